Context: an optimization exercise on an open-source flow, tuned for small area and a short achievable clock period. The choices shown serve that exercise and are no tape-out recipe. In this exercise RTL edits were held to simulation tests only and were not proved equivalent to the original. Order is by start time. A run may have started before the one above it ended, and the first run may already hold edits. The series may have gaps, and a smaller design here may also do less where the tests do not look. In runs 5 to 7 the design's own scripts or RTL, not TritonCTS, make the clock network. The clock input has no modelled driver; a real chip could not lean on it and would need a root buffer or a full tree. Power figures rest on the tool's default switching activity, not on a simulated workload.

--- design.v ---
module full_adder (A, B, C_in, C_out, S);
input logic A, B, C_in;
output logic S, C_out;
assign S = A ^ B ^ C_in;
assign C_out = (A & B) | (C_in & (A ^ B));
endmodule
module posl_adder_param #(parameter W = 128) (A, B, C_in, C_out, S);
input logic [W-1:0] A, B;
input logic C_in;
output logic [W-1:0] S;
output logic C_out;
logic [W:0] C;
genvar i;
generate
	for (i = 0; i < W; i++) begin :
		add_stage full_adder one_bit_adder(.A(A[i]), .B(B[i]), .C_in(C[i]), .C_out(C[i+1]), .S(S[i]));
	end
endgenerate
assign C[0] = C_in;
assign C_out = C[W];
endmodule
module register #(parameter W = 8)
(input logic clock, reset, enable,
input logic [W-1:0] data_in,
output logic [W-1:0] data_out);
always_ff @(posedge clock or negedge reset)
if(!reset)
data_out <= {W{1'b0}};
else if(enable)
data_out <= data_in;
endmodule
module unit_latch #(parameter W = 1)
(input logic clock,
input logic [W-1:0] data_in,
output logic [W-1:0] data_out);
always_ff @(posedge clock)
data_out <= data_in;
endmodule
module posl_top #(parameter W = 128) (A, B, C_in, C_out, S, CLK_50, reset, enable);
input logic [W-1:0] A, B;
input logic C_in;
output logic [W-1:0] S;
output logic C_out;
logic [W-1:0] Q_A, Q_B, Q_S;
input logic CLK_50, reset, enable;
logic Q_C_in, Q_C_out;
posl_adder_param #(.W(W)) DUT (.A(Q_A), .B(Q_B), .C_in(Q_C_in), .C_out(Q_C_out), .S(Q_S));
register #(.W(W)) A_i (.clock(CLK_50), .reset(reset), .enable(enable), .data_in(A), .data_out(Q_A));
register #(.W(W)) B_i (.clock(CLK_50), .reset(reset), .enable(enable), .data_in(B), .data_out(Q_B));
register #(.W(1)) C_i (.clock(CLK_50), .reset(reset), .enable(enable), .data_in(C_in), .data_out(Q_C_in));
unit_latch #(.W(W)) S_o (.clock(CLK_50), .data_in(Q_S), .data_out(S));
unit_latch #(.W(1)) C_o (.clock(CLK_50), .data_in(Q_C_out), .data_out(C_out));
endmodule
--- run.sh ---
#!/bin/bash
# synth_recipe.tcl (not shown) runs the flow's synth.tcl, then flattens the netlist and writes it again
# the make line also repeats each setting of config.mk as NAME=value (left out here)
make -C /OpenROAD-flow-scripts/flow DESIGN_CONFIG=/design/flow/config.mk WORK_HOME=/design/flow/orfs CLKGATE_MAP_FILE= SYNTH_SCRIPT=/design/flow/synth_recipe.tcl finish
--- config.mk ---
export PLATFORM = sky130hd
export DESIGN_NAME = posl_top
export DESIGN_NICKNAME = posl_top
export VERILOG_FILES = /design/flow/design.v
export SDC_FILE = /design/flow/constraint.sdc
export NUM_CORES = 4
export LEC_CHECK = 0
export CAP_MARGIN = 20
export CORE_MARGIN = 2
export CORE_UTILIZATION = 40
export SLEW_MARGIN = 20
--- constraint.sdc ---
create_clock -name core_clock -period 52.0 [get_ports {CLK_50}]
set_input_delay 10.4000 -clock core_clock [delete_from_list [all_inputs] [get_ports {CLK_50}]]
set_output_delay 10.4000 -clock core_clock [all_outputs]
set_load 0.01 [all_outputs]
==> results of run 1 <==
-- cells in the final DEF, fill, tap and decap left out, drive strengths merged --
| cell type | n |
|---|---|
| buf | 10 |
| bufinv | 5 |
| clkbuf | 62 |
| clkdlybuf4s50 | 386 |
| clkinv | 12 |
| dfrtp | 257 |
| dfxtp | 129 |
| diode | 5 |
| fa | 128 |
| inv | 11 |
| mux2 | 257 |
-- logic make-up after synthesis --
logic type and count (synthesis):
fa+ha+maj 128, buf+inv 39, flops 386, mux 257
-- final cells by class --
cell class | instances | area (sq um)
clock inverter | 18 | 230
tap | 518 | 648
timing repair buffer | 396 | 3970
fill | 3120 | 17000
multi-input combinational | 385 | 6630
sequential | 386 | 9010
antenna | 5 | 12.5
inverter | 10 | 37.5
clock buffer | 62 | 1250
-- critical path, delay by kind of cell (launching register included) --
| kind | cells | cell delay, ps |
|---|---|---|
| buf+inv | 4 | 260 |
| fa+ha+maj | 128 | 49800 |
| flops | 1 | 400 |
-- synthesized netlist by cell type --
| master | n |
|---|---|
| buf_8 | 11 |
| mux2_2 | 27 |
| fa_1 | 128 |
| buf_2 | 2 |
| mux2_4 | 230 |
| inv_1 | 10 |
| buf_6 | 15 |
| buf_12 | 1 |
| dfrtp_1 | 257 |
| dfxtp_1 | 129 |
-- how the worst min path moves through the flow --
stage	start	end	slack [ps]	cells after the start
floorplan	A_i.data_out[99]	A_i.data_out[99]	480	1
global placement	B_i.data_out[99]	B_i.data_out[99]	500	1
detailed placement	B_i.data_out[99]	B_i.data_out[99]	490	1
CTS	A_i.data_out[127]	A_i.data_out[127]	520	1
global route	A_i.data_out[127]	A_i.data_out[127]	530	1
finish	A_i.data_out[127]	A_i.data_out[127]	510	1
-- stage by stage --
step	cells	hold WS, ps	util	setup slack (ps)
CTS	1775	517	0.562	8.76
global placement	1695	503	0.523	-1090
finish	1780	508	0.562	1430
detailed placement	1695	492	0.523	-1350
global route	1779	529	0.562	39.2
floorplan	810	482	-	26.8
-- sequential cells by signal, indices dropped and copies added, names as in the netlist --
| name | flops |
|---|---|
| A_i.data_out | 128 |
| B_i.data_out | 128 |
| S_o.data_out | 128 |
| C_i.data_out | 1 |
| C_o.data_out | 1 |
-- power by group --
part           switching, mW  total (mW)  internal, mW
sequential            0.0306       0.392         0.361
clock                  0.124       0.316         0.192
combinational         0.0853       0.225         0.140
total                  0.240       0.933         0.694
-- repair_timing --
action,4_1_cts,5_1_grt
pin swaps,16,43
resized for setup,10,4
setup endpoints to repair,5,4
hold buffers,0,0
-- metal layers --
layer | part of all wire | wire length, um | up-vias
li1 | - | - | 3548
met2 | 0.48 | 16800 | 226
met1 | 0.42 | 14700 | 4039
met5 | 0.00037 | 13 | -
met3 | 0.070 | 2460 | 69
met4 | 0.033 | 1180 | 2
==> impl_results.rst, run 1 <==
.. list-table::
   :header-rows: 1

   * - Metric
     - Value
   * - Length in cells of the worst reg-to-reg path
     - 132
   * - Die Area
     - 40900 sq um
   * - Port bufs
     - 388
   * - Root cell of the clock tree
     - clkbuf_16
   * - Cell area reported after detailed placement
     - 20300 sq um
   * - Avg WL per Cell
     - 19.7 um
   * - Maximum number of pins on one net before global-route repair
     - 145
   * - Gate count after technology mapping
     - 810
   * - Critical Path Source
     - A_i.data_out[0]
   * - GR Layer Usage met3
     - 0.0555
   * - Share of cell area taken by muxes after synthesis
     - 0.239
   * - Clock latency on the worst-skew pair
     - 560 ps
   * - Category of the critical setup timing path
     - register to register
   * - CTS tree
     - done
   * - Final Net Count
     - 1610
   * - Class of the tightest hold or removal check
     - register to register
   * - Top-area cell type share of the netlist area
     - 0.409
   * - Standard cell core area
     - 38700 sq um
   * - Number of synthesis warnings
     - 4
   * - Leading post-synthesis cells by cell area
     - dfrtp_1 (41%), mux2_4 (22%), dfxtp_1 (16%), fa_1 (16%), mux2_2 (1.9%)
   * - Outcome
     - no timing/DRC/antenna violations
   * - Number of levels in the clock H-tree
     - 2
   * - Final Cycle Share
     - 0.973
   * - Busiest layer in global routing
     - met2
   * - Capturing element of the worst setup path
     - S_o.data_out[127]
   * - Synthesized area per cell
     - 19.4 sq um
   * - Min Clock Period, post-route
     - 50570 ps
   * - Critical path arrival
     - 51070 ps
   * - Num CTS Buffers
     - 43
   * - Delay of the slowest cell on the worst path
     - 430 ps
   * - GRT overflow
     - 0
   * - Overall via count from detail_route
     - 7884
   * - Std cell rows
     - 72
   * - Worst reg2reg endpoint
     - S_o.data_out[127]
   * - Vias in the first global route
     - 9141
   * - Share of final-layout standard cells stronger than drive strength 1
     - 0.366
   * - Chip Height
     - 202 um
   * - Final HPWL from detailed placement
     - 25.4 mm
   * - Worst endpoint required time
     - 52500 ps
   * - Synthesis-stage register bit count
     - 386
   * - Cell area after technology mapping
     - 15700 sq um
   * - # setup viols final
     - 0
   * - Cell type with the largest total area after synthesis
     - dfrtp_1
   * - Register-to-register setup slack
     - 1430 ps
   * - Maximum frequency from static timing analysis
     - 0.0198 GHz
   * - Max-Cap Viols
     - 0
   * - Pin slew with the least headroom to its limit
     - 1120 ps
   * - Starting utilization of the core area
     - 0.406
   * - Clock transition at the registers of the reported paths
     - 60 ps
   * - Setup tns final
     - 0 ps
   * - Met2 GRT Util
     - 0.278
   * - Adder-cell share of the synthesized area
     - 0.163
   * - Area of all placed cells without fillers
     - 21800 sq um
   * - Clock net sink count
     - 386
   * - Compound-Gate Fraction of Synth Area
     - 0
   * - Maximum fanout along the worst path
     - 2
   * - Last weighted congestion value of the routability-driven placer
     - 0.765
   * - Synthesis-to-finish area growth
     - 38.4%
   * - Global-route wire length before repair
     - 55.2 mm
   * - Startpoint of the most critical register-to-register path
     - A_i.data_out[0]
   * - Worst clock skew on the final layout
     - 24.1 ps
   * - DR DRC count
     - 0
   * - Dominant combinational cell family by area after synthesis
     - multiplexers
   * - Post-detailed-route via-to-cell ratio
     - 4.43
   * - Cell type with the highest occurrence count on the critical path
     - fa_2
   * - Overall routing resource usage
     - 0.177
   * - Crit path launch type
     - register
   * - Die X
     - 202 um
   * - Max rail drop VDD
     - 0.0000222 V
   * - Clock Tree Buf Depth
     - 3
   * - Antenna viol nets, final
     - 0
   * - Met1 track demand over resource in global routing
     - 0.228
   * - Number of hold violations in the final report
     - 0
   * - Number of slew-limit violations in the final report
     - 0
   * - Boundary pin count
     - 389
   * - First-iteration detailed-routing DRC count
     - 233
   * - Headroom to the max-slew limit
     - 0.255
   * - Number of buffers added for setup after CTS
     - 0
   * - First-pass DRT Iterations
     - 4
   * - Netlist cell types
     - 10
   * - Tot Pwr
     - 933 uW
   * - Unrepaired setup endpoints after global routing
     - no
   * - Antenna violations before repair
     - 6
   * - Pwr Density
     - 42.8 nW/um^2
   * - Slowest stage cell, crit path
     - fa_2
   * - Area share of xor/xnor cells in the synthesized design
     - 0
   * - Portion of the post-synthesis area used by sequential elements
     - 0.573
   * - Leak
     - 9.29 nW
   * - Post-detailed-routing wire length
     - 35.2 mm
   * - Worst setup EP type
     - register
   * - Share of synthesized cell area in and, or, nand and nor gates
     - 0
==> run 2: changes to the inputs <==
==> design.v (replaced) <==
module full_adder (A, B, C_in, C_out, S);
input logic A, B, C_in;
output logic S, C_out;
assign S = A ^ B ^ C_in;
assign C_out = (A & B) | (C_in & (A ^ B));
endmodule
module posl_adder_param #(parameter W = 128, parameter K = 8) (A, B, C_in, C_out, S);
input logic [W-1:0] A, B;
input logic C_in;
output logic [W-1:0] S;
output logic C_out;
localparam NB = (W + K - 1) / K;
logic [NB:0] BC;           
genvar j, i;
generate
	for (j = 0; j < NB; j++) begin : blk
		localparam LO = j * K;
		localparam N = (W - LO < K) ? (W - LO) : K;
		logic [N:0] c;       
		logic [N-1:0] s;     
		logic [N:0] u;       
		assign c[0] = (j == 0) ? C_in : 1'b0;
		for (i = 0; i < N; i++) begin : bit_stage
			full_adder one_bit_adder(.A(A[LO+i]), .B(B[LO+i]), .C_in(c[i]), .C_out(c[i+1]), .S(s[i]));
		end
		if (j == 0) begin : first
			assign S[LO +: N] = s;
			assign BC[1] = c[N];
		end else begin : rest
			assign BC[j+1] = c[N] | (&s & BC[j]);
			assign u[0] = BC[j];
			for (i = 0; i < N; i++) begin : inc_stage
				assign S[LO+i] = s[i] ^ u[i];
				assign u[i+1] = s[i] & u[i];
			end
		end
	end
endgenerate
assign BC[0] = C_in;
assign C_out = BC[NB];
endmodule
module register #(parameter W = 8)
(input logic clock,
input logic [W-1:0] data_in,
output logic [W-1:0] data_out);
always_ff @(posedge clock)
data_out <= data_in;
endmodule
module register_clr #(parameter W = 1)
(input logic clock, reset,
input logic [W-1:0] data_in,
output logic [W-1:0] data_out);
always_ff @(posedge clock or negedge reset)
if (!reset)
data_out <= {W{1'b0}};
else
data_out <= data_in;
endmodule
module unit_latch #(parameter W = 1)
(input logic clock, reset, enable,
input logic [W-1:0] data_in,
output logic [W-1:0] data_out);
always_ff @(posedge clock or negedge reset)
if (!reset)
data_out <= {W{1'b0}};
else if (enable)
data_out <= data_in;
endmodule
module posl_top #(parameter W = 128) (A, B, C_in, C_out, S, CLK_50, reset, enable);
input logic [W-1:0] A, B;
input logic C_in;
output logic [W-1:0] S;
output logic C_out;
input logic CLK_50, reset, enable;
logic [W-1:0] R_A, R_B, Q_S;
logic R_C, R_EN, Q_C_out;
register #(.W(W)) A_i (.clock(CLK_50), .data_in(A), .data_out(R_A));
register #(.W(W)) B_i (.clock(CLK_50), .data_in(B), .data_out(R_B));
register #(.W(1)) C_i (.clock(CLK_50), .data_in(C_in), .data_out(R_C));
register_clr #(.W(1)) E_i (.clock(CLK_50), .reset(reset), .data_in(enable), .data_out(R_EN));
posl_adder_param #(.W(W)) DUT (.A(R_A), .B(R_B), .C_in(R_C), .C_out(Q_C_out), .S(Q_S));
unit_latch #(.W(W+1)) S_o (.clock(CLK_50), .reset(reset), .enable(R_EN), .data_in({Q_C_out, Q_S}), .data_out({C_out, S}));
endmodule
--- a/config.mk
+++ b/config.mk
@@ -9,3 +9,5 @@
 export CORE_MARGIN = 2
 export CORE_UTILIZATION = 40
 export SLEW_MARGIN = 20
+export SYNTH_HIERARCHICAL = 1
+export SYNTH_MINIMUM_KEEP_SIZE = 0
==> run 2 against run 1 <==
Against the previous run:
- still clean on timing, DRC and antenna
- first-iteration DRC count shrank 29%
- register-to-register slack gained 44000 ps
- routed wire length is 7.1% lower
- critical endpoint is now S[106]
- largest power group unchanged
- highest routed layer unchanged
==> impl_results.rst, run 2 <==
.. list-table::
   :header-rows: 1

   * - Metric
     - Value
   * - First-iteration detailed-routing DRC count
     - 165 (-29%)
   * - Avg WL per Cell
     - 18.2 um (-7.8%)
   * - Class of the tightest hold or removal check
     - register to register
   * - Boundary pin count
     - 389 (unchanged)
   * - Slowest stage cell, crit path
     - clkdlybuf4s50_1
   * - Num CTS Buffers
     - 42 (-2.3%)
   * - Min setup slack post-route
     - 40110 ps (+38680 ps)
   * - Category of the critical setup timing path
     - register to primary output
   * - Headroom to the max-slew limit
     - 0.347 (+0.0921)
   * - Global-route wire length before repair
     - 51.2 mm (-7.1%)
   * - List of cells traversed by the critical path
     - clkdlybuf4s50_1
   * - Max-Cap Viols
     - 0 (unchanged)
   * - Synthesized area per cell
     - 16.9 sq um (-13%)
   * - Overall via count from detail_route
     - 8090 (+2.6%)
   * - CTS tree
     - done
   * - Starting utilization of the core area
     - 0.407 (+0.000894)
   * - Post-detailed-route via-to-cell ratio
     - 4.51 (+1.8%)
   * - Critical path arrival
     - 1490 ps (-49580 ps)
   * - Last weighted congestion value of the routability-driven placer
     - 0.783 (+2.4%)
   * - Kind of cell adding the most delay to the critical path
     - buffers and inverters
   * - Antenna violations before repair
     - 11 (+5)
   * - Delay of the slowest cell on the worst path
     - 600 ps (+170 ps)
   * - Netlist cell types
     - 31 (+21)
   * - Clock Tree Buf Depth
     - 3 (unchanged)
   * - Largest registers
     - S_o.data_out (129), A_i.data_out (128), B_i.data_out (128)
   * - Number of buffers added for setup after CTS
     - 0 (unchanged)
   * - Post-cts repair resize count
     - 0 (-10)
   * - Number of flip-flops under the largest register name
     - 129
   * - Switching power total
     - 213 uW (-11%)
   * - Clock group share of total power
     - 0.339 (about the same)
   * - Root cell of the clock tree
     - clkbuf_16
   * - Share of final-layout standard cells stronger than drive strength 1
     - 0.151 (-0.215)
   * - Final Instance Count excl. Fillers
     - 1794 (+0.79%)
   * - First-pass DRT Iterations
     - 4 (unchanged)
   * - Pin slew with the least headroom to its limit
     - 980 ps (-138 ps)
   * - Clock latency on the worst-skew pair
     - 540 ps (-20 ps)
   * - Register-to-register setup slack
     - 44950 ps (+43520 ps)
   * - Worst setup EP type
     - primary output
   * - Register bank with the most flops
     - S_o.data_out
   * - Most repeated cell in the gate-level netlist after synthesis
     - dfxtp_1
   * - Die Area
     - 37800 sq um (-7.6%)
   * - Highest-count cells in the layout ignoring fill and taps
     - clkdlybuf4s50_1 (387), dfxtp_1 (257), dfrtp_1 (129), mux2_2 (129), fa_1 (128)
   * - Outcome
     - no timing/DRC/antenna violations
   * - Overall routing resource usage
     - 0.179 (+0.00109)
   * - Internal Dissipation
     - 624 uW (-10%)
   * - Fill cell count
     - 2903 (-7.0%)
   * - Std cell rows
     - 69 (-4.2%)
   * - Number of levels in the clock H-tree
     - 2 (unchanged)
   * - Number of placed instances with taps included
     - 1710 (+0.88%)
   * - Ys async rst share
     - 0.336 (-0.330)
   * - # setup viols final
     - 0 (unchanged)
   * - Post-synth EDFFs
     - 0 (unchanged)
   * - Most common cell after layout, fill and taps aside
     - clkdlybuf4s50_1
   * - Switching portion of total power
     - 0.255 (-0.00209)
   * - Worst clock skew on the final layout
     - 10.3 ps (-13.8 ps)
   * - Sequential Power Share
     - 0.432 (+0.012)
   * - Unrepaired setup endpoints after global routing
     - no
   * - Clock net sink count
     - 387 (+0.26%)
   * - GRT overflow
     - 0 (unchanged)
   * - Final HPWL from detailed placement
     - 25.7 mm (+1.1%)
   * - Setup tns final
     - 0 ps (unchanged)
   * - Crit path buf inv count
     - 1 (-3)
   * - Maximum frequency from static timing analysis
     - 0.0841 GHz (+330%)
   * - Utilization after layout
     - 0.568 (+0.00555)
   * - Cell area after technology mapping
     - 14500 sq um (-7.8%)
   * - Top-area cell type share of the netlist area
     - 0.354 (-0.0543)
   * - Met2 GRT Util
     - 0.296 (+0.0181)
   * - Number of slew-limit violations in the final report
     - 0 (unchanged)
   * - Die X
     - 194 um (-3.9%)
   * - Final Net Count
     - 1786 (+11%)
   * - Number of synthesis warnings
     - 10 (+6)
   * - Primary flip-flop cell chosen by synthesis mapping
     - dfxtp_1
   * - Maximum number of pins on one net before global-route repair
     - 72 (-50%)
   * - Synthesis-stage register bit count
     - 387 (+0.26%)
   * - Post-detailed-routing wire length
     - 32.7 mm (-7.1%)
   * - Final Cycle Share
     - 0.229 (-0.744)
   * - Maximum fanout along the worst path
     - 2 (unchanged)
   * - DR DRC count
     - 0 (unchanged)
   * - Synthesis-to-finish area growth
     - 39.5%
   * - Leading post-synthesis cells by cell area
     - dfxtp_1 (35%), dfrtp_1 (22%), fa_1 (18%), mux2_2 (10%), ha_1 (9.1%)
   * - Min Clock Period, post-route
     - 11890 ps (-38680 ps)
   * - Clock transition at the registers of the reported paths
     - 60 ps (about the same)
   * - Busiest layer in global routing
     - met2
   * - Max rail drop VDD
     - 0.0000304 V (+37%)
   * - Met1 track demand over resource in global routing
     - 0.208 (-0.0193)
   * - Logic pwr share
     - 0.229 (-0.013)
   * - GR Layer Usage met3
     - 0.0692 (+0.0138)
   * - Top cells by count, synth
     - dfxtp_1 (257), dfrtp_1 (130), mux2_2 (129)
   * - Crit path launch type
     - register
   * - Number of hold violations in the final report
     - 0 (unchanged)
   * - Leak
     - 8.52 nW (-8.2%)
   * - Antenna viol nets, final
     - 0 (unchanged)
   * - Port bufs
     - 388 (unchanged)
   * - Standard cell core area
     - 35700 sq um (-8.0%)
   * - Worst endpoint required time
     - 41600 ps (-10900 ps)
   * - Count of hold-fix buffers inserted at cts
     - 0 (unchanged)
   * - Cell type with the largest total area after synthesis
     - dfxtp_1
   * - Placement-stage worst setup slack
     - 40090 ps (+41430 ps)
   * - Pwr Density
     - 41.4 nW/um^2 (-3.5%)
   * - Vias in the first global route
     - 9070 (-0.78%)
   * - Gate count after technology mapping
     - 859 (+6.0%)
   * - Portion of the post-synthesis area used by sequential elements
     - 0.579 (+0.00573)
   * - Chip Height
     - 194 um (-3.9%)
run 2: cell count changes after synthesis, sizes merged, moves of 3 or more:
cell / before / now
a21o: 0 / 6
buf: 29 / 14
dfrtp: 257 / 130
dfxtp: 129 / 257
ha: 0 / 105
inv: 10 / 3
mux2: 257 / 129
nand4: 0 / 28
nor2: 0 / 16
o211ai: 0 / 4
o21bai: 0 / 3
xor2: 0 / 15
run 2: power by group through the flow:
| stage | clock [mW] | sequential (mW) | combinational (mW) |
|---|---|---|---|
| final | 0.284 | 0.362 | 0.191 |
| after global routing | 0.306 | 0.368 | 0.209 |
| after CTS | 0.295 | 0.363 | 0.196 |
| after detailed placement | 0 | 0.368 | 0.194 |
| after global placement | 0 | 0.367 | 0.194 |
| after floorplan | 0 | 0.379 | 0.0679 |
run 2: final cells by class:
cell class / count / area [sq um] / area share
sequential: 387 / 8400 / 0.415
timing repair buffer: 390 / 3900 / 0.193
clock inverter: 6 / 33.8 / 0.00167
clock buffer: 71 / 1300 / 0.0643
multi-input combinational: 469 / 6010 / 0.297
inverter: 3 / 11.3 / 0.000556
tap: 461 / 577 / 0.0285
antenna: 7 / 17.5 / 0.000865
run 2: worst paths after layout:
path                                      to         startpoint  depth (start not counted)
setup reg to reg           S_o.data_out[103]    A_i.data_out[8]                         24
hold reg to reg              S_o.data_out[8]    S_o.data_out[8]                          1
hold / removal               S_o.data_out[8]    S_o.data_out[8]                          1
min in group asynchronous   S_o.data_out[79]              reset                          1
max in group asynchronous   S_o.data_out[75]              reset                          2
setup / recovery                      S[106]  S_o.data_out[106]                          1
run 2: routing by layer:
metal / part of all wire / up-vias
met1: 0.40 / 3969
met3: 0.085 / 58
met2: 0.49 / 243
met5: 0.0016 / -
met4: 0.031 / 8
li1: - / 3812
run 2: cell families after synthesis:
logic type | count (synthesis) | synth area share
flip-flops | 387 | 0.579
adder cells (fa/ha/maj) | 233 | 0.267
multiplexers | 129 | 0.100
AND/OR/NAND/NOR | 58 | 0.0217
AO/OA/AOI/OAI | 19 | 0.0121
buffers and inverters | 17 | 0.0112
XOR/XNOR | 15 | 0.00905
other | 1 | 0.000258
run 2: through the flow:
step	area [sq um]	total power, mW	hold WS (ps)
3_3_place_gp	18900	0.561	488
3_5_place_dp	18900	0.562	494
4_1_cts	20200	0.853	507
2_1_floorplan	14600	0.447	551
6_report	20200	0.837	502
5_1_grt	20200	0.884	516
==> run 3: changes to the inputs <==
==> design.v (replaced) <==
module full_adder (A, B, C_in, C_out, S);
input logic A, B, C_in;
output logic S, C_out;
assign S = A ^ B ^ C_in;
assign C_out = (A & B) | (C_in & (A ^ B));
endmodule
module half_adder (A, B, C_out, S);
input logic A, B;
output logic S, C_out;
assign S = A ^ B;
assign C_out = A & B;
endmodule
module posl_adder_param #(parameter W = 128, parameter K0 = 8, parameter K = 8) (A, B, C_in, C_out, S);
input logic [W-1:0] A, B;
input logic C_in;
output logic [W-1:0] S;
output logic C_out;
localparam NB = 1 + (W - K0 + K - 1) / K;
logic [NB:0] BC;           
genvar j, i;
generate
	for (j = 0; j < NB; j++) begin : blk
		localparam LO = (j == 0) ? 0 : K0 + (j - 1) * K;
		localparam KJ = (j == 0) ? K0 : K;
		localparam N = (W - LO < KJ) ? (W - LO) : KJ;
		logic [N:0] c;       
		logic [N-1:0] s;     
		logic [N:0] u;       
		if (j == 0) begin : first
			assign c[0] = C_in;
			full_adder one_bit_adder(.A(A[LO]), .B(B[LO]), .C_in(c[0]), .C_out(c[1]), .S(s[0]));
		end else begin : rest
			half_adder one_bit_adder(.A(A[LO]), .B(B[LO]), .C_out(c[1]), .S(s[0]));
		end
		for (i = 1; i < N; i++) begin : bit_stage
			full_adder one_bit_adder(.A(A[LO+i]), .B(B[LO+i]), .C_in(c[i]), .C_out(c[i+1]), .S(s[i]));
		end
		if (j == 0) begin : sum0
			assign S[LO +: N] = s;
			assign BC[1] = c[N];
		end else begin : sumj
			assign BC[j+1] = c[N] | (&s & BC[j]);
			assign u[0] = BC[j];
			for (i = 0; i < N; i++) begin : inc_stage
				assign S[LO+i] = s[i] ^ u[i];
				assign u[i+1] = s[i] & u[i];
			end
		end
	end
endgenerate
assign BC[0] = C_in;
assign C_out = BC[NB];
endmodule
module register #(parameter W = 8)
(input logic clock,
input logic [W-1:0] data_in,
output logic [W-1:0] data_out);
always_ff @(posedge clock)
data_out <= data_in;
endmodule
module register_clr #(parameter W = 1)
(input logic clock, reset,
input logic [W-1:0] data_in,
output logic [W-1:0] data_out);
always_ff @(posedge clock or negedge reset)
if (!reset)
data_out <= {W{1'b0}};
else
data_out <= data_in;
endmodule
module unit_latch #(parameter W = 1)
(input logic clock, load, hold,
input logic [W-1:0] data_in,
output logic [W-1:0] data_out);
always_ff @(posedge clock)
data_out <= ({W{load}} & data_in) | ({W{hold}} & data_out);
endmodule
module posl_top #(parameter W = 128) (A, B, C_in, C_out, S, CLK_50, reset, enable);
input logic [W-1:0] A, B;
input logic C_in;
output logic [W-1:0] S;
output logic C_out;
input logic CLK_50, reset, enable;
logic [W-1:0] R_A, R_B, Q_S;
logic R_C, L, H, Q_C_out;
register #(.W(W)) A_i (.clock(CLK_50), .data_in(A), .data_out(R_A));
register #(.W(W)) B_i (.clock(CLK_50), .data_in(B), .data_out(R_B));
register #(.W(1)) C_i (.clock(CLK_50), .data_in(C_in), .data_out(R_C));
register_clr #(.W(1)) L_i (.clock(CLK_50), .reset(reset), .data_in(enable), .data_out(L));
register_clr #(.W(1)) H_i (.clock(CLK_50), .reset(reset), .data_in(~enable), .data_out(H));
posl_adder_param #(.W(W)) DUT (.A(R_A), .B(R_B), .C_in(R_C), .C_out(Q_C_out), .S(Q_S));
unit_latch #(.W(W+1)) S_o (.clock(CLK_50), .load(L), .hold(H), .data_in({Q_C_out, Q_S}), .data_out({C_out, S}));
endmodule
==> flow/run.sh (new file) <==
#!/bin/bash
# The standard layout (standard.sh, ORFS from synthesis to finish), with
# the port buffers that ORFS inserts made the smallest buffer cell, buf_1,
# instead of the cell buffer_ports picks by default.  The make output goes to
# standard.log; ORFS keeps each step's log under orfs/logs/.
set -euo pipefail
bash standard.sh "BUFFER_PORTS_ARGS=-buffer_cell sky130_fd_sc_hd__buf_1" finish > standard.log 2>&1
==> standard.sh (new file) <==
#!/bin/bash
# synth_recipe.tcl (not shown) runs the flow's synth.tcl, then flattens the netlist and writes it again
# the make line also repeats each setting of config.mk as NAME=value (left out here)
make -C /OpenROAD-flow-scripts/flow DESIGN_CONFIG=/design/flow/config.mk WORK_HOME=/design/flow/orfs CLKGATE_MAP_FILE= SYNTH_SCRIPT=/design/flow/synth_recipe.tcl "${@:-finish}"
--- a/config.mk
+++ b/config.mk
@@ -8,6 +8,8 @@
 export CAP_MARGIN = 20
 export CORE_MARGIN = 2
 export CORE_UTILIZATION = 40
+export CTS_CLUSTER_DIAMETER = 80
+export CTS_CLUSTER_SIZE = 30
 export SLEW_MARGIN = 20
 export SYNTH_HIERARCHICAL = 1
 export SYNTH_MINIMUM_KEEP_SIZE = 0
removed: run.sh
==> run 3 against run 2 <==
Against the previous run:
- still clean
- sequential share of layout area grew 7.5 points
- register-to-register slack lost 410 ps
- first-iteration DRC count grew 52%
- critical path depth is the same
- routed wire length shrank 4.6%
- clock power shrank about 40%
- cell count shrank 4.6%
- synthesized cell count grew 1.4%
- cell area shrank 21%
- utilization shrank 9.1 points
- hold slack lost 26 ps
- fmax grew 3.2%
- highest routed layer is now met4
==> impl_results.rst, run 3 <==
.. list-table::
   :header-rows: 1

   * - Metric
     - Value
   * - Synthesis-to-finish area growth
     - 17.8%
   * - Startpoint of the most critical register-to-register path
     - A_i.data_out[0]
   * - Kind of cell adding the most delay to the critical path
     - flip-flops
   * - Port bufs
     - 388 (unchanged)
   * - Post-cts repair resize count
     - 0 (unchanged)
   * - Avg WL per Cell
     - 18.2 um (about the same)
   * - Top cells by count, synth
     - dfxtp_1 (386), a22o_1 (129), ha_1 (120)
   * - Post-detailed-route via-to-cell ratio
     - 4.70 (+4.3%)
   * - Top-area cell type share of the netlist area
     - 0.572 (+0.218)
   * - Final HPWL from detailed placement
     - 24.7 mm (-3.5%)
   * - Vias in the first global route
     - 8708 (-4.0%)
   * - Root cell of the clock tree
     - clkbuf_16
   * - Tot Pwr
     - 633 uW (-24%)
   * - First-pass DRT Iterations
     - 4 (unchanged)
   * - Overall routing resource usage
     - 0.176 (-0.00302)
   * - Chip Height
     - 188 um (-3.5%)
   * - Final Cycle Share
     - 0.222 (-0.00713)
   * - Min Clock Period, post-route
     - 11520 ps (-371 ps)
   * - Worst setup EP type
     - primary output
   * - Synthesis-stage register bit count
     - 388 (+0.26%)
   * - Clock Tree Buf Depth
     - 3 (unchanged)
   * - Netlist cell types
     - 28 (-9.7%)
   * - Startpoint of the tightest hold check path
     - S_o.data_out[66]
   * - Global-route wire length before repair
     - 48.3 mm (-5.6%)
   * - Slowest stage cell, crit path
     - dfxtp_1
   * - Std cell rows
     - 67 (-2.9%)
   * - Standard cell core area
     - 33400 sq um (-6.4%)
   * - GRT overflow
     - 0 (unchanged)
   * - Maximum frequency from static timing analysis
     - 0.0868 GHz (+3.2%)
   * - # setup viols final
     - 0 (unchanged)
   * - Cell area reported after detailed placement
     - 15300 sq um (-19%)
   * - Portion of the post-synthesis area used by sequential elements
     - 0.576 (-0.00238)
   * - Utilization after layout
     - 0.477 (-0.0912)
   * - Leak
     - 6.67 nW (-22%)
   * - Class of the tightest hold or removal check
     - register to register
   * - Starting utilization of the core area
     - 0.405 (-0.00254)
   * - Synthesized area per cell
     - 15.5 sq um (-8.3%)
   * - CTS tree
     - done
   * - Largest registers
     - S_o.data_out (129), A_i.data_out (128), B_i.data_out (128)
   * - Number of levels in the clock H-tree
     - 1 (-1)
   * - Delay of the slowest cell on the worst path
     - 410 ps (-190 ps)
   * - Cell type with the largest total area after synthesis
     - dfxtp_1
   * - Number of buffers added for setup after CTS
     - 0 (unchanged)
   * - Unrepaired setup endpoints after global routing
     - no
   * - Overall via count from detail_route
     - 8054 (-0.44%)
   * - Gate count after technology mapping
     - 871 (+1.4%)
   * - Highest-count cells in the layout ignoring fill and taps
     - buf_1 (388), dfxtp_1 (386), a22o_1 (129)
   * - Ys async rst share
     - 0.00515 (-0.331)
   * - Share of final-layout standard cells stronger than drive strength 1
     - 0.0277 (-0.123)
   * - Num CTS Buffers
     - 18 (-57%)
   * - Worst clock skew on the final layout
     - 23.6 ps (+13.3 ps)
   * - Number of slew-limit violations in the final report
     - 0 (unchanged)
   * - Max-Cap Viols
     - 0 (unchanged)
   * - Headroom to the max-slew limit
     - 0.375 (+0.0280)
   * - Outcome
     - no timing/DRC/antenna violations
   * - Setup tns final
     - 0 ps (unchanged)
   * - Number of synthesis warnings
     - 10 (unchanged)
   * - Last weighted congestion value of the routability-driven placer
     - 0.799 (+2.0%)
   * - Die X
     - 188 um (-3.5%)
   * - Critical path arrival
     - 1120 ps (-370 ps)
   * - Clock transition at the registers of the reported paths
     - 100 ps (+40 ps)
   * - Cell area after technology mapping
     - 13500 sq um (-7.0%)
   * - Post-synth EDFFs
     - 0 (unchanged)
   * - First-iteration detailed-routing DRC count
     - 250 (+52%)
   * - Max rail drop VDD
     - 0.0000306 V (+0.74%)
   * - Crit path buf inv count
     - 1 (unchanged)
   * - Crit path launch type
     - register
   * - Area of all placed cells without fillers
     - 15900 sq um (-21%)
   * - Number of flip-flops under the largest register name
     - 129 (unchanged)
   * - Primary flip-flop cell chosen by synthesis mapping
     - dfxtp_1
   * - Boundary pin count
     - 389 (unchanged)
   * - Category of the critical setup timing path
     - register to primary output
   * - Antenna viol nets, final
     - 0 (unchanged)
   * - Pwr Density
     - 39.8 nW/um^2 (-3.8%)
   * - Most repeated cell in the gate-level netlist after synthesis
     - dfxtp_1
   * - Worst endpoint required time
     - 41600 ps (about the same)
   * - Clock net sink count
     - 388 (+0.26%)
   * - Register bank with the most flops
     - S_o.data_out
   * - Number of hold violations in the final report
     - 0 (unchanged)
   * - Pin slew with the least headroom to its limit
     - 938 ps (-42.0 ps)
   * - Critical Path Source
     - S_o.data_out[1]
   * - DR DRC count
     - 0 (unchanged)
   * - Leading post-synthesis cells by cell area
     - dfxtp_1 (57%), fa_1 (17%), ha_1 (11%), a22o_1 (8.4%), nand4_1 (1.3%)
   * - Post-detailed-routing wire length
     - 31.1 mm (-4.6%)
   * - Most common cell after layout, fill and taps aside
     - buf_1
   * - Clock latency on the worst-skew pair
     - 530 ps (about the same)
   * - Maximum fanout along the worst path
     - 2 (unchanged)
   * - Final Net Count
     - 1746 (-2.2%)
   * - Maximum number of pins on one net before global-route repair
     - 78 (+8.3%)
   * - List of cells traversed by the critical path
     - buf_1
   * - Fill cell count
     - 3049 (+5.0%)
   * - Antenna violations before repair
     - 0 (-11)
   * - Count of hold-fix buffers inserted at cts
     - 0 (unchanged)
   * - Die Area
     - 35200 sq um (-6.9%)
-- run 3: power by group --
group          internal [mW]  total [mW]  switching [mW]
registers              0.330       0.351          0.0212
clock network         0.0744       0.170          0.0952
logic                 0.0541       0.112          0.0579
-- run 3: layout make-up --
cell class | instances | area (sq um) | area share
Sequential cell | 388 | 7780 | 0.489
Clock inverter | 9 | 105 | 0.00661
Antenna cell | 2 | 5.00 | 0.000315
Tap cell | 448 | 561 | 0.0352
Timing Repair Buffer | 390 | 1470 | 0.0925
Inverter | 2 | 7.51 | 0.000472
Clock buffer | 20 | 479 | 0.0301
Multi-Input combinational cell | 453 | 5490 | 0.345
-- run 3: final timing paths --
| path | to | slack [ps] | cells after the start |
|---|---|---|---|
| setup / recovery | S[1] | 40480 | 1 |
| hold / removal | S_o.data_out[66] | 480 | 1 |
| setup reg to reg | S_o.data_out[119] | 44540 | 25 |
| hold reg to reg | S_o.data_out[66] | 480 | 1 |
| max in group asynchronous | L_i.data_out | 42210 | 1 |
| min in group asynchronous | H_i.data_out | 9640 | 1 |
-- run 3: layer usage --
metal	GRT usage	wire length, um
met3	0.0481	2280
met5	0	0
met1	0.223	13400
met4	0.0509	856
met2	0.293	14600
-- run 3: per-module statistics from Yosys, one instance, submodules excluded, a selection --
| module | cells | area [sq um] | times used |
|---|---|---|---|
| posl_top | 1 | 3.75 | 1 |
| full_adder | 1 | 20.0 | 113 |
| half_adder | 1 | 12.5 | 15 |
-- run 3: stage by stage --
stage	hold WS [ps]	instances	setup slack, ps
6_report	476	1712	40480
5_1_grt	491	1710	40420
4_1_cts	481	1710	40440
3_5_place_dp	451	1681	41030
3_3_place_gp	450	1681	41030
2_1_floorplan	511	871	41250
-- run 3: kinds of logic after synthesis --
logic type,share of synthesized area
DFF,0.576
buffers and inverters,0.0171
xor gates and xnor gates,0.00973
and+or+nand+nor,0.0229
adders and majority gates,0.279
AOI/OAI and AO/OA,0.0953
==> run 4: changes to the inputs <==
--- a/design.v
+++ b/design.v
@@ -10,46 +10,191 @@
 assign S = A ^ B;
 assign C_out = A & B;
 endmodule
-module posl_adder_param #(parameter W = 128, parameter K0 = 8, parameter K = 8) (A, B, C_in, C_out, S);
+module posl_adder_param #(parameter W = 128) (A, B, C_in, C_out, S);
 input logic [W-1:0] A, B;
 input logic C_in;
 output logic [W-1:0] S;
 output logic C_out;
-localparam NB = 1 + (W - K0 + K - 1) / K;
-logic [NB:0] BC;           
-genvar j, i;
-generate
-	for (j = 0; j < NB; j++) begin : blk
-		localparam LO = (j == 0) ? 0 : K0 + (j - 1) * K;
-		localparam KJ = (j == 0) ? K0 : K;
-		localparam N = (W - LO < KJ) ? (W - LO) : KJ;
-		logic [N:0] c;       
-		logic [N-1:0] s;     
-		logic [N:0] u;       
-		if (j == 0) begin : first
-			assign c[0] = C_in;
-			full_adder one_bit_adder(.A(A[LO]), .B(B[LO]), .C_in(c[0]), .C_out(c[1]), .S(s[0]));
-		end else begin : rest
-			half_adder one_bit_adder(.A(A[LO]), .B(B[LO]), .C_out(c[1]), .S(s[0]));
-		end
-		for (i = 1; i < N; i++) begin : bit_stage
-			full_adder one_bit_adder(.A(A[LO+i]), .B(B[LO+i]), .C_in(c[i]), .C_out(c[i+1]), .S(s[i]));
-		end
-		if (j == 0) begin : sum0
-			assign S[LO +: N] = s;
-			assign BC[1] = c[N];
-		end else begin : sumj
-			assign BC[j+1] = c[N] | (&s & BC[j]);
-			assign u[0] = BC[j];
-			for (i = 0; i < N; i++) begin : inc_stage
-				assign S[LO+i] = s[i] ^ u[i];
-				assign u[i+1] = s[i] & u[i];
-			end
-		end
-	end
-endgenerate
+logic [W:0] c;        
+logic [W-1:0] s;      
+logic [W:0] u;        
+logic [10:0] G, P;     
+logic [10:0] GG, PP;   
+logic [11:0] BC;       
+assign c[0] = C_in;
+genvar i;
+generate
+	for (i = 0; i < 18; i++) begin : b0
+		full_adder fa(.A(A[i]), .B(B[i]), .C_in(c[i]), .C_out(c[i+1]), .S(s[i]));
+		assign S[i] = s[i];
+	end
+endgenerate
+assign BC[1] = c[18];
+half_adder ha18(.A(A[18]), .B(B[18]), .C_out(c[19]), .S(s[18]));
+generate
+	for (i = 19; i < 29; i++) begin : b1
+		full_adder fa(.A(A[i]), .B(B[i]), .C_in(c[i]), .C_out(c[i+1]), .S(s[i]));
+	end
+	for (i = 18; i < 28; i++) begin : i1
+		half_adder inc(.A(s[i]), .B(u[i]), .C_out(u[i+1]), .S(S[i]));
+	end
+endgenerate
+assign S[28] = s[28] ^ u[28];
+assign G[1] = c[29];
+assign P[1] = &s[28:18];
+assign u[18] = BC[1];
+assign GG[1] = G[1];
+assign PP[1] = P[1];
+half_adder ha29(.A(A[29]), .B(B[29]), .C_out(c[30]), .S(s[29]));
+generate
+	for (i = 30; i < 40; i++) begin : b2
+		full_adder fa(.A(A[i]), .B(B[i]), .C_in(c[i]), .C_out(c[i+1]), .S(s[i]));
+	end
+	for (i = 29; i < 39; i++) begin : i2
+		half_adder inc(.A(s[i]), .B(u[i]), .C_out(u[i+1]), .S(S[i]));
+	end
+endgenerate
+assign S[39] = s[39] ^ u[39];
+assign G[2] = c[40];
+assign P[2] = &s[39:29];
+assign u[29] = BC[2];
+assign GG[2] = G[2] | (P[2] & GG[1]);
+assign PP[2] = P[2] & PP[1];
+assign BC[2] = GG[1] | (PP[1] & BC[1]);
+half_adder ha40(.A(A[40]), .B(B[40]), .C_out(c[41]), .S(s[40]));
+generate
+	for (i = 41; i < 51; i++) begin : b3
+		full_adder fa(.A(A[i]), .B(B[i]), .C_in(c[i]), .C_out(c[i+1]), .S(s[i]));
+	end
+	for (i = 40; i < 50; i++) begin : i3
+		half_adder inc(.A(s[i]), .B(u[i]), .C_out(u[i+1]), .S(S[i]));
+	end
+endgenerate
+assign S[50] = s[50] ^ u[50];
+assign G[3] = c[51];
+assign P[3] = &s[50:40];
+assign u[40] = BC[3];
+assign GG[3] = G[3] | (P[3] & GG[2]);
+assign PP[3] = P[3] & PP[2];
+assign BC[3] = GG[2] | (PP[2] & BC[1]);
+half_adder ha51(.A(A[51]), .B(B[51]), .C_out(c[52]), .S(s[51]));
+generate
+	for (i = 52; i < 62; i++) begin : b4
+		full_adder fa(.A(A[i]), .B(B[i]), .C_in(c[i]), .C_out(c[i+1]), .S(s[i]));
+	end
+	for (i = 51; i < 61; i++) begin : i4
+		half_adder inc(.A(s[i]), .B(u[i]), .C_out(u[i+1]), .S(S[i]));
+	end
+endgenerate
+assign S[61] = s[61] ^ u[61];
+assign G[4] = c[62];
+assign P[4] = &s[61:51];
+assign u[51] = BC[4];
+assign GG[4] = G[4] | (P[4] & GG[3]);
+assign PP[4] = P[4] & PP[3];
+assign BC[4] = GG[3] | (PP[3] & BC[1]);
+half_adder ha62(.A(A[62]), .B(B[62]), .C_out(c[63]), .S(s[62]));
+generate
+	for (i = 63; i < 73; i++) begin : b5
+		full_adder fa(.A(A[i]), .B(B[i]), .C_in(c[i]), .C_out(c[i+1]), .S(s[i]));
+	end
+	for (i = 62; i < 72; i++) begin : i5
+		half_adder inc(.A(s[i]), .B(u[i]), .C_out(u[i+1]), .S(S[i]));
+	end
+endgenerate
+assign S[72] = s[72] ^ u[72];
+assign G[5] = c[73];
+assign P[5] = &s[72:62];
+assign u[62] = BC[5];
+assign GG[5] = G[5] | (P[5] & GG[4]);
+assign PP[5] = P[5] & PP[4];
+assign BC[5] = GG[4] | (PP[4] & BC[1]);
+half_adder ha73(.A(A[73]), .B(B[73]), .C_out(c[74]), .S(s[73]));
+generate
+	for (i = 74; i < 84; i++) begin : b6
+		full_adder fa(.A(A[i]), .B(B[i]), .C_in(c[i]), .C_out(c[i+1]), .S(s[i]));
+	end
+	for (i = 73; i < 83; i++) begin : i6
+		half_adder inc(.A(s[i]), .B(u[i]), .C_out(u[i+1]), .S(S[i]));
+	end
+endgenerate
+assign S[83] = s[83] ^ u[83];
+assign G[6] = c[84];
+assign P[6] = &s[83:73];
+assign u[73] = BC[6];
+assign GG[6] = G[6] | (P[6] & GG[5]);
+assign PP[6] = P[6] & PP[5];
+assign BC[6] = GG[5] | (PP[5] & BC[1]);
+half_adder ha84(.A(A[84]), .B(B[84]), .C_out(c[85]), .S(s[84]));
+generate
+	for (i = 85; i < 95; i++) begin : b7
+		full_adder fa(.A(A[i]), .B(B[i]), .C_in(c[i]), .C_out(c[i+1]), .S(s[i]));
+	end
+	for (i = 84; i < 94; i++) begin : i7
+		half_adder inc(.A(s[i]), .B(u[i]), .C_out(u[i+1]), .S(S[i]));
+	end
+endgenerate
+assign S[94] = s[94] ^ u[94];
+assign G[7] = c[95];
+assign P[7] = &s[94:84];
+assign u[84] = BC[7];
+assign GG[7] = G[7] | (P[7] & GG[6]);
+assign PP[7] = P[7] & PP[6];
+assign BC[7] = GG[6] | (PP[6] & BC[1]);
+half_adder ha95(.A(A[95]), .B(B[95]), .C_out(c[96]), .S(s[95]));
+generate
+	for (i = 96; i < 106; i++) begin : b8
+		full_adder fa(.A(A[i]), .B(B[i]), .C_in(c[i]), .C_out(c[i+1]), .S(s[i]));
+	end
+	for (i = 95; i < 105; i++) begin : i8
+		half_adder inc(.A(s[i]), .B(u[i]), .C_out(u[i+1]), .S(S[i]));
+	end
+endgenerate
+assign S[105] = s[105] ^ u[105];
+assign G[8] = c[106];
+assign P[8] = &s[105:95];
+assign u[95] = BC[8];
+assign GG[8] = G[8] | (P[8] & GG[7]);
+assign PP[8] = P[8] & PP[7];
+assign BC[8] = GG[7] | (PP[7] & BC[1]);
+half_adder ha106(.A(A[106]), .B(B[106]), .C_out(c[107]), .S(s[106]));
+generate
+	for (i = 107; i < 117; i++) begin : b9
+		full_adder fa(.A(A[i]), .B(B[i]), .C_in(c[i]), .C_out(c[i+1]), .S(s[i]));
+	end
+	for (i = 106; i < 116; i++) begin : i9
+		half_adder inc(.A(s[i]), .B(u[i]), .C_out(u[i+1]), .S(S[i]));
+	end
+endgenerate
+assign S[116] = s[116] ^ u[116];
+assign G[9] = c[117];
+assign P[9] = &s[116:106];
+assign u[106] = BC[9];
+assign GG[9] = G[9] | (P[9] & GG[8]);
+assign PP[9] = P[9] & PP[8];
+assign BC[9] = GG[8] | (PP[8] & BC[1]);
+half_adder ha117(.A(A[117]), .B(B[117]), .C_out(c[118]), .S(s[117]));
+generate
+	for (i = 118; i < 128; i++) begin : b10
+		full_adder fa(.A(A[i]), .B(B[i]), .C_in(c[i]), .C_out(c[i+1]), .S(s[i]));
+	end
+	for (i = 117; i < 127; i++) begin : i10
+		half_adder inc(.A(s[i]), .B(u[i]), .C_out(u[i+1]), .S(S[i]));
+	end
+endgenerate
+assign S[127] = s[127] ^ u[127];
+assign G[10] = c[128];
+assign P[10] = &s[127:117];
+assign u[117] = BC[10];
+assign GG[10] = G[10] | (P[10] & GG[9]);
+assign PP[10] = P[10] & PP[9];
+assign BC[10] = GG[9] | (PP[9] & BC[1]);
+assign C_out = GG[10] | (PP[10] & BC[1]);
+assign G[0] = 1'b0;
+assign P[0] = 1'b0;
+assign GG[0] = 1'b0;
+assign PP[0] = 1'b0;
 assign BC[0] = C_in;
-assign C_out = BC[NB];
 endmodule
 module register #(parameter W = 8)
 (input logic clock,
==> run 4 against run 3 <==
Against the previous run:
- critical endpoint is now S[24]
- critical path depth stayed put
- highest routed layer unchanged
- utilization is 0.24 points lower
- clock-buffer cell count stayed put
- combinational power hardly changed
- sequential power hardly changed
- sequential share of layout area is 0.12 points higher
- register-to-register slack worse by 3600 ps
- die area is 0.41% higher
- synthesized area is 0.42% higher
==> impl_results.rst, run 4 <==
.. list-table::
   :header-rows: 1

   * - Metric
     - Value
   * - Post-synth EDFFs
     - 0 (unchanged)
   * - Synthesis-stage register bit count
     - 388 (unchanged)
   * - Port bufs
     - 388 (unchanged)
   * - Highest routed layer
     - met4
   * - Register-to-register setup slack
     - 40920 ps (-3620 ps)
   * - DR DRC count
     - 0 (unchanged)
   * - Clock Tree Buf Depth
     - 3 (unchanged)
   * - Portion of the post-synthesis area used by sequential elements
     - 0.574 (-0.00239)
   * - Number of placed instances with taps included
     - 1663 (-1.1%)
   * - Switching portion of total power
     - 0.278 (+0.00245)
   * - Final Net Count
     - 1724 (-1.3%)
   * - Internal Dissipation
     - 458 uW (about the same)
   * - Largest registers
     - S_o.data_out (129), A_i.data_out (128), B_i.data_out (128)
   * - Global-route wire length before repair
     - 47.9 mm (-0.87%)
   * - Max-Cap Viols
     - 0 (unchanged)
   * - Antenna violations before repair
     - 1 (+1)
   * - Die Area
     - 35400 sq um (+0.41%)
   * - Overall via count from detail_route
     - 7847 (-2.6%)
   * - Die X
     - 188 um (+0.21%)
   * - Pin slew with the least headroom to its limit
     - 957 ps (+19.0 ps)
   * - Setup tns final
     - 0 ps (unchanged)
   * - Register bank with the most flops
     - S_o.data_out
   * - Cell area after technology mapping
     - 13600 sq um (+0.42%)
   * - Post-detailed-route via-to-cell ratio
     - 4.64 (-1.4%)
   * - Post-cts repair resize count
     - 0 (unchanged)
   * - Most repeated cell in the gate-level netlist after synthesis
     - dfxtp_1
   * - Highest-count cells in the layout ignoring fill and taps
     - buf_1 (388), dfxtp_1 (386), a22o_1 (129)
   * - Share of final-layout standard cells stronger than drive strength 1
     - 0.0330 (+0.00525)
   * - Clock group share of total power
     - 0.278 (+0.010)
   * - Headroom to the max-slew limit
     - 0.362 (-0.0127)
   * - Antenna viol nets, final
     - 0 (unchanged)
   * - Critical Path Source
     - S_o.data_out[24]
   * - GRT overflow
     - 0 (unchanged)
   * - Outcome
     - no timing/DRC/antenna violations
   * - Count of hold-fix buffers inserted at cts
     - 0 (unchanged)
   * - Critical path arrival
     - 1110 ps (about the same)
   * - # setup viols final
     - 0 (unchanged)
   * - Max rail drop VDD
     - 0.0000267 V (-13%)
   * - Synthesis-to-finish area growth
     - 17.0%
   * - Final HPWL from detailed placement
     - 24.0 mm (-3.0%)
   * - Unrepaired setup endpoints after global routing
     - no
   * - First-iteration detailed-routing DRC count
     - 260 (+4.0%)
   * - Met3 WL
     - 2.28 mm (unchanged)
   * - Overall routing resource usage
     - 0.173 (-0.00293)
   * - Routed wire length on met2
     - 15.0 mm (+3.0%)
   * - Crit path launch type
     - register
   * - Logic pwr share
     - 0.173 (-0.004)
   * - Post-detailed-routing wire length
     - 30.2 mm (-2.9%)
   * - Category of the critical setup timing path
     - register to primary output
   * - Final Instance Count excl. Fillers
     - 1692 (-1.2%)
   * - Number of hold violations in the final report
     - 0 (unchanged)
   * - Startpoint of the most critical register-to-register path
     - A_i.data_out[0]
   * - Number of slew-limit violations in the final report
     - 0 (unchanged)
   * - Class of the tightest hold or removal check
     - register to register
   * - Number of flip-flops under the largest register name
     - 129 (unchanged)
   * - Std cell rows
     - 67 (unchanged)
   * - Boundary pin count
     - 389 (unchanged)
   * - Gate count after technology mapping
     - 871 (unchanged)
   * - Number of synthesis warnings
     - 10 (unchanged)
   * - Synthesized area per cell
     - 15.6 sq um (+0.42%)
   * - Ys async rst share
     - 0.00515 (unchanged)
   * - Startpoint of the tightest hold check path
     - S_o.data_out[55]
   * - Final Cycle Share
     - 0.221 (about the same)
   * - Netlist cell types
     - 31 (+11%)
   * - Clock latency on the worst-skew pair
     - 540 ps (about the same)
   * - Kind of cell adding the most delay to the critical path
     - flip-flops
   * - List of cells traversed by the critical path
     - buf_1
   * - Slowest stage cell, crit path
     - dfxtp_1
   * - Primary flip-flop cell chosen by synthesis mapping
     - dfxtp_1
   * - Worst setup EP type
     - primary output
   * - Top cells by count, synth
     - dfxtp_1 (386), a22o_1 (129), fa_1 (118)
   * - Number of buffers added for setup after CTS
     - 0 (unchanged)
   * - First-pass DRT Iterations
     - 4 (unchanged)
   * - Chip Height
     - 188 um (+0.21%)
   * - Delay of the slowest cell on the worst path
     - 360 ps (-50 ps)
   * - Avg WL per Cell
     - 17.9 um (-1.8%)
   * - Cell type with the largest total area after synthesis
     - dfxtp_1
   * - Maximum number of pins on one net before global-route repair
     - 83 (+6.4%)
   * - Starting utilization of the core area
     - 0.405 (+0.000669)
   * - Maximum frequency from static timing analysis
     - 0.0869 GHz (about the same)
   * - Last weighted congestion value of the routability-driven placer
     - 0.804 (+0.61%)
   * - CTS tree
     - done
   * - Met1 wire length
     - 12.1 mm (-10%)
   * - Root cell of the clock tree
     - clkbuf_16
   * - Worst endpoint required time
     - 41600 ps (about the same)
   * - Leak
     - 6.56 nW (-1.8%)
   * - Vias in the first global route
     - 8692 (-0.18%)
   * - Maximum fanout along the worst path
     - 2 (unchanged)
   * - Pwr Density
     - 40.0 nW/um^2 (+0.54%)
   * - Clock net sink count
     - 388 (unchanged)
   * - Worst clock skew on the final layout
     - 29.3 ps (+5.68 ps)
   * - Crit path buf inv count
     - 1 (unchanged)
   * - Sequential Power Share
     - 0.549 (-0.006)
   * - Leading post-synthesis cells by cell area
     - dfxtp_1 (57%), fa_1 (17%), ha_1 (10%), a22o_1 (8.3%), buf_4 (1.2%)
   * - Most common cell after layout, fill and taps aside
     - buf_1
   * - Num CTS Buffers
     - 19 (+1)
   * - Number of levels in the clock H-tree
     - 1 (unchanged)
   * - Clock transition at the registers of the reported paths
     - 110 ps (about the same)
   * - Switching power total
     - 176 uW (+1.2%)
   * - Min Clock Period, post-route
     - 11510 ps (-6.20 ps)
   * - Top-area cell type share of the netlist area
     - 0.570 (-0.00238)
   * - Standard cell core area
     - 33400 sq um (+0.25%)
==> run 4: cell types whose count changed in the layout (fill, tap and decap cells not counted), moves of 5 or more <==
| cell | previous run | this run |
|---|---|---|
| nor2_1 | 16 | 1 |
| ha_1 | 120 | 110 |
| nand4_1 | 28 | 18 |
| nand3_1 | 0 | 9 |
| nor3_1 | 2 | 9 |
| a21o_1 | 8 | 3 |
| fa_1 | 113 | 118 |
| xor2_1 | 15 | 10 |
==> run 4: kinds of logic after synthesis <==
| kind of cell | after synthesis | synth area share |
|---|---|---|
| XOR/XNOR | 10 | 0.00646 |
| AO/OA/AOI/OAI | 144 | 0.0919 |
| buffers and inverters | 51 | 0.0278 |
| AND/OR/NAND/NOR | 50 | 0.0242 |
| flip-flops | 388 | 0.574 |
| adder cells (fa/ha/maj) | 228 | 0.276 |
==> run 4: final cells by class <==
cell class	count	area, sq um
fill	3062	17600
sequential	388	7780
multi-input combinational	432	5400
timing repair buffer	390	1470
tap	448	561
clock buffer	20	489
clock inverter	8	136
inverter	5	18.8
antenna	1	2.50
==> run 4: per-stage QoR <==
step	setup slack, ps	util	power (mW)	instance area (sq um)	hold slack [ps]
after floorplan	41250	-	0.422	13600	511
after global placement	40940	0.456	0.465	15200	453
after detailed placement	40840	0.456	0.466	15200	451
after CTS	40460	0.474	0.644	15900	479
after global routing	40350	0.474	0.668	15900	489
final	40490	0.474	0.634	15900	477
==> run 4: final timing paths <==
kind                            cells after the start           endpoint
worst max-delay path                                1              S[24]
worst min-delay path                                1   S_o.data_out[55]
worst max register to register                     36  S_o.data_out[127]
worst min register to register                      1   S_o.data_out[55]
max in group asynchronous                           1       L_i.data_out
min in group asynchronous                           1       H_i.data_out
==> run 4: metal layers <==
| metal | track usage | vias up |
|---|---|---|
| met5 | 0 | - |
| met2 | 0.305 | 271 |
| li1 | - | 3774 |
| met1 | 0.207 | 3761 |
| met4 | 0.0472 | 0 |
| met3 | 0.0468 | 41 |
==> run 4: Yosys stat by module, one instance, submodules excluded, excerpt <==
module,times used,cells,flops+latches
posl_top,1,1,0
half_adder,110,1,0
full_adder,118,1,0
==> run 4: power by group through the flow <==
stage	sequential (mW)	combinational (mW)	clock, mW
final	0.348	0.109	0.177
after global routing	0.352	0.123	0.192
after CTS	0.349	0.112	0.183
after detailed placement	0.355	0.111	0
after global placement	0.354	0.111	0
after floorplan	0.361	0.0604	0
==> run 4: worst register-to-register path, delay by kind of cell, from the launching register on <==
kind                     cells  cell delay, ps
AND/OR/NAND/NOR              4             730
adder cells (fa/ha/maj)     28            8920
XOR/XNOR                     1             140
AO/OA/AOI/OAI                3             860
flip-flops                   1             340
==> run 5: changes to the inputs <==
==> flow/run.sh (replaced) <==
#!/bin/bash
# Layout: the standard flow (standard.sh) to placement, with the port
# buffers made buf_1 cells; then the clock tree from flow/cts.tcl in place of
# ORFS's clock tree synthesis; then the standard flow again from global
# routing to the end.  Each tool's output goes to a log file in this folder.
set -euo pipefail
B="BUFFER_PORTS_ARGS=-buffer_cell sky130_fd_sc_hd__buf_1"
bash standard.sh "$B" place > standard_place.log 2>&1
export RD=orfs/results/$FLOW_PLATFORM/posl_top/base
export CTS_MID_DEPTH=2 CTS_LEAF_DEPTH=2
export CTS_MID_CELL=sky130_fd_sc_hd__clkbuf_16 CTS_LEAF_CELL=sky130_fd_sc_hd__clkbuf_16
openroad -no_init -exit flow/cts.tcl > cts.log 2>&1
mkdir -p orfs/logs/$FLOW_PLATFORM/posl_top/base
cp cts.log orfs/logs/$FLOW_PLATFORM/posl_top/base/4_1_cts.log
bash standard.sh "$B" finish > standard_finish.log 2>&1
==> flow/cts.tcl (new file) <==
# Clock tree for this design, built in place of TritonCTS: the clock port
# drives NMID buffers, each of which drives NLEAF leaf buffers, each of which
# drives one cluster of flip-flops.  The clusters come from splitting the
# placed flip-flops in halves at the median, along the wider side, so every
# flip-flop sees the same two buffer stages.
set platform_dir $::env(FLOW_HOME)/platforms/$::env(FLOW_PLATFORM)
set rd $::env(RD)
set nmid_depth $::env(CTS_MID_DEPTH)
set nleaf_depth $::env(CTS_LEAF_DEPTH)
set mid_cell $::env(CTS_MID_CELL)
set leaf_cell $::env(CTS_LEAF_CELL)

read_liberty $platform_dir/lib/sky130_fd_sc_hd__tt_025C_1v80.lib
read_db $rd/3_place.odb
read_sdc $rd/3_place.sdc
source $platform_dir/setRC.tcl

set db [ord::get_db]
set block [ord::get_db_block]
set clk_net [$block findNet CLK_50]

# the clock pins on the clock net, with their locations
set items {}
foreach it [$clk_net getITerms] {
  set inst [$it getInst]
  lassign [$inst getLocation] x y
  set m [$inst getMaster]
  lappend items [list [expr {$x + [$m getWidth] / 2}] [expr {$y + [$m getHeight] / 2}] $it]
}
puts "clock sinks: [llength $items]"

proc bisect {items depth} {
  if {$depth == 0} { return [list $items] }
  set xs {}; set ys {}
  foreach i $items { lappend xs [lindex $i 0]; lappend ys [lindex $i 1] }
  set xs [lsort -integer $xs]; set ys [lsort -integer $ys]
  set ax [expr {[lindex $xs end] - [lindex $xs 0] >= [lindex $ys end] - [lindex $ys 0] ? 0 : 1}]
  set s [lsort -integer -index $ax $items]
  set h [expr {[llength $s] / 2}]
  return [concat [bisect [lrange $s 0 [expr {$h - 1}]] [expr {$depth - 1}]] \
                 [bisect [lrange $s $h end] [expr {$depth - 1}]]]
}

proc centroid {items} {
  set sx 0; set sy 0
  foreach i $items { set sx [expr {$sx + [lindex $i 0]}]; set sy [expr {$sy + [lindex $i 1]}] }
  set n [llength $items]
  return [list [expr {$sx / $n}] [expr {$sy / $n}]]
}

set n 0
proc add_buffer {name master x y in_net} {
  global block
  set inst [odb::dbInst_create $block $master $name]
  set w [$master getWidth]; set h [$master getHeight]
  $inst setLocation [expr {int($x - $w / 2)}] [expr {int($y - $h / 2)}]
  $inst setPlacementStatus PLACED
  set net [odb::dbNet_create $block ${name}_net]
  $net setSigType CLOCK
  [$inst findITerm A] connect $in_net
  [$inst findITerm X] connect $net
  return [list $inst $net]
}

set mid_master [$db findMaster $mid_cell]
set leaf_master [$db findMaster $leaf_cell]
set mi 0
foreach mg [bisect $items $nmid_depth] {
  set leaves [bisect $mg $nleaf_depth]
  set lc {}
  foreach lg $leaves { lappend lc [concat [centroid $lg] x] }
  lassign [centroid $lc] mx my
  lassign [add_buffer clkmid_$mi $mid_master $mx $my $clk_net] minst mnet
  set li 0
  foreach lg $leaves {
    lassign [centroid $lg] lx ly
    lassign [add_buffer clkleaf_${mi}_$li $leaf_master $lx $ly $mnet] linst lnet
    foreach i $lg {
      set it [lindex $i 2]
      $it disconnect
      $it connect $lnet
    }
    incr li
  }
  incr mi
}
global_connect

set_propagated_clock [all_clocks]
estimate_parasitics -placement
detailed_placement
check_placement -verbose
estimate_parasitics -placement
report_clock_latency
report_check_types -max_slew -max_capacitance -max_fanout -violators
report_worst_slack -max
report_worst_slack -min

write_db $rd/4_1_cts.odb
write_sdc -no_timestamp $rd/4_cts.sdc
--- a/config.mk
+++ b/config.mk
@@ -8,8 +8,6 @@
 export CAP_MARGIN = 20
 export CORE_MARGIN = 2
 export CORE_UTILIZATION = 40
-export CTS_CLUSTER_DIAMETER = 80
-export CTS_CLUSTER_SIZE = 30
 export SLEW_MARGIN = 20
 export SYNTH_HIERARCHICAL = 1
 export SYNTH_MINIMUM_KEEP_SIZE = 0
==> run 5 against run 4 <==
Against the previous run:
- still clean on timing, DRC and antenna
- die area did not move
- combinational power is essentially flat
- clock power down 12%
- sequential power hardly changed
- hold slack got worse by 0.58 ps
- utilization decreased by 0.38 points
- critical path type unchanged
- largest cell class unchanged
==> impl_results.rst, run 5 <==
.. list-table::
   :header-rows: 1

   * - Metric
     - Value
   * - Antenna diodes
     - 0 (-1)
   * - Last weighted congestion value of the routability-driven placer
     - 0.804 (unchanged)
   * - Synthesis-to-finish area growth
     - 16.1%
   * - Unrepaired setup endpoints after global routing
     - no
   * - Tot Pwr
     - 613 uW (-3.4%)
   * - Busiest layer in global routing
     - met2
   * - Number of slew-limit violations in the final report
     - 0 (unchanged)
   * - GR Layer Usage met3
     - 0.0365 (-0.0103)
   * - Met1 track demand over resource in global routing
     - 0.208 (+0.00170)
   * - Worst endpoint required time
     - 41600 ps (about the same)
   * - Crit path buf inv count
     - 1 (unchanged)
   * - Startpoint of the most critical register-to-register path
     - A_i.data_out[0]
   * - Max-Cap Viols
     - 0 (unchanged)
   * - Headroom to the max-slew limit
     - 0.352 (-0.0101)
   * - Cell type with the largest total area after synthesis
     - dfxtp_1
   * - Pin slew with the least headroom to its limit
     - 972 ps (+15.2 ps)
   * - Setup tns final
     - 0 ps (unchanged)
   * - Met2 GRT Util
     - 0.304 (-0.000426)
   * - Min Clock Period, post-route
     - 11300 ps (-212 ps)
   * - Synthesis-stage register bit count
     - 388 (unchanged)
   * - Maximum frequency from static timing analysis
     - 0.0885 GHz (+1.9%)
   * - Worst clock skew on the final layout
     - 18.9 ps (-10.4 ps)
   * - Capturing element of the worst setup path
     - S[69]
   * - Post-detailed-route via-to-cell ratio
     - 4.65 (+0.25%)
   * - Clock latency on the worst-skew pair
     - 330 ps (-210 ps)
   * - Starting utilization of the core area
     - 0.405 (unchanged)
   * - Outcome
     - no timing/DRC/antenna violations
   * - Register bank with the most flops
     - S_o.data_out
   * - Post-detailed-routing wire length
     - 30.2 mm (about the same)
   * - Chip Height
     - 188 um (unchanged)
   * - Top cells by count, synth
     - dfxtp_1 (386), a22o_1 (129), fa_1 (118)
   * - Die X
     - 188 um (unchanged)
   * - Number of flip-flops under the largest register name
     - 129 (unchanged)
   * - Worst reg2reg endpoint
     - S_o.data_out[127]
   * - # setup viols final
     - 0 (unchanged)
   * - Most repeated cell in the gate-level netlist after synthesis
     - dfxtp_1
   * - List of cells traversed by the critical path
     - buf_1
   * - Top-area cell type share of the netlist area
     - 0.570 (unchanged)
   * - Post-synth EDFFs
     - 0 (unchanged)
   * - Category of the critical setup timing path
     - register to primary output
   * - First-pass DRT Iterations
     - 4 (unchanged)
   * - DR DRC count
     - 0 (unchanged)
   * - Critical path arrival
     - 900 ps (-210 ps)
   * - Kind of cell adding the most delay to the critical path
     - flip-flops
   * - Max rail drop VDD
     - 0.0000310 V (+16%)
   * - Vias in the first global route
     - 8720 (+0.32%)
   * - Slowest stage cell, crit path
     - dfxtp_1
   * - Die Area
     - 35400 sq um (unchanged)
   * - Worst setup EP type
     - primary output
   * - Synthesized area per cell
     - 15.6 sq um (unchanged)
   * - Ys async rst share
     - 0.00515 (unchanged)
   * - Overall via count from detail_route
     - 7825 (-0.28%)
   * - Port bufs
     - 388 (unchanged)
   * - Fill cell count
     - 3074 (+0.39%)
   * - Overall routing resource usage
     - 0.170 (-0.00308)
   * - Stages on the worst setup path
     - 1 (unchanged)
   * - Share of final-layout standard cells stronger than drive strength 1
     - 0.0267 (-0.00626)
   * - Number of synthesis warnings
     - 10 (unchanged)
   * - Gate count after technology mapping
     - 871 (unchanged)
   * - Highest-count cells in the layout ignoring fill and taps
     - buf_1 (388), dfxtp_1 (386), a22o_1 (129)
   * - Portion of the post-synthesis area used by sequential elements
     - 0.574 (unchanged)
   * - Length in cells of the worst reg-to-reg path
     - 36 (unchanged)
   * - Class of the tightest hold or removal check
     - register to register
   * - Critical Path Source
     - S_o.data_out[69]
   * - Std cell rows
     - 67 (unchanged)
   * - Antenna violations before repair
     - 0 (-1)
   * - GRT overflow
     - 0 (unchanged)
   * - Boundary pin count
     - 389 (unchanged)
   * - Standard cell core area
     - 33400 sq um (unchanged)
   * - Largest registers
     - S_o.data_out (129), A_i.data_out (128), B_i.data_out (128)
   * - First-iteration detailed-routing DRC count
     - 243 (-6.5%)
   * - Primary flip-flop cell chosen by synthesis mapping
     - dfxtp_1
   * - Number of hold violations in the final report
     - 0 (unchanged)
   * - Cell area after technology mapping
     - 13600 sq um (unchanged)
   * - Pwr Density
     - 39.0 nW/um^2 (-2.6%)
   * - Maximum fanout along the worst path
     - 2 (unchanged)
   * - Global-route wire length before repair
     - 47.7 mm (-0.37%)
   * - Antenna viol nets, final
     - 0 (unchanged)
   * - Clock transition at the registers of the reported paths
     - 100 ps (about the same)
   * - Crit path launch type
     - register
   * - Delay of the slowest cell on the worst path
     - 340 ps (-20 ps)
   * - Leak
     - 6.50 nW (-0.88%)
   * - Final HPWL from detailed placement
     - 24.0 mm (unchanged)
   * - Leading post-synthesis cells by cell area
     - dfxtp_1 (57%), fa_1 (17%), ha_1 (10%), a22o_1 (8.3%), buf_4 (1.2%)
   * - Netlist cell types
     - 31 (unchanged)
   * - Final Cycle Share
     - 0.217 (-0.00407)
   * - Maximum number of pins on one net before global-route repair
     - 83 (unchanged)
   * - Register-to-register setup slack
     - 40940 ps (+20 ps)
   * - Most common cell after layout, fill and taps aside
     - buf_1
   * - Avg WL per Cell
     - 17.9 um (+0.44%)
   * - Final Net Count
     - 1725 (+0.058%)
[run 5: logic make-up after synthesis]
kind of cell / after synthesis / synth area share
DFF: 388 / 0.574
adders and majority gates: 228 / 0.276
AOI/OAI and AO/OA: 144 / 0.0919
buffers and inverters: 51 / 0.0278
and+or+nand+nor: 50 / 0.0242
xor gates and xnor gates: 10 / 0.00646
[run 5: final cells by class]
cell class	count	area, sq um	area share
Inverter	5	18.8	0.00119
Multi-Input combinational cell	432	5400	0.343
Tap cell	448	561	0.0356
Timing Repair Buffer	390	1470	0.0935
Buffer	20	500	0.0318
Sequential cell	388	7780	0.495
[run 5: stage by stage]
step | util | hold slack, ps | setup WS (ps) | instances | area (sq um)
2_1_floorplan | - | 511 | 41250 | 871 | 13600
3_3_place_gp | 0.456 | 453 | 40940 | 1663 | 15200
3_5_place_dp | 0.456 | 451 | 40840 | 1663 | 15200
5_1_grt | 0.470 | 487 | 40390 | 1683 | 15700
6_report | 0.470 | 477 | 40700 | 1683 | 15700
[run 5: where the power goes]
group          internal [mW]  total, mW  switching (mW)
Combinational         0.0513      0.109          0.0580
Clock                 0.0695      0.155          0.0859
Sequential             0.329      0.348          0.0191
Total                  0.450      0.613           0.163
[run 5: layer usage]
layer	vias up	wire length [um]
met4	0	802
met5	-	0
met3	48	2170
met1	3758	12200
li1	3762	-
met2	257	15000
[run 5: worst min path at each step]
stage                            startpoint                end  slack [ps]  cells after the start
after global placement     S_o.data_out[87]   S_o.data_out[87]         450                      1
final                      S_o.data_out[82]   S_o.data_out[82]         480                      1
after floorplan           S_o.data_out[128]  S_o.data_out[128]         510                      1
after detailed placement   S_o.data_out[25]   S_o.data_out[25]         450                      1
after global routing       S_o.data_out[66]   S_o.data_out[66]         490                      1
[run 5: per-module statistics from Yosys, one instance, submodules excluded, excerpt]
module	cells inside	flops+latches	times used
full_adder	1	0	118
half_adder	1	0	110
posl_top	1	0	1
==> run 6: changes to the inputs <==
--- a/flow/run.sh
+++ b/flow/run.sh
@@ -7,8 +7,8 @@
 B="BUFFER_PORTS_ARGS=-buffer_cell sky130_fd_sc_hd__buf_1"
 bash standard.sh "$B" place > standard_place.log 2>&1
 export RD=orfs/results/$FLOW_PLATFORM/posl_top/base
-export CTS_MID_DEPTH=2 CTS_LEAF_DEPTH=2
-export CTS_MID_CELL=sky130_fd_sc_hd__clkbuf_16 CTS_LEAF_CELL=sky130_fd_sc_hd__clkbuf_16
+export CTS_MIDS=4 CTS_LEAVES_PER_MID=2
+export CTS_MID_CELL=sky130_fd_sc_hd__clkinv_16 CTS_LEAF_CELL=sky130_fd_sc_hd__clkinv_16
 openroad -no_init -exit flow/cts.tcl > cts.log 2>&1
 mkdir -p orfs/logs/$FLOW_PLATFORM/posl_top/base
 cp cts.log orfs/logs/$FLOW_PLATFORM/posl_top/base/4_1_cts.log
--- a/flow/cts.tcl
+++ b/flow/cts.tcl
@@ -5,8 +5,8 @@
 # flip-flop sees the same two buffer stages.
 set platform_dir $::env(FLOW_HOME)/platforms/$::env(FLOW_PLATFORM)
 set rd $::env(RD)
-set nmid_depth $::env(CTS_MID_DEPTH)
-set nleaf_depth $::env(CTS_LEAF_DEPTH)
+set nmid $::env(CTS_MIDS)
+set nleaf $::env(CTS_LEAVES_PER_MID)
 set mid_cell $::env(CTS_MID_CELL)
 set leaf_cell $::env(CTS_LEAF_CELL)
 
@@ -29,16 +29,19 @@
 }
 puts "clock sinks: [llength $items]"
 
-proc bisect {items depth} {
-  if {$depth == 0} { return [list $items] }
+# split items into n groups of nearly equal size: first along the wider
+# side into two parts sized in proportion, then each part recursively
+proc bisect {items n} {
+  if {$n <= 1} { return [list $items] }
   set xs {}; set ys {}
   foreach i $items { lappend xs [lindex $i 0]; lappend ys [lindex $i 1] }
   set xs [lsort -integer $xs]; set ys [lsort -integer $ys]
   set ax [expr {[lindex $xs end] - [lindex $xs 0] >= [lindex $ys end] - [lindex $ys 0] ? 0 : 1}]
   set s [lsort -integer -index $ax $items]
-  set h [expr {[llength $s] / 2}]
-  return [concat [bisect [lrange $s 0 [expr {$h - 1}]] [expr {$depth - 1}]] \
-                 [bisect [lrange $s $h end] [expr {$depth - 1}]]]
+  set n1 [expr {$n / 2}]
+  set h [expr {([llength $s] * $n1 + $n / 2) / $n}]
+  return [concat [bisect [lrange $s 0 [expr {$h - 1}]] $n1] \
+                 [bisect [lrange $s $h end] [expr {$n - $n1}]]]
 }
 
 proc centroid {items} {
@@ -57,16 +60,18 @@
   $inst setPlacementStatus PLACED
   set net [odb::dbNet_create $block ${name}_net]
   $net setSigType CLOCK
-  [$inst findITerm A] connect $in_net
-  [$inst findITerm X] connect $net
+  foreach it [$inst getITerms] {
+    if {[$it isInputSignal]} { $it connect $in_net }
+    if {[$it isOutputSignal]} { $it connect $net }
+  }
   return [list $inst $net]
 }
 
 set mid_master [$db findMaster $mid_cell]
 set leaf_master [$db findMaster $leaf_cell]
 set mi 0
-foreach mg [bisect $items $nmid_depth] {
-  set leaves [bisect $mg $nleaf_depth]
+foreach mg [bisect $items $nmid] {
+  set leaves [bisect $mg $nleaf]
   set lc {}
   foreach lg $leaves { lappend lc [concat [centroid $lg] x] }
   lassign [centroid $lc] mx my
==> run 6 against run 5 <==
Against the previous run:
- critical endpoint is now S[105]
- combinational power about the same
- hold slack got worse by 1.2 ps
- fmax is 1.2% higher
- critical path type unchanged
==> impl_results.rst, run 6 <==
.. list-table::
   :header-rows: 1

   * - Metric
     - Value
   * - Outcome
     - no timing/DRC/antenna violations
   * - Synthesis-stage register bit count
     - 388 (unchanged)
   * - Clock group share of total power
     - 0.200 (-0.054)
   * - Tot Pwr
     - 573 uW (-6.6%)
   * - Slowest stage cell, crit path
     - dfxtp_1
   * - Global-route wire length before repair
     - 47.5 mm (-0.52%)
   * - Top cells by count, synth
     - dfxtp_1 (386), a22o_1 (129), fa_1 (118)
   * - Number of synthesis warnings
     - 10 (unchanged)
   * - Maximum fanout along the worst path
     - 2 (unchanged)
   * - Delay of the slowest cell on the worst path
     - 370 ps (+30 ps)
   * - Clock latency on the worst-skew pair
     - 190 ps (-140 ps)
   * - Largest registers
     - S_o.data_out (129), A_i.data_out (128), B_i.data_out (128)
   * - First-pass DRT Iterations
     - 4 (unchanged)
   * - Crit path buf inv count
     - 1 (unchanged)
   * - Unrepaired setup endpoints after global routing
     - no
   * - Post-synth EDFFs
     - 0 (unchanged)
   * - Vias in the first global route
     - 8620 (-1.1%)
   * - Switching portion of total power
     - 0.300 (+0.0336)
   * - Met2 GRT Util
     - 0.304 (about the same)
   * - Final Cycle Share
     - 0.215 (-0.00248)
   * - Pwr Density
     - 36.7 nW/um^2 (-5.7%)
   * - Max rail drop VDD
     - 0.0000286 V (-7.7%)
   * - # setup viols final
     - 0 (unchanged)
   * - Gate count after technology mapping
     - 871 (unchanged)
   * - Critical path arrival
     - 770 ps (-130 ps)
   * - Maximum number of pins on one net before global-route repair
     - 83 (unchanged)
   * - Internal Dissipation
     - 401 uW (-11%)
   * - Highest-count cells in the layout ignoring fill and taps
     - buf_1 (388), dfxtp_1 (386), a22o_1 (129)
   * - Chip Height
     - 188 um (unchanged)
   * - Antenna viol nets, final
     - 0 (unchanged)
   * - Max-Cap Viols
     - 0 (unchanged)
   * - Netlist cell types
     - 31 (unchanged)
   * - Final Net Count
     - 1717 (-0.46%)
   * - Busiest layer in global routing
     - met2
   * - Primary flip-flop cell chosen by synthesis mapping
     - dfxtp_1
   * - Category of the critical setup timing path
     - register to primary output
   * - Switching power total
     - 172 uW (+5.3%)
   * - Maximum frequency from static timing analysis
     - 0.0895 GHz (+1.2%)
   * - Avg WL per Cell
     - 17.9 um (-0.46%)
   * - Final HPWL from detailed placement
     - 24.0 mm (unchanged)
   * - Sequential Power Share
     - 0.608 (+0.040)
   * - Worst setup EP type
     - primary output
   * - Leading post-synthesis cells by cell area
     - dfxtp_1 (57%), fa_1 (17%), ha_1 (10%), a22o_1 (8.3%), buf_4 (1.2%)
   * - Synthesis-to-finish area growth
     - 15.1%
   * - Pin slew with the least headroom to its limit
     - 959 ps (-12.7 ps)
   * - Antenna violations before repair
     - 0 (unchanged)
   * - Crit path launch type
     - register
   * - Final Instance Count excl. Fillers
     - 1675 (-0.48%)
   * - GR Layer Usage met3
     - 0.0363 (-0.000187)
   * - Share of final-layout standard cells stronger than drive strength 1
     - 0.0204 (-0.00635)
   * - Post-detailed-routing wire length
     - 29.9 mm (-0.93%)
   * - Post-detailed-route via-to-cell ratio
     - 4.65 (about the same)
   * - Worst clock skew on the final layout
     - 26.4 ps (+7.42 ps)
   * - Most repeated cell in the gate-level netlist after synthesis
     - dfxtp_1
   * - Headroom to the max-slew limit
     - 0.360 (+0.00848)
   * - Cell area after technology mapping
     - 13600 sq um (unchanged)
   * - Antenna diodes
     - 0 (unchanged)
   * - Top-area cell type share of the netlist area
     - 0.570 (unchanged)
   * - Std cell rows
     - 67 (unchanged)
   * - Overall via count from detail_route
     - 7783 (-0.54%)
   * - Min Clock Period, post-route
     - 11170 ps (-129 ps)
   * - Ys async rst share
     - 0.00515 (unchanged)
   * - Boundary pin count
     - 389 (unchanged)
   * - Leak
     - 6.39 nW (-1.7%)
   * - Kind of cell adding the most delay to the critical path
     - flip-flops
   * - Starting utilization of the core area
     - 0.405 (unchanged)
   * - DR DRC count
     - 0 (unchanged)
   * - Register bank with the most flops
     - S_o.data_out
   * - Setup tns final
     - 0 ps (unchanged)
   * - Worst endpoint required time
     - 41600 ps (about the same)
   * - Class of the tightest hold or removal check
     - register to register
   * - Number of flip-flops under the largest register name
     - 129 (unchanged)
   * - Number of placed instances with taps included
     - 1663 (unchanged)
   * - Number of slew-limit violations in the final report
     - 0 (unchanged)
   * - Most common cell after layout, fill and taps aside
     - buf_1
   * - List of cells traversed by the critical path
     - buf_1
   * - First-iteration detailed-routing DRC count
     - 270 (+11%)
   * - Cell type with the largest total area after synthesis
     - dfxtp_1
   * - Clock transition at the registers of the reported paths
     - 110 ps (about the same)
   * - Logic pwr share
     - 0.191 (+0.013)
   * - Standard cell core area
     - 33400 sq um (unchanged)
   * - Number of hold violations in the final report
     - 0 (unchanged)
   * - Overall routing resource usage
     - 0.169 (-0.000958)
   * - Portion of the post-synthesis area used by sequential elements
     - 0.574 (unchanged)
   * - Die Area
     - 35400 sq um (unchanged)
   * - GRT overflow
     - 0 (unchanged)
   * - Met1 track demand over resource in global routing
     - 0.208 (-0.000495)
   * - Port bufs
     - 388 (unchanged)
   * - Die X
     - 188 um (unchanged)
   * - Last weighted congestion value of the routability-driven placer
     - 0.804 (unchanged)
   * - Synthesized area per cell
     - 15.6 sq um (unchanged)
## run 6: cell counts after synthesis
No cell type changed its count.
## run 6: per-layer routing
metal,wire [um],up-vias
met5,0,-
met3,2100,34
met1,12000,3756
met4,686,0
met2,15100,256
li1,-,3737
## run 6: layout make-up
cell class	count	area, sq um
inverter	17	379
timing repair buffer	390	1470
tap	448	561
sequential	388	7780
fill	3090	17900
multi-input combinational	432	5400
## run 6: Yosys stat by module, one instance, submodules excluded, a selection
module / area (sq um) / cells
full_adder: 20.0 / 1
half_adder: 12.5 / 1
posl_top: 3.75 / 1
## run 6: cell families (layout without fill, tap and decap cells)
family	count (synthesis)	count (layout)	share of synthesized area
xor gates and xnor gates	10	10	0.00646
AOI/OAI and AO/OA	144	144	0.0919
DFF	388	388	0.574
and+or+nand+nor	50	50	0.0242
buffers and inverters	51	407	0.0278
adders and majority gates	228	228	0.276
## run 6: stage by stage
step | cell area (sq um) | hold WS (ps) | worst slack (ps) | utilization
after global routing | 15600 | 490 | 40380 | 0.466
after global placement | 15200 | 453 | 40940 | 0.456
after detailed placement | 15200 | 451 | 40840 | 0.456
final | 15600 | 476 | 40830 | 0.466
after floorplan | 13600 | 511 | 41250 | -
## run 6: path summary, 6_finish.rpt
check	slack (ps)	endpoint	startpoint	cells after the start
worst min register to register	480	S_o.data_out[55]	S_o.data_out[55]	1
worst max register to register	40940	S_o.data_out[127]	A_i.data_out[0]	36
min in group asynchronous	9990	L_i.data_out	reset	1
worst min-delay path	480	S_o.data_out[55]	S_o.data_out[55]	1
max in group asynchronous	41870	H_i.data_out	reset	1
worst max-delay path	40830	S[105]	S_o.data_out[105]	1
## run 6: power groups by stage
| stage | clock network, mW | registers [mW] | logic (mW) |
|---|---|---|---|
| after detailed placement | 0 | 0.355 | 0.111 |
| after global placement | 0 | 0.354 | 0.111 |
| final | 0.115 | 0.348 | 0.110 |
| after floorplan | 0 | 0.361 | 0.0604 |
| after global routing | 0.131 | 0.353 | 0.123 |
==> run 7: changes to the inputs <==
--- a/flow/run.sh
+++ b/flow/run.sh
@@ -8,7 +8,7 @@
 bash standard.sh "$B" place > standard_place.log 2>&1
 export RD=orfs/results/$FLOW_PLATFORM/posl_top/base
 export CTS_MIDS=4 CTS_LEAVES_PER_MID=2
-export CTS_MID_CELL=sky130_fd_sc_hd__clkinv_16 CTS_LEAF_CELL=sky130_fd_sc_hd__clkinv_16
+export CTS_MID_CELL=sky130_fd_sc_hd__clkinv_8 CTS_LEAF_CELL=sky130_fd_sc_hd__clkinv_16
 openroad -no_init -exit flow/cts.tcl > cts.log 2>&1
 mkdir -p orfs/logs/$FLOW_PLATFORM/posl_top/base
 cp cts.log orfs/logs/$FLOW_PLATFORM/posl_top/base/4_1_cts.log
==> run 7 against run 6 <==
Against the previous run:
- sequential power about the same
- routed wire length up 0.21%
- total power down 0.65%
- first-iteration DRC count down 5.2%
- critical path depth unchanged
- hold slack better by 2.3 ps
- die area unchanged
- via count down 0.53%
- synthesized cell count unchanged
- global-route usage about the same
- sequential share of layout area up 0.18 points
- utilization down 0.16 points
==> impl_results.rst, run 7 <==
.. list-table::
   :header-rows: 1

   * - Metric
     - Value
   * - Global-route wire length before repair
     - 47.5 mm (about the same)
   * - Crit path launch type
     - register
   * - Kind of cell adding the most delay to the critical path
     - flip-flops
   * - Cell type with the largest total area after synthesis
     - dfxtp_1
   * - Post-detailed-routing wire length
     - 30.0 mm (+0.21%)
   * - Register-to-register setup slack
     - 40920 ps (-20 ps)
   * - Worst clock skew on the final layout
     - 26.2 ps (-0.195 ps)
   * - Pin slew with the least headroom to its limit
     - 960 ps (+0.516 ps)
   * - Worst endpoint required time
     - 41600 ps (about the same)
   * - Utilization after layout
     - 0.465 (-0.00165)
   * - Post-synth EDFFs
     - 0 (unchanged)
   * - Capturing element of the worst setup path
     - S[105]
   * - Most repeated cell in the gate-level netlist after synthesis
     - dfxtp_1
   * - Overall via count from detail_route
     - 7742 (-0.53%)
   * - Clock latency on the worst-skew pair
     - 220 ps (+30 ps)
   * - Share of final-layout standard cells stronger than drive strength 1
     - 0.0204 (unchanged)
   * - Leak
     - 6.37 nW (-0.28%)
   * - Final HPWL from detailed placement
     - 24.0 mm (unchanged)
   * - Gate count after technology mapping
     - 871 (unchanged)
   * - Chip Height
     - 188 um (unchanged)
   * - Crit path buf inv count
     - 1 (unchanged)
   * - Startpoint of the tightest hold check path
     - S_o.data_out[55]
   * - Length in cells of the worst reg-to-reg path
     - 36 (unchanged)
   * - Area of all sequential standard cells
     - 7780 sq um (unchanged)
   * - Portion of the post-synthesis area used by sequential elements
     - 0.574 (unchanged)
   * - Area of combinational cells with multiple inputs
     - 5400 sq um (unchanged)
   * - Max rail drop VDD
     - 0.0000286 V (-0.28%)
   * - Largest registers
     - S_o.data_out (129), A_i.data_out (128), B_i.data_out (128)
   * - Top cells by count, synth
     - dfxtp_1 (386), a22o_1 (129), fa_1 (118)
   * - Outcome
     - no timing/DRC/antenna violations
   * - Port bufs
     - 388 (unchanged)
   * - Synthesis-to-finish area growth
     - 14.7%
   * - Top-area cell type share of the netlist area
     - 0.570 (unchanged)
   * - Fill cell count
     - 3096 (+0.19%)
   * - Startpoint of the most critical register-to-register path
     - A_i.data_out[0]
   * - # setup viols final
     - 0 (unchanged)
   * - Critical Path Source
     - S_o.data_out[105]
   * - First-pass DRT Iterations
     - 4 (unchanged)
   * - Most common cell after layout, fill and taps aside
     - buf_1
   * - Die Area
     - 35400 sq um (unchanged)
   * - Antenna violations before repair
     - 0 (unchanged)
   * - Number of placed instances with taps included
     - 1663 (unchanged)
   * - GRT overflow
     - 0 (unchanged)
   * - Worst reg2reg endpoint
     - S_o.data_out[127]
   * - Highest-count cells in the layout ignoring fill and taps
     - buf_1 (388), dfxtp_1 (386), a22o_1 (129)
   * - Starting utilization of the core area
     - 0.405 (unchanged)
   * - Std cell rows
     - 67 (unchanged)
   * - Slowest stage cell, crit path
     - dfxtp_1
   * - Maximum number of pins on one net before global-route repair
     - 83 (unchanged)
   * - Final Cycle Share
     - 0.215 (+0.000525)
   * - Critical path arrival
     - 800 ps (+30 ps)
   * - Pwr Density
     - 36.6 nW/um^2 (-0.29%)
   * - Overall routing resource usage
     - 0.169 (about the same)
   * - Standard cell core area
     - 33400 sq um (unchanged)
   * - Number of hold violations in the final report
     - 0 (unchanged)
   * - Netlist cell types
     - 31 (unchanged)
   * - Number of synthesis warnings
     - 10 (unchanged)
   * - Min Clock Period, post-route
     - 11200 ps (+27.3 ps)
   * - Die X
     - 188 um (unchanged)
   * - Number of flip-flops under the largest register name
     - 129 (unchanged)
   * - List of cells traversed by the critical path
     - buf_1
   * - Synthesis-stage register bit count
     - 388 (unchanged)
   * - Setup tns final
     - 0 ps (unchanged)
   * - Max-Cap Viols
     - 0 (unchanged)
   * - Boundary pin count
     - 389 (unchanged)
   * - Number of slew-limit violations in the final report
     - 0 (unchanged)
   * - Cell area after technology mapping
     - 13600 sq um (unchanged)
   * - DR DRC count
     - 0 (unchanged)
   * - Headroom to the max-slew limit
     - 0.360 (about the same)
   * - Antenna diodes
     - 0 (unchanged)
   * - Antenna viol nets, final
     - 0 (unchanged)
   * - Delay of the slowest cell on the worst path
     - 370 ps (about the same)
   * - Leading post-synthesis cells by cell area
     - dfxtp_1 (57%), fa_1 (17%), ha_1 (10%), a22o_1 (8.3%), buf_4 (1.2%)
   * - Last weighted congestion value of the routability-driven placer
     - 0.804 (unchanged)
   * - Ys async rst share
     - 0.00515 (unchanged)
   * - Unrepaired setup endpoints after global routing
     - no
   * - Category of the critical setup timing path
     - register to primary output
   * - Post-detailed-route via-to-cell ratio
     - 4.62 (-0.53%)
   * - Maximum fanout along the worst path
     - 2 (unchanged)
   * - Class of the tightest hold or removal check
     - register to register
   * - Clock transition at the registers of the reported paths
     - 110 ps (about the same)
   * - Register bank with the most flops
     - S_o.data_out
   * - Final Net Count
     - 1717 (unchanged)
   * - Synthesized area per cell
     - 15.6 sq um (unchanged)
   * - Worst setup EP type
     - primary output
   * - Avg WL per Cell
     - 17.9 um (+0.21%)
   * - Primary flip-flop cell chosen by synthesis mapping
     - dfxtp_1
   * - Final Instance Count excl. Fillers
     - 1675 (unchanged)
   * - Maximum frequency from static timing analysis
     - 0.0893 GHz (-0.24%)
   * - Vias in the first global route
     - 8623 (+0.035%)
   * - Stages on the worst setup path
     - 1 (unchanged)
   * - First-iteration detailed-routing DRC count
     - 256 (-5.2%)
run 7: changes by cell type in the layout (fill, tap and decap cells not counted):
| cell | before | now |
|---|---|---|
| clkinv_16 | 12 | 8 |
| clkinv_8 | 0 | 4 |
run 7: layout make-up:
cell class / count / area share
repair buffers: 390 / 0.0947
well taps: 448 / 0.0361
flip-flops and latches: 388 / 0.501
inverters: 17 / 0.0209
multi-input cells: 432 / 0.347
run 7: routing by layer:
metal,global-route usage,routed length (um),vias to the layer above,share of wire
met5,0,0,-,0
met4,0.0282,578,0,0.019
met3,0.0391,2290,31,0.077
met2,0.304,15100,261,0.50
met1,0.208,12000,3711,0.40
li1,-,-,3739,-
run 7: worst min path at each step:
stage / to / slack (ps) / cells after the start
2_1_floorplan: S_o.data_out[128] / 510 / 1
3_3_place_gp: S_o.data_out[87] / 450 / 1
3_5_place_dp: S_o.data_out[25] / 450 / 1
5_1_grt: S_o.data_out[66] / 490 / 1
6_report: S_o.data_out[55] / 480 / 1
run 7: per-module statistics from Yosys, one instance, submodules excluded, a selection:
module      cells inside  flops+latches  cell area, sq um
full_adder             1              0              20.0
half_adder             1              0              12.5
posl_top               1              0              3.75
run 7: kinds of logic after synthesis:
kind of cell    Yosys count  share of synthesized area
buf+inv                  51                     0.0278
simple gates             50                     0.0242
compound gates          144                     0.0919
flops                   388                      0.574
fa+ha+maj               228                      0.276
xor+xnor                 10                    0.00646
run 7: where the power goes:
| part | internal [mW] | leakage (nW) | switching (mW) |
|---|---|---|---|
| logic | 0.0514 | 2.97 | 0.0581 |
| clock network | 0.0163 | 0.119 | 0.0948 |
| registers | 0.329 | 3.28 | 0.0191 |
| total | 0.397 | 6.37 | 0.172 |
run 7: per-stage QoR:
stage | worst slack, ps | power [mW] | hold WS (ps) | cell area, sq um
global route | 40370 | 0.602 | 490 | 15500
detailed placement | 40840 | 0.466 | 451 | 15200
global placement | 40940 | 0.465 | 453 | 15200
finish | 40800 | 0.569 | 478 | 15500
floorplan | 41250 | 0.422 | 511 | 13600

separate check: timing with driven ports:
How much do the figures lean on ideal ports? The routed layouts below were timed once more, with nothing changed but the port constraints.
Step 1 assumes that a clkbuf_16 drives the clock port and a buf_2 every other input.
Step 2, shift: input delay + t, output delay - t, t = (earliest + latest rising clock arrival at the registers) / 2. This alone moves slack from input paths to output paths.
Three values: no drivers, after step 1, after step 2; two values: the first two.
run	shift t [ns]	setup slack, ns	latest minus earliest clock arrival (ns)	cell pins on the clock port's net
run 1	0.603	1.428 / 1.428 / 1.428	0.024 / 0.024	1
run 2	0.591	40.110 / 40.057 / 40.151	0.011 / 0.011	1
run 3	0.563	40.481 / 40.433 / 40.996	0.024 / 0.024	1
run 4	0.572	40.487 / 40.437 / 40.925	0.029 / 0.029	1
run 5	0.424	40.698 / 40.593 / 40.940	0.019 / 0.019	4
run 6	0.400	40.828 / 40.599 / 40.939	0.027 / 0.027	4
run 7	0.373	40.800 / 40.631 / 40.922	0.026 / 0.026	4
After both steps every run listed still meets setup and hold. Setup slack includes reset recovery checks.
